This is an optimization exercise on Yosys and OpenROAD, whose aim is small area, not a production implementation. Function was checked by simulation only, so behaviour that the tests miss may differ from the original. The runs stand in the order in which they began. Some may have run side by side, so a run need not build on the results above it, and the first need not be the original design. Not every run is shown, and edits may drop behaviour that the tests do not exercise.

**flow/config.mk**
```make
export PLATFORM = sky130hd
export DESIGN_NAME = Pinball
export DESIGN_NICKNAME = Pinball
export VERILOG_FILES = /design/flow/design.v
export SDC_FILE = /design/flow/constraint.sdc
export NUM_CORES = 4
export LEC_CHECK = 0
export CAP_MARGIN = 20
export CORE_MARGIN = 2
export CORE_UTILIZATION = 40
export SLEW_MARGIN = 20
```
**flow/run.sh**
```bash
#!/bin/bash
# synth_recipe.tcl (not shown) runs the flow's synth.tcl, then flattens the netlist and writes it again
# the make line also repeats each setting of config.mk as NAME=value (left out here)
make -C /OpenROAD-flow-scripts/flow DESIGN_CONFIG=/design/flow/config.mk WORK_HOME=/design/flow/orfs CLKGATE_MAP_FILE= SYNTH_SCRIPT=/design/flow/synth_recipe.tcl finish
```
**flow/constraint.sdc**
```tcl
create_clock -name core_clock -period 25.0 [get_ports {CLK}]
set_input_delay 5.0000 -clock core_clock [delete_from_list [all_inputs] [get_ports {CLK}]]
set_output_delay 5.0000 -clock core_clock [all_outputs]
set_load 0.01 [all_outputs]
```
**flow/design.v**
```verilog
module vga640x480(
    input wire i_clk,            
    input wire i_pix_stb,        
    input wire i_rst,            
    output wire o_hs,            
    output wire o_vs,            
    output wire o_blanking,      
    output wire o_active,        
    output wire o_screenend,     
    output wire o_animate,       
    output wire [9:0] o_x,       
    output wire [8:0] o_y        
    );
    localparam HS_STA = 16;               
    localparam HS_END = 16 + 96;          
    localparam HA_STA = 16 + 96 + 48;     
    localparam VS_STA = 480 + 10;         
    localparam VS_END = 480 + 10 + 2;     
    localparam VA_END = 480;              
    localparam LINE   = 800;              
    localparam SCREEN = 525;              
    reg [9:0] h_count;   
    reg [9:0] v_count;   
    assign o_hs = ~((h_count >= HS_STA) & (h_count < HS_END));
    assign o_vs = ~((v_count >= VS_STA) & (v_count < VS_END));
    assign o_x = (h_count < HA_STA) ? 0 : (h_count - HA_STA);
    assign o_y = (v_count >= VA_END) ? (VA_END - 1) : (v_count);
    assign o_blanking = ((h_count < HA_STA) | (v_count > VA_END - 1));
    assign o_active = ~((h_count < HA_STA) | (v_count > VA_END - 1)); 
    assign o_screenend = ((v_count == SCREEN - 1) & (h_count == LINE));
    assign o_animate = ((v_count == VA_END - 1) & (h_count == LINE));
    always @ (posedge i_clk)
    begin
        if (i_rst)   
        begin
            h_count <= 0;
            v_count <= 0;
        end
        if (i_pix_stb)   
        begin
            if (h_count == LINE)   
            begin
                h_count <= 0;
                v_count <= v_count + 1;
            end
            else 
                h_count <= h_count + 1;
            if (v_count == SCREEN)   
                v_count <= 0;
        end
    end
endmodule
module rectangle(
    input wire [31:0] s_x,
    input wire [31:0] s_y,
    input wire [31:0] wi,
    input wire [31:0] he,
    input wire [31:0] x,
    input wire [31:0] y,
    output wire rect
    );
    assign rect =
        x >= s_x &
        x < s_x + wi &
        y >= s_y &
        y < s_y + he;
endmodule
module ssd_vga(
	 input wire CLK,
    input wire [31:0] s_x,      
    input wire [31:0] s_y,      
    input wire [3:0] number,    
    input wire [31:0] x,        
    input wire [31:0] y,        
    output wire digit           
    );
    reg [6:0] lines;
    always @ (posedge CLK)
	 begin
        case (number)
        4'd0: lines = 7'b0111111;
        4'd1: lines = 7'b0000110;
        4'd2: lines = 7'b1011011;
        4'd3: lines = 7'b1001111;
        4'd4: lines = 7'b1100110;
        4'd5: lines = 7'b1101101;
        4'd6: lines = 7'b1111101;
        4'd7: lines = 7'b0000111;
        4'd8: lines = 7'b1111111;
        4'd9: lines = 7'b1101111;
        endcase
    end
    wire [6:0] rectangle_vs;
    rectangle rectangle0(
        s_x + 10, s_y,
        30, 10, x, y, rectangle_vs[0]);
    rectangle rectangle6(
        s_x + 10, s_y + 40,
        30, 10, x, y, rectangle_vs[6]);
    rectangle rectangle3(
        s_x + 10, s_y + 80,
        30, 10, x, y, rectangle_vs[3]);
    rectangle rectangle5(
        s_x, s_y + 10,
        10, 30, x, y, rectangle_vs[5]);
    rectangle rectangle1(
        s_x + 40, s_y + 10,
        10, 30, x, y, rectangle_vs[1]);
    rectangle rectangle4(
        s_x, s_y + 50,
        10, 30, x, y, rectangle_vs[4]);
    rectangle rectangle2(
        s_x + 40, s_y + 50,
        10, 30, x, y, rectangle_vs[2]);
	     assign digit = lines[0] & rectangle_vs[0] |
		  lines[1] & rectangle_vs[1] | lines[2] & rectangle_vs[2] | lines[3] & rectangle_vs[3] | 
		  lines[4] & rectangle_vs[4] | lines[5] & rectangle_vs[5] | lines[6] & rectangle_vs[6];	 
endmodule
module random_gen (
    input CLK,
    input reset,
    output rnd1,
    output rnd3,
    output rnd7,
    output rnd8,
    output rnd11
    );
wire feedback = random[7] ^ random[9] ^ random[11] ^ random[3]; 
reg [12:0] random, random_next, random_done;
reg [3:0] count, count_next;  
always @ (posedge CLK)
begin
 if (reset)
 begin
  random <= 13'hF;  
  count <= 0;
 end
 else
 begin
  random <= random_next;
  count <= count_next;
 end
  random_next <= {random[11:0], feedback};  
  count_next <= count + 1;
 if (count == 13)
 begin
  count <= 0;
  random_done <= random;  
 end
end
assign rnd1 = random_done[1];
assign rnd3 = random_done[3];
assign rnd7 = random_done[7];
assign rnd8 = random_done[8];
assign rnd11 = random_done[11];
endmodule
module Pinball(
    input wire CLK,              
    input wire RST_BTN,          
	 input wire plunger_BTN,		   
	 input wire flipper_left,	   
	 input wire flipper_right,	   
    output wire VGA_HS_O,        
    output wire VGA_VS_O,        
    output wire [7:0] VGA_R,     
    output wire [7:0] VGA_G,     
    output wire [7:0] VGA_B,      
    output wire clk_25MHz 
	 );
	 wire digit_count = ~RST_BTN;
	 wire t0, t1, t2, t3, p0, p1, p2, p3;
	 wire hexagon1, hexagon2, plunger;
    wire rst = ~RST_BTN;     
	 assign clk_25MHz = pix_stb;
    wire [9:0] x;   
    wire [8:0] y;   
    wire animate;   
    reg [15:0] cnt;
    reg pix_stb;
    always @(posedge CLK)
        if (rst)
            {pix_stb, cnt} <= 17'd0;
        else
            {pix_stb, cnt} <= cnt + 16'h8000;   
    vga640x480 display (
        .i_clk(CLK),
        .i_pix_stb(pix_stb),
        .i_rst(rst),
        .o_hs(VGA_HS_O), 
        .o_vs(VGA_VS_O), 
        .o_x(x), 
        .o_y(y),
        .o_animate(animate)
    );
	 integer counter_time;
	 integer s0;	 
	 integer s1;	 
	 integer m0;	 
	 integer m1; 	 
	 always @ (posedge CLK)
	 begin	
		if (rst)
		begin
			 counter_time <=0;
			 s0 <= 0;
			 s1 <= 0;
			 m0 <= 0;
			 m1 <= 0; 
		end
		else if ((counter_time == 99_999)&(s0 == 9)&(s1 == 5)&(m0 == 9))
		begin
			counter_time <= 0;
			s0 <= 0;
			s1 <= 0;
			m0 <= 0;
			m1 <= m1+1;
		end
		else if ((counter_time == 99_999)&(s0 == 9)&(s1 == 5))
		begin
			counter_time <= 0;
			s0 <= 0;
			s1 <= 0;
			m0 <= m0+1;
		end
		else if ((counter_time == 99_999)&(s0 == 9))
		begin
			counter_time <= 0;
			s0 <= 0;
			s1 <= s1+1;
		end
		else if (counter_time == 99_999)
		begin
			counter_time <= 0;
			s0 <= s0+1;
		end
		else
			counter_time <= counter_time +1;
	 end	 
		 ssd_vga time3 (
				CLK, 350, 100, m1, x, y, t3);
		 ssd_vga time2 (
				CLK, 410, 100, m0, x, y, t2);
		 ssd_vga time1 (
				CLK, 500, 100, s1, x, y, t1);
		 ssd_vga time0 (
				CLK, 560, 100, s0, x, y, t0);
		 ssd_vga pt3 (
			CLK, 365, 300, point3, x, y, p3);
		 ssd_vga pt2 (
			CLK, 425, 300, point2, x, y, p2);
		 ssd_vga pt1 (
			CLK, 485, 300, point1, x, y, p1);
		 ssd_vga pt0 (
			CLK, 545, 300, point0*5, x, y, p0);
	 integer timecounter;
	 wire flag_collision;		 
	 wire flag_velocityset;		 
	 wire flag_move;			 
	 wire flag_point;			 
	 assign flag_collision = timecounter == 100_000;
	 assign flag_velocityset = timecounter == 150_000;
	 assign flag_move = timecounter == 200_000;
	 assign flag_point = timecounter == 300_000;
	 always @ (posedge CLK)
	 begin
		if (rst | animate)
			timecounter <= 0;		 
		else
			timecounter <= timecounter +1;
		end
	 localparam integer max_x = 640;   
	 localparam integer max_y = 480;  
	 localparam integer top_edge_in = 10;
	 localparam integer left_edge_in = 10;
	 localparam integer left_edge_bottom = 370;
	 localparam integer right_edge_in = 270;
	 localparam integer right_edge_out = 280;
	 localparam integer right_edge_bottom = 370;
	 localparam integer left_parallel_top = 369;
	 localparam integer left_parallel_bottom = 431;
	 localparam integer right_parallel_top = 369;
	 localparam integer right_parallel_bottom = 431;
	 wire border;
	 wire top_edge;
	 wire left_edge;
	 wire right_edge;
	 wire left_parallel;
	 wire right_parallel;
	 assign top_edge = ((x > 0)&(x <= right_edge_out) & (y > 0)&(y < top_edge_in));
	 assign left_edge = ((x > 0)&(x < left_edge_in) & (y > 0)&(y < left_edge_bottom));
	 assign right_edge = ((x > right_edge_in)&(x <= right_edge_out) & (y > 0)&(y < right_edge_bottom));
	 assign left_parallel= ((y-x >= 361)&(y-x <= 370) & (y > left_parallel_top)&(y < left_parallel_bottom));
	 assign right_parallel= ((x+y >= 641)&(x+y <= 650) & (y > right_parallel_top)&(y < right_parallel_bottom));
    assign border =
	 ((top_edge|left_edge|right_edge|left_parallel|right_parallel)&(x>0)&(x<640)&(y>0)&(y<480));	 
	 wire flipper_left_vga;
	 integer counter_8_left;
	 reg trigger_left;
	 integer flipper_left_state;
	 always @(posedge CLK)
	 begin	
		if (rst)
		begin
			counter_8_left <= 0;
			flipper_left_state <= 0;
			trigger_left <= 1'b0;
		end
		else begin
		if ((flipper_left==1'b0) || trigger_left == 1)
		begin
			trigger_left <=1;
			if (counter_8_left == 781_250)
			begin
				flipper_left_state <= flipper_left_state + 1;
				counter_8_left <=0;								
			end		
			else
				counter_8_left <= counter_8_left+1;		
		end
		if (flipper_left_state == 16)
		begin
			flipper_left_state <= 2'd0;
			trigger_left <= 1'b0;
		end
		end
	 end
	 assign flipper_left_vga = ((((x-65)*(x-65))+((y-431)*(y-431)) < 3601)&
		 (((y-x >= 361)&(y-x <= 371) & (y >= 431) &((flipper_left_state == 0)|(flipper_left_state == 16))) |				 
		 ((3*y-2*x >= 1153)&(y-x <= 371) & (y >= 431) & ((flipper_left_state == 1)|(flipper_left_state == 15))) |		 
		 ((5*y-2*x >= 2015)&(3*y-2*x <= 1173) & (y >= 431) &((flipper_left_state == 2)|(flipper_left_state == 14))) |	 
		 ((5*y-x >= 2085)&(5*y-2*x <= 2035) & (y >= 431) &((flipper_left_state == 3)|(flipper_left_state == 13))) |		 
		 ((y >= 431) & (5*y-x <= 2095) &((flipper_left_state == 4)|(flipper_left_state == 12))) |								 
		 ((5*y+x >= 2215) & (y <= 431) &((flipper_left_state == 5)|(flipper_left_state == 11))) |								 
		 ((5*y+2*x >= 2275)&(5*y+x <= 2225) & (y <= 431) &((flipper_left_state == 6)|(flipper_left_state == 10))) |		 
		 ((3*y+2*x >= 1413)&(5*y+2*x <= 2295) & (y <= 431) &((flipper_left_state == 7)|(flipper_left_state == 9))) |	 
		 ((y+x >= 491)&(3*y+2*x <= 1433) & (y <= 431) &(flipper_left_state == 8))));												 
	 wire flipper_right_vga;
	 integer counter_8_right;
	 reg trigger_right;
	 integer flipper_right_state;
	 always @(posedge CLK)
	 begin	
		if (rst)
		begin
			counter_8_right <= 0;
			flipper_right_state <= 0;
			trigger_right <= 1'b0;
		end
		else begin
		if ((flipper_right==1'b0) || trigger_right == 1)
		begin
			trigger_right <=1;
			if (counter_8_right == 781_250)
			begin
				flipper_right_state <= flipper_right_state + 1;
				counter_8_right <=0;								
			end		
			else
				counter_8_right <= counter_8_right+1;		
		end
		if (flipper_right_state == 16)
		begin
			flipper_right_state <= 2'd0;
			trigger_right <= 1'b0;
		end
		end
	 end
	 assign flipper_right_vga = ((((x-215)*(x-215))+((y-431)*(y-431)) < 3601)&
		 (((y+x >= 641)&(y+x <= 650) & (y >= 431) &((flipper_right_state == 0)|(flipper_right_state == 16))) |				 
		 ((3*y+2*x >= 1713)&(y+x <= 650) & (y >= 431) & ((flipper_right_state == 1)|(flipper_right_state == 15))) |		 
		 ((5*y+2*x >= 2575)&(3*y+2*x <= 1731) & (y >= 431) &((flipper_right_state == 2)|(flipper_right_state == 14))) |	 
		 ((5*y+x >= 2365)&(5*y+2*x <= 2593) & (y >= 431) &((flipper_right_state == 3)|(flipper_right_state == 13))) |		 
		 ((y >= 431) & (5*y+x <= 2374) &((flipper_right_state == 4)|(flipper_right_state == 12))) |								 
		 ((5*y-x >= 1936) & (y <= 431) &((flipper_right_state == 5)|(flipper_right_state == 11))) |								 
		 ((5*y-2*x >= 1717)&(5*y-x <= 1945) & (y <= 431) &((flipper_right_state == 6)|(flipper_right_state == 10))) |		 
		 ((3*y-2*x >= 855)&(5*y-2*x <= 1735) & (y <= 431) &((flipper_right_state == 7)|(flipper_right_state == 9))) |	 
		 ((y-x >= 212)&(3*y-2*x <= 873) & (y <= 431) &(flipper_right_state == 8))));												 
	 localparam ball_r=7;
	 integer ball_x;
	 integer ball_y;
	 integer ball_x_f;
	 integer ball_y_f; 
	 wire [19:0] distance_ball;
	 assign distance_ball = (x-ball_x)*(x-ball_x)+(y-ball_y)*(y-ball_y);
	 wire ball;
	 assign ball = distance_ball < (ball_r*ball_r);
	 localparam circular_r=12;   
	 localparam circular1_x=96;
	 localparam circular1_y=180;
	 wire [19:0] distance_c1;
	 assign distance_c1 = (x-circular1_x)*(x-circular1_x)+(y-circular1_y)*(y-circular1_y);
	 wire circular1;
	 assign circular1 = distance_c1 < (circular_r*circular_r);
	 localparam circular2_x=184;
	 localparam circular2_y=180;
	 wire [19:0] distance_c2;
	 assign distance_c2 = (x-circular2_x)*(x-circular2_x)+(y-circular2_y)*(y-circular2_y);
	 wire circular2;
	 assign circular2 = distance_c2 < (circular_r*circular_r);
	 localparam  penalty_r=10;   
	 localparam penalty1_x=70;
	 localparam penalty1_y=120;
	 wire [19:0] distance_p1;
	 assign distance_p1 = (x-penalty1_x)*(x-penalty1_x)+(y-penalty1_y)*(y-penalty1_y);
	 wire penalty1;
	 assign penalty1 = distance_p1 < (penalty_r*penalty_r);
	 localparam penalty2_x=210;
	 localparam penalty2_y=120;
	 wire [19:0] distance_p2;
	 assign distance_p2 = (x-penalty2_x)*(x-penalty2_x)+(y-penalty2_y)*(y-penalty2_y);
	 wire penalty2;
	 assign penalty2 = distance_p2 < (penalty_r*penalty_r);
	 localparam integer hex_r = 20;
	 localparam integer hex1_x = 85;
	 localparam integer hex1_y = 280;
	 assign hexagon1 = ((((x==66)|(x==105))&(y<282)&(y>279))|(((x==67)|(x==104))&(y<284)&(y>277))|
	 (((x==68)|(x==103))&(y<286)&(y>275))|(((x==69)|(x==102))&(y<288)&(y>273))|(((x==70)|(x==101))&(y<290)&(y>271))|
	 (((x==71)|(x==100))&(y<292)&(y>269))|(((x==72)|(x==99))&(y<294)&(y>267))|(((x==73)|(x==98))&(y<296)&(y>265))|
	 (((x==74)|(x==97))&(y<298)&(y>263))|(((x==75)|(x==96))&(y<300)&(y>261))|((x<96)&(x>75)&(y<302)&(y>259)));
	 localparam integer hex2_x = 215;
	 localparam integer hex2_y = 280;
	 assign hexagon2 = ((((x==234)|(x==195))&(y<282)&(y>279))|(((x==233)|(x==196))&(y<284)&(y>277))|
	 (((x==232)|(x==197))&(y<286)&(y>275))|(((x==231)|(x==198))&(y<288)&(y>273))|(((x==230)|(x==199))&(y<290)&(y>271))|
	 (((x==229)|(x==200))&(y<292)&(y>269))|(((x==228)|(x==201))&(y<294)&(y>267))|(((x==227)|(x==202))&(y<296)&(y>265))|
	 (((x==226)|(x==203))&(y<298)&(y>263))|(((x==225)|(x==204))&(y<300)&(y>261))|((x<225)&(x>204)&(y<302)&(y>259)));
	 assign plunger = 
	 ((x >= 30)&(x < 33) & (y > 357)&(y < 393)) | 	 
	 ((x > 0)&(x < 33) & (y >357)&(y <= 360)); 		 
	 integer collision_state;				 
	 integer velocity_x_temp;
	 integer velocity_y_temp;
	 integer timer_left_parallel;			 
	 integer timer_right_parallel;			 
	 integer timer_left_flipper;
	 integer timer_right_flipper;
	 integer timer_c1;
	 integer timer_c2;
	 integer timer_p1;
	 integer timer_p2;
	 integer timer_h1;
	 integer timer_h2;
	 localparam integer disable_collision_frames = 8;  
	 reg point_c;							 
	 reg point_p;
	 reg point_h;
	 integer velocity_x;
	 integer velocity_y;
	 integer counter_collision_frame;
	 reg velocity_x_direction;
	 reg velocity_y_direction;
	 reg plunger_state;
	 wire random_direction [2:0];
	 wire random_direction0, random_direction1, random_direction2, random_directionx, random_directiony;
	 	random_gen hexa1 (
	CLK,
	rst,
	random_direction0,
	random_direction1,
	random_direction2,
	random_directionx,
	random_directiony);
	assign random_direction[0] = random_direction0;
	assign random_direction[1] = random_direction1;
	assign random_direction[2] = random_direction2;
	 integer point;
	 integer point0;
	 integer point1;
	 integer point2;
	 integer point3;
	 always @ (posedge CLK)
	 begin
	if(rst)
	begin
		 ball_x<=20;
		 ball_y<=370;
		 ball_x_f<=320;
		 ball_y_f<=5920;
		 collision_state <= 13;
		 timer_left_parallel <= 0;
		 timer_right_parallel <= 0;
		 timer_left_flipper <= 0;
		 timer_right_flipper <= 0;
		 timer_c1 <= 0;
		 timer_c2 <= 0;
		 timer_p1 <= 0;
		 timer_p2 <= 0;
		 timer_h1 <= 0;
		 timer_h2 <= 0;
		 velocity_x<=0;
		 velocity_y<=0;
		 velocity_x_direction <= 1;
		 velocity_y_direction <= 0;
		 counter_collision_frame <= 0;
		 plunger_state <= 1;			 
		 point0 <= 0;
		 point1 <= 0;
		 point2 <= 0;
		 point3 <= 0;
		 point <= 0;
		 point_c <= 0;
		 point_p <= 0;
		 point_h <= 0;
	end
	else begin
		if (flag_collision)
		begin
			if (ball_y <= 10+ball_r)  
			begin
				collision_state <= 0;
			end
			else if (ball_x <= 10 + ball_r )  
			begin
				collision_state <= 1;
			end
			else if (ball_x >= 270 - ball_r)  
			begin
				collision_state <= 2;
			end
			else if ((ball_y - ball_x >= 356)&(ball_y<=430)&(ball_x>=10)&(ball_y>369)&(ball_x<80)&(timer_left_parallel==0))  
			begin
				collision_state <= 3;
				timer_left_parallel <= disable_collision_frames;
			end
			else if ((ball_x + ball_y >= 636)&(ball_y<=430)&(ball_y > 369)&(ball_x<=270)&(ball_x > 60)&(timer_right_parallel==0))  
			begin
				collision_state <= 4;
				timer_right_parallel <= disable_collision_frames;
			end
			else if (ball & flipper_left_vga)  
			begin
				collision_state <= 5;
				timer_right_parallel <= disable_collision_frames;
			end
			else if (ball & flipper_right_vga )  
			begin
				collision_state <= 6;
				timer_right_parallel <= disable_collision_frames;
			end
			else if ((((ball_x-circular1_x)*(ball_x-circular1_x)+(ball_y-circular1_y)*(ball_y-circular1_y))<=(ball_r+circular_r)*(ball_r+circular_r))&(timer_c1==0))  
			begin
				collision_state <= 7;
				timer_c1 <= disable_collision_frames;
				point_c <= 1;
			end
			else if ((((ball_x-circular2_x)*(ball_x-circular2_x)+(ball_y-circular2_y)*(ball_y-circular2_y))<=(ball_r+circular_r)*(ball_r+circular_r))&(timer_c2==0))  
			begin
				collision_state <= 8;
				timer_c2 <= disable_collision_frames;
				point_c <= 1;
			end
			else if ((((ball_x-penalty1_x)*(ball_x-penalty1_x)+(ball_y-penalty1_y)*(ball_y-penalty1_y))<=(ball_r+penalty_r)*(ball_r+penalty_r))&(timer_p1==0))  
			begin
				collision_state <= 9;
				timer_p1 <= disable_collision_frames;
				point_p <= 1;
			end
			else if (((((ball_x-penalty2_x)*(ball_x-penalty2_x)+(ball_y-penalty2_y)*(ball_y-penalty2_y))<=(ball_r+penalty_r)*(ball_r+penalty_r)))&(timer_p2==0))  
			begin
				collision_state <= 10;
				timer_p2 <= disable_collision_frames;
				point_p <= 1;
			end
			else if (((((ball_x-hex1_x)*(ball_x-hex1_x)+(ball_y-hex1_y)*(ball_y-hex1_y))<=(ball_r+hex_r)*(ball_r+hex_r))&(timer_h1==0))|
						((((ball_x-hex2_x)*(ball_x-hex2_x)+(ball_y-hex2_y)*(ball_y-hex2_y))<=(ball_r+hex_r)*(ball_r+hex_r))&(timer_h2==0))) 
			begin
				collision_state <= 11;
				timer_h1 <= disable_collision_frames;
				timer_h2 <= disable_collision_frames;
				point_h <= 1;
			end
			else if (ball_y > 415)  
			begin
				collision_state <= 12;
				timer_h2 <= disable_collision_frames;
			end
			else
				collision_state <= 13;
			if (timer_left_parallel > 0)
				timer_left_parallel <= timer_left_parallel -1;
			if (timer_right_parallel > 0)
				timer_right_parallel <= timer_right_parallel -1;
			if (timer_left_flipper > 0)
				timer_left_flipper <= timer_left_flipper -1;
			if (timer_right_flipper > 0)
				timer_right_flipper <= timer_right_flipper -1;
			if (timer_c1 > 0)
				timer_c1 <= timer_c1 -1;
			if (timer_c2 > 0)
				timer_c2 <= timer_c2 -1;
			if (timer_p1 > 0)
				timer_p1 <= timer_p1 -1;
			if (timer_p2 > 0)
				timer_p2 <= timer_p2 -1;
			if (timer_h1 > 0)
				timer_h1 <= timer_h1 -1;
			if (timer_h2 > 0)
				timer_h2 <= timer_h2 -1;
		end
		if ((plunger_BTN==0)&plunger_state)	 
		begin
		 velocity_x<=100;
		 velocity_y<=150;
		 plunger_state <= 0;
		end
		velocity_x_temp = velocity_x;
		velocity_y_temp = velocity_y;
		if (flag_velocityset&(plunger_state == 0))
		begin
			case (collision_state)					 
				0:	velocity_y_direction <= 1;
				1:	velocity_x_direction <= 1;
				2:	velocity_x_direction <= 0;
				3: begin
					velocity_x <= 200;
					velocity_y <= 100;
					velocity_x_direction <= 1;
					velocity_x_direction <= 1;
				end
				4: begin
					velocity_x <= 200;
					velocity_y <= 100;
					velocity_x_direction <= 1;
					velocity_x_direction <= 1;						
				end
				7:begin
					velocity_x_direction <= ~velocity_x_direction;
					velocity_y_direction <= ~velocity_y_direction;
				end
				8:begin
					velocity_x_direction <= ~velocity_x_direction;
					velocity_y_direction <= ~velocity_y_direction;
				end
				9:begin
					velocity_x_direction <= ~velocity_x_direction;
					velocity_y_direction <= ~velocity_y_direction;
				end
				10:begin
					velocity_x_direction <= ~velocity_x_direction;
					velocity_y_direction <= ~velocity_y_direction;
				end
				11:begin
					velocity_x_direction <= random_directionx;
					velocity_y_direction <= random_directiony;
					case ({random_direction[0],random_direction[1],random_direction[2]})
						0:begin
							velocity_x <=120;
							velocity_y <=120;
						end
						1:begin
							velocity_x <=135;
							velocity_y <=90;
						end
						2:begin
							velocity_x <=150;
							velocity_y <=30;
						end
						3:begin
							velocity_x <=150;
							velocity_y <=15;
						end
						4:begin
							velocity_x <=150;
							velocity_y <=0;
						end
						5:begin
							velocity_x <=15;
							velocity_y <=150;
						end
						6:begin
							velocity_x <=30;
							velocity_y <=150;
						end
						7:begin
							velocity_x <=90;
							velocity_y <=135;
						end
					endcase
				end
				12: velocity_y_direction <= 0;
			endcase
		end
		if (flag_move&(plunger_state == 0))
		begin
			if (velocity_x_direction)					 
				ball_x_f <= ball_x_f + velocity_x;
			else
				ball_x_f <= ball_x_f - velocity_x;
			if (velocity_y_direction)					 
			begin
				ball_y_f <= ball_y_f + velocity_y;
				if (velocity_y < 250)
					velocity_y <= velocity_y +1;		 
			end
			else
			begin
				ball_y_f <= ball_y_f - velocity_y;
				if (velocity_y > 100)
					velocity_y <= velocity_y -1;		 
			end
			ball_x <= ball_x_f[12:4];
			ball_y <= ball_y_f[12:4];							
		end		
		if (flag_point)
		begin
			if (point_c)
			begin
				point <= point +2;
				point_c <= 0;
			end
			if (point_p)
			begin
					point <= point - 3;
					point_p <= 0;
			end
			if (point_h)
			begin
				point <= point + 4;
				point_h <= 0;
			end
			if (point > 0)
			begin
				point <= point -1;
				if ((point0 == 1 )&(point1 == 9)&(point2	== 9))
				begin
					point0 <= 0;
					point1 <= 0;
					point2 <= 0;
					point3 <= point3 + 1;
				end
				else if ((point0 == 1 )&(point1 == 9))
				begin
					point0 <= 0;
					point1 <= 0;
					point2 <= point2 + 1;
				end
				else if ((point0 == 1 ))
				begin
					point0 <= 0;
					point1 <= point1 + 1;
				end
				else
					point0 <= point0 + 1;
			end
			if (point < 0)
			begin
				point <= point + 1;
				if ((point0 == 0 )&(point1 == 0)&(point2	== 0))
				begin
					point0 <= 1;
					point1 <= 9;
					point2 <= 9;
					point3 <= point3 - 1;
				end
				else if ((point0 == 0 )&(point1 == 0))
				begin
					point0 <= 1;
					point1 <= 9;
					point2 <= point2 - 1;
				end
				else if (point0 == 0 )
				begin
					point0 <= 1;
					point1 <= point1 - 1;
				end
				else
					point0 <= point0 - 1;
			end
		end
	end
	 end
    assign VGA_R = {8{((border)|circular1|circular2|flipper_left_vga|flipper_right_vga|ball|(t3&(timer_c1>0))|(t2&(timer_c2>0))|(t1&(timer_h1>0))|(t0&(timer_h2>0))|p3|p2|(p1&(timer_p1>0))|(p0&(timer_p2>0)))}};	 
    assign VGA_G = {8{((border)|penalty1|penalty2|ball|plunger|t3|t2|t1|t0|p3|p2|p1|p0)}};													 
    assign VGA_B = {8{((border)|hexagon1|hexagon2|plunger|t3|t2|t1|t0|p3|p2|p1|p0)}};  																				 
endmodule
```
==> reports/metrics.csv, run 1 <==
stage;metric;value;unit
run_status;status;timing/DRC/antenna clean;
detailed_routing;vias;115000;
floorplan;coreArea;355000;um^2
clock_tree;clk_latency;750;ps
clock_tree;cts_max_path_buffers;3;
logic_synthesis;synth.area.mux_share;0.476;%
global_routing;grt_usage;21.4;%
sta;fin_tns_setup;0;ps
logic_synthesis;synthDistinctLibCells;101;
sta;grt_setup_unrepaired;no;
clock_tree;ctsRootBufferMaster;clkbuf_16;
run;maxCapViolations;0;
global_routing;antenna_found_initial;8;
detailed_routing;vias_per_cell;5.28;
logic_synthesis;yosysTopAreaCellShare;28.1;%
logic_synthesis;syn_inst;17200;
detailed_routing;wl_per_cell;17.8;um
cells_and_area;final_nets;20300;
placed_design;hpwl;309000;um
logic_synthesis;synth_compound_area_share;12.1;%
sta;period_share;84.4;%
logic_synthesis;synthAdderAreaFrac;39.8;%
logic_synthesis;synth_top_family_by_area;adder cells;
global_routing;grt-ovfl-total;0;
sta;worst_pin_slew;1220;ps
cells_and_area;drive_gt1_share;3.25;%
sta;slew_headroom;18.6;%
global_routing;grt_pass1_vias;115000;
cells_and_area;final_common_cell;inv_1;
global_routing;grt_pass1_wl;629000;um
critical_path;path_common_cell;inv_1;
critical_path;worstPathMaxFanout;24;
sta;fin_crit;21110;ps
logic_synthesis;synth_warnings;28;
critical_path;cpPeakStageDelay;710;ps
logic_synthesis;synthFlopType;dfxtp_1;
clock_tree;postCtsSetupRepairBufs;0;
logic_synthesis;synth_top_area_cell;fa_1;
logic_synthesis;syn_area;142000;um^2
critical_path;arrival;16110;ps
detailed_routing;ant_nets;0;
sta;finalMaxSlewViolations;0;
logic_synthesis;yosys-top-cells-area;fa_1 (28%), dfxtp_1 (12%), ha_1 (12%), inv_1 (8.6%), nor2_1 (4.5%);
floorplan;die_x;601;um
critical_path;critPathKind;register to output pin;
cells_and_area;nFillCells;35900;
clock_tree;ctsHoldBuffers;0;
logic_synthesis;synth_xor_area_share;6.77;%
global_routing;grt_max_degree;89;
floorplan;io_pins;32;
critical_path;cp-start-kind;register;
logic_synthesis;synth-seq-area-share;13.3;%
sta;max_freq;47.4;MHz
clock_tree;cts_tree;built;
sta;whs;298;ps
logic_synthesis;async_flop_share;0;%
clock_tree;cts_resized;0;
critical_path;worstSetupEndpointType;output pin;
clock_tree;clk_pin_slew_worst_paths;60;ps
clock_tree;cts.sinks;911;
logic_synthesis;postSynthRegisterBits;911;
cells_and_area;area_delta_synth_final;6.66;%
sta;clock_skew;75.4;ps
cells_and_area;final_core_util;42.7;%
clock_tree;htree_levels;3;
logic_synthesis;postSynthAreaPerCell;8.28;um^2
logic_synthesis;synth_edf_count;71;
floorplan;rows;219;
floorplan;start_util;40.1;%
logic_synthesis;synthSimpleGateAreaFrac;17.2;%
critical_path;cp_slowest_cell;fa_1;
critical_path;worst_ep_required_time;20000;ps
worst_hold_path;hold_class;register to register;
clock_tree;cts_buffers;106;
floorplan;fp.dieH;601;um
detailed_routing;drc_errors;0;
detailed_routing;drt_iter0_drc;7987;
placed_design;gp_congestion;0.970;
cells_and_area;mostFrequentLayoutCells;inv_1 (3,248), fa_1 (1,995), nor2_1 (1,689);
detailed_routing;first_pass_iters;8;
floorplan;die_area;361000;um^2
sta;final-hold-violation-count;0;
placed_design;io_buffers;31;
detailed_routing;wl;388000;um
sta;final-setup-viol-count;0;
## final timing paths
path                      start                        to  slack, ps  cells after the start
min             hexa1.random[0]      hexa1.random_next[1]        300                      0
max reg2reg  display.v_count[6]  timer_right_parallel[29]       8970                     50
max          display.v_count[6]                  VGA_R[6]       3890                     47
min reg2reg     hexa1.random[0]      hexa1.random_next[1]        300                      0
## worst max-delay path: cells and delay by family, from the launching register on
family,cells,cell delay [ps]
compound gates,12,4020
fa+ha+maj,13,6200
simple gates,7,2010
xor+xnor,2,450
buf+inv,13,2370
flops,1,300
## layer usage
| metal | share of wire, % | GRT usage, % | wire [um] |
|---|---|---|---|
| met1 | 46 | 30.3 | 180000 |
| met2 | 45 | 34.5 | 173000 |
| met3 | 5.7 | 2.35 | 22200 |
| met4 | 3.1 | 6.09 | 12200 |
| met5 | 0.015 | 0 | 57 |
## cells in the mapped netlist (372+ instances only)
library cell / count
ha_1: 1336
dfxtp_1: 840
clkbuf_1: 471
a21oi_1: 842
nor2_1: 1690
nand2_1: 1358
xor2_1: 431
inv_1: 3249
fa_1: 1995
nand3_1: 372
o21ai_0: 601
xnor2_1: 664
## cell type report
type                            count  area [um^2]  share of cell area [%]
Antenna cell                        3         7.51                 0.00495
Clock buffer                      135         2900                    1.91
Clock inverter                     63          823                   0.542
Inverter                         3311        12400                    8.19
Multi-Input combinational cell  12400       109000                    71.8
Sequential cell                   911        19000                    12.5
Tap cell                         4751         5940                    3.92
Timing Repair Buffer              224         1760                    1.16
## cells by family after synthesis
| family | Yosys count |
|---|---|
| DFF | 911 |
| and+or+nand+nor | 5201 |
| AOI/OAI and AO/OA | 2709 |
| buffers and inverters | 3865 |
| muxes | 65 |
| xor gates and xnor gates | 1097 |
| other | 1 |
| adders and majority gates | 3333 |
## stage by stage
stage               cells  worst slack [ps]  cell area, um^2
detailed placement  21600              4920           148000
global placement    21600              5120           148000
CTS                 21800              4140           152000
finish              21800              3890           152000
floorplan           17200              7180           142000
global route        21800              3060           152000
Power of run 1 is not shown: the default activity estimate is doubtful for this run.
==> inputs of run 2 (changes only) <==
==> flow/design.v (replaced) <==
module vga640x480(
    input  wire       i_clk,
    input  wire       i_pix_stb,
    input  wire       i_rst,
    output wire       o_hs,
    output wire       o_vs,
    output wire       o_animate,
    output wire       o_hend,
    output wire [9:0] o_x,
    output wire [8:0] o_y,
    output wire [9:0] o_hx,
    output wire [9:0] o_v
    );
    reg [9:0] hx;
    reg [9:0] v;
    wire hblank = hx[9] & hx[8];           
    wire hend   = (hx == 10'd640);         
    wire vend   = (v == 10'd525);
    assign o_hs = ~((hx >= 10'd880) & (hx < 10'd976));      
    assign o_vs = ~((v == 10'd490) | (v == 10'd491));
    assign o_x  = hblank ? 10'd0 : hx;
    assign o_y  = (v >= 10'd480) ? 9'd479 : v[8:0];
    assign o_animate = (v == 10'd479) & hend;
    assign o_hend = hend;
    assign o_hx = hx;
    assign o_v  = v;
    always @(posedge i_clk)
        if (i_rst) begin
            hx <= 10'd864;
            v  <= 10'd0;
        end else if (i_pix_stb) begin
            hx <= hend ? 10'd864 : hx + 10'd1;
            if (vend)
                v <= 10'd0;
            else if (hend)
                v <= v + 10'd1;
        end
endmodule
module ssd_seg(
    input  wire [3:0] number,
    input  wire [2:0] seg,
    output reg        on
    );
    reg [6:0] lines;
    always @(*) begin
        case (number)
        4'd0: lines = 7'b0111111;
        4'd1: lines = 7'b0000110;
        4'd2: lines = 7'b1011011;
        4'd3: lines = 7'b1001111;
        4'd4: lines = 7'b1100110;
        4'd5: lines = 7'b1101101;
        4'd6: lines = 7'b1111101;
        4'd7: lines = 7'b0000111;
        4'd8: lines = 7'b1111111;
        4'd9: lines = 7'b1101111;
        default: lines = 7'bxxxxxxx;
        endcase
        on = lines[seg];
    end
endmodule
module ssd_vga(
    input  wire [9:0] x,
    input  wire [8:0] y,
    input  wire [3:0] t3, t2, t1, t0,    
    input  wire [3:0] p3, p2, p1, p0,    
    input  wire [7:0] red_en,            
    output wire       digit,             
    output wire       digit_red
    );
    wire trow = (y >= 9'd100) & (y < 9'd190);
    wire prow = (y >= 9'd300) & (y < 9'd390);
    wire [8:0] ly = trow ? (y - 9'd100) : (y - 9'd300);
    reg        incol;
    reg  [2:0] di;
    reg  [9:0] sx;
    always @(*) begin
        incol = 1'b1; di = 3'd0; sx = 10'd0;
        if (trow) begin
            if      (x >= 10'd350 && x < 10'd400) begin di = 3'd7; sx = 10'd350; end
            else if (x >= 10'd410 && x < 10'd460) begin di = 3'd6; sx = 10'd410; end
            else if (x >= 10'd500 && x < 10'd550) begin di = 3'd5; sx = 10'd500; end
            else if (x >= 10'd560 && x < 10'd610) begin di = 3'd4; sx = 10'd560; end
            else incol = 1'b0;
        end else begin
            if      (x >= 10'd365 && x < 10'd415) begin di = 3'd3; sx = 10'd365; end
            else if (x >= 10'd425 && x < 10'd475) begin di = 3'd2; sx = 10'd425; end
            else if (x >= 10'd485 && x < 10'd535) begin di = 3'd1; sx = 10'd485; end
            else if (x >= 10'd545 && x < 10'd595) begin di = 3'd0; sx = 10'd545; end
            else incol = 1'b0;
        end
    end
    wire [5:0] lx = x[5:0] - sx[5:0];
    wire cl = lx < 6'd10;
    wire cr = lx >= 6'd40;
    wire cm = ~cl & ~cr;
    wire ra = ly < 9'd10;
    wire rb = (ly >= 9'd10) & (ly < 9'd40);
    wire rc = (ly >= 9'd40) & (ly < 9'd50);
    wire rd = (ly >= 9'd50) & (ly < 9'd80);
    wire re = (ly >= 9'd80);
    reg       segv;
    reg [2:0] seg;
    always @(*) begin
        segv = 1'b1; seg = 3'd0;
        if      (cm & ra) seg = 3'd0;
        else if (cm & rc) seg = 3'd6;
        else if (cm & re) seg = 3'd3;
        else if (cl & rb) seg = 3'd5;
        else if (cr & rb) seg = 3'd1;
        else if (cl & rd) seg = 3'd4;
        else if (cr & rd) seg = 3'd2;
        else segv = 1'b0;
    end
    reg [3:0] num;
    always @(*)
        case (di)
        3'd7: num = t3; 3'd6: num = t2; 3'd5: num = t1; 3'd4: num = t0;
        3'd3: num = p3; 3'd2: num = p2; 3'd1: num = p1; default: num = p0;
        endcase
    wire on;
    ssd_seg dec(.number(num), .seg(seg), .on(on));
    assign digit = (trow | prow) & incol & segv & on;
    assign digit_red = digit & red_en[di];
endmodule
module random_gen (
    input  wire       CLK,
    input  wire       reset,
    input  wire       step,        
    output wire [4:0] rnd
    );
    reg odd;
    always @(posedge CLK)
        if (reset)
            odd <= 1'b0;
        else if (step)
            odd <= ~odd;
    assign rnd = odd ? 5'b00011 : 5'b01001;
endmodule
module Pinball(
    input wire CLK,              
    input wire RST_BTN,          
	 input wire plunger_BTN,		   
	 input wire flipper_left,	   
	 input wire flipper_right,	   
    output wire VGA_HS_O,        
    output wire VGA_VS_O,        
    output wire [7:0] VGA_R,     
    output wire [7:0] VGA_G,     
    output wire [7:0] VGA_B,      
    output wire clk_25MHz
	 );
    wire rst = ~RST_BTN;
    reg c15, pix;
    always @(posedge CLK)
        if (rst) begin
            c15 <= 1'b0;
            pix <= 1'b0;
        end else begin
            c15 <= ~c15;
            pix <= c15;
        end
    assign clk_25MHz = pix;
    wire k0 = ~c15 & ~pix;       
    wire [9:0] x;
    wire [8:0] y;
    wire [9:0] hx, v;
    wire animate, hend;
    vga640x480 display (
        .i_clk(CLK), .i_pix_stb(pix), .i_rst(rst),
        .o_hs(VGA_HS_O), .o_vs(VGA_VS_O), .o_animate(animate), .o_hend(hend),
        .o_x(x), .o_y(y), .o_hx(hx), .o_v(v));
    reg first;
    always @(posedge CLK)
        if (rst)
            first <= 1'b1;
        else if (animate)
            first <= 1'b0;
    wire fcol = first ? (v == 10'd62  && hx == 10'd177 &&  pix) : (v == 10'd17  && hx == 10'd178 && !pix);
    wire fvel = first ? (v == 10'd93  && hx == 10'd346 &&  pix) : (v == 10'd48  && hx == 10'd347 && !pix);
    wire fmov = first ? (v == 10'd124 && hx == 10'd515 &&  pix) : (v == 10'd79  && hx == 10'd516 && !pix);
    wire fpt  = first ? (v == 10'd187 && hx == 10'd53  && !pix) : (v == 10'd142 && hx == 10'd53  &&  pix);
    reg [16:0] ct;
    reg [3:0] s0, m0, m1;
    reg [2:0] s1;
    always @(posedge CLK)
        if (rst)
            ct <= 17'd0;
        else if (ct == 17'd99999)
            ct <= 17'd0;
        else
            ct <= ct + 17'd1;
    wire tick = (ct == 17'd0) & ~k0;
    always @(posedge CLK)
        if (rst) begin
            s0 <= 4'd0; s1 <= 3'd0; m0 <= 4'd0; m1 <= 4'd0;
        end else if (tick) begin
            if (s0 == 4'd9) begin
                s0 <= 4'd0;
                if (s1 == 3'd5) begin
                    s1 <= 3'd0;
                    if (m0 == 4'd9) begin
                        m0 <= 4'd0;
                        m1 <= m1 + 4'd1;
                    end else
                        m0 <= m0 + 4'd1;
                end else
                    s1 <= s1 + 3'd1;
            end else
                s0 <= s0 + 4'd1;
        end
    reg [19:0] cntL, cntR;
    reg [4:0] stL, stR;
    reg trL, trR;
    always @(posedge CLK)
        if (rst) begin
            cntL <= 20'd0; stL <= 5'd0; trL <= 1'b0;
        end else begin
            if (!flipper_left || trL) begin
                trL <= 1'b1;
                if (cntL == 20'd781250) begin
                    stL <= stL + 5'd1;
                    cntL <= 20'd0;
                end else
                    cntL <= cntL + 20'd1;
            end
            if (stL == 5'd16) begin
                stL <= 5'd0;
                trL <= 1'b0;
            end
        end
    always @(posedge CLK)
        if (rst) begin
            cntR <= 20'd0; stR <= 5'd0; trR <= 1'b0;
        end else begin
            if (!flipper_right || trR) begin
                trR <= 1'b1;
                if (cntR == 20'd781250) begin
                    stR <= stR + 5'd1;
                    cntR <= 20'd0;
                end else
                    cntR <= cntR + 20'd1;
            end
            if (stR == 5'd16) begin
                stR <= 5'd0;
                trR <= 1'b0;
            end
        end
    wire flipper_vga;
    flippers flip(.x(x), .y(y), .stL(stL), .stR(stR), .on(flipper_vga));
    wire border, circ, pen, hexa, plunger;
    playfield field(.x(x), .y(y), .border(border), .circ(circ), .pen(pen), .hexa(hexa), .plunger(plunger));
    reg [8:0] bx, by;
    reg [12:0] bxf, byf;
    reg [3:0] cs;             
    reg [3:0] tlp, trp, tc1, tc2, tp1, tp2, th1, th2;
    reg [3:0] vxc;            
    reg [7:0] vy;
    reg xdir, ydir, ps;
    reg signed [3:0] pt;      
    reg p0, hf;
    reg [3:0] p1, p2, p3;
    wire [4:0] rnd;
    random_gen hexa1(.CLK(CLK), .reset(rst), .step(fvel), .rnd(rnd));
    wire ball;
    ball_disc bd(.x(x), .y(y), .bx(bx), .by(by), .on(ball));
    wire [3:0] hit;           
    objects_hit oh(.bx(bx), .by(by), .hit(hit));
    wire c3 = ({1'b0, by} >= {1'b0, bx} + 10'd356) & (by <= 9'd430) & (bx >= 9'd10) & (by > 9'd369) & (bx < 9'd80) & (tlp == 4'd0);
    wire c4 = ({1'b0, bx} + {1'b0, by} >= 10'd636) & (by <= 9'd430) & (by > 9'd369) & (bx <= 9'd270) & (bx > 9'd60) & (trp == 4'd0);
    wire h7  = (hit == 4'd7)  & (tc1 == 4'd0);
    wire h8  = (hit == 4'd8)  & (tc2 == 4'd0);
    wire h9  = (hit == 4'd9)  & (tp1 == 4'd0);
    wire h10 = (hit == 4'd10) & (tp2 == 4'd0);
    wire h11 = ((hit == 4'd11) & (th1 == 4'd0)) | ((hit == 4'd12) & (th2 == 4'd0));
    reg [3:0] cs_n;
    reg set_lp, set_rp, set_c1, set_c2, set_p1, set_p2, set_h1, set_h2;
    always @(*) begin
        cs_n = 4'd13;
        {set_lp, set_rp, set_c1, set_c2, set_p1, set_p2, set_h1, set_h2} = 8'd0;
        if (by <= 9'd17)       cs_n = 4'd0;
        else if (bx <= 9'd17)  cs_n = 4'd1;
        else if (bx >= 9'd263) cs_n = 4'd2;
        else if (c3)  begin cs_n = 4'd3;  set_lp = 1'b1; end
        else if (c4)  begin cs_n = 4'd3;  set_rp = 1'b1; end
        else if (h7)  begin cs_n = 4'd7;  set_c1 = 1'b1; end
        else if (h8)  begin cs_n = 4'd7;  set_c2 = 1'b1; end
        else if (h9)  begin cs_n = 4'd9;  set_p1 = 1'b1; end
        else if (h10) begin cs_n = 4'd9;  set_p2 = 1'b1; end
        else if (h11) begin cs_n = 4'd11; set_h1 = 1'b1; set_h2 = 1'b1; end
        else if (by > 9'd415) begin cs_n = 4'd12; set_h2 = 1'b1; end
    end
    localparam [3:0] VX0 = 4'd0, VX100 = 4'd1, VX200 = 4'd2, VX120 = 4'd3, VX135 = 4'd4,
                     VX150 = 4'd5, VX15 = 4'd6, VX30 = 4'd7, VX90 = 4'd8;
    reg [7:0] vx;
    always @(*)
        case (vxc)
        VX100: vx = 8'd100; VX200: vx = 8'd200; VX120: vx = 8'd120; VX135: vx = 8'd135;
        VX150: vx = 8'd150; VX15:  vx = 8'd15;  VX30:  vx = 8'd30;  VX90:  vx = 8'd90;
        VX0:   vx = 8'd0;
        default: vx = 8'bxxxxxxxx;
        endcase
    reg [3:0] rvxc;
    reg [7:0] rvy;
    always @(*)
        case (rnd[4:2])
        3'd0: begin rvxc = VX120; rvy = 8'd120; end
        3'd1: begin rvxc = VX135; rvy = 8'd90;  end
        3'd2: begin rvxc = VX150; rvy = 8'd30;  end
        3'd3: begin rvxc = VX150; rvy = 8'd15;  end
        3'd4: begin rvxc = VX150; rvy = 8'd0;   end
        3'd5: begin rvxc = VX15;  rvy = 8'd150; end
        3'd6: begin rvxc = VX30;  rvy = 8'd150; end
        default: begin rvxc = VX90; rvy = 8'd135; end
        endcase
    wire pc = (cs == 4'd7);
    wire pp = (cs == 4'd9);
    wire ph = (cs == 4'd11);
    always @(posedge CLK)
        if (rst) begin
            bx <= 9'd20; by <= 9'd370;
            bxf <= 13'd320; byf <= 13'd5920;
            cs <= 4'd13;
            tlp <= 4'd0; trp <= 4'd0; tc1 <= 4'd0; tc2 <= 4'd0;
            tp1 <= 4'd0; tp2 <= 4'd0; th1 <= 4'd0; th2 <= 4'd0;
            vxc <= VX0; vy <= 8'd0;
            xdir <= 1'b1; ydir <= 1'b0; ps <= 1'b1;
            pt <= 4'sd0; p0 <= 1'b0; p1 <= 4'd0; p2 <= 4'd0; p3 <= 4'd0; hf <= 1'b0;
        end else begin
            if (fcol) begin
                cs <= cs_n;
                tlp <= (tlp != 4'd0) ? tlp - 4'd1 : (set_lp ? 4'd8 : 4'd0);
                trp <= (trp != 4'd0) ? trp - 4'd1 : (set_rp ? 4'd8 : 4'd0);
                tc1 <= (tc1 != 4'd0) ? tc1 - 4'd1 : (set_c1 ? 4'd8 : 4'd0);
                tc2 <= (tc2 != 4'd0) ? tc2 - 4'd1 : (set_c2 ? 4'd8 : 4'd0);
                tp1 <= (tp1 != 4'd0) ? tp1 - 4'd1 : (set_p1 ? 4'd8 : 4'd0);
                tp2 <= (tp2 != 4'd0) ? tp2 - 4'd1 : (set_p2 ? 4'd8 : 4'd0);
                th1 <= (th1 != 4'd0) ? th1 - 4'd1 : (set_h1 ? 4'd8 : 4'd0);
                th2 <= (th2 != 4'd0) ? th2 - 4'd1 : (set_h2 ? 4'd8 : 4'd0);
            end
            if (!plunger_BTN && ps) begin
                vxc <= VX100;
                vy <= 8'd150;
                ps <= 1'b0;
            end
            if (fvel && !ps)
                case (cs)
                4'd0: ydir <= 1'b1;
                4'd1: xdir <= 1'b1;
                4'd2: xdir <= 1'b0;
                4'd3: begin vxc <= VX200; vy <= 8'd100; xdir <= 1'b1; end
                4'd7, 4'd9: begin xdir <= ~xdir; ydir <= ~ydir; end
                4'd11: begin xdir <= rnd[1]; ydir <= rnd[0]; vxc <= rvxc; vy <= rvy; end
                4'd12: ydir <= 1'b0;
                default: ;
                endcase
            if (fmov && !ps) begin
                bxf <= xdir ? bxf + {5'd0, vx} : bxf - {5'd0, vx};
                if (ydir) begin
                    byf <= byf + {5'd0, vy};
                    if (vy < 8'd250) vy <= vy + 8'd1;
                end else begin
                    byf <= byf - {5'd0, vy};
                    if (vy > 8'd100) vy <= vy - 8'd1;
                end
                bx <= bxf[12:4];
                by <= byf[12:4];
            end
            if (fpt) begin
                if (pt > 4'sd0) begin
                    pt <= pt - 4'sd1;
                    if (p0) begin
                        p0 <= 1'b0;
                        if (p1 == 4'd9) begin
                            p1 <= 4'd0;
                            if (p2 == 4'd9) begin
                                p2 <= 4'd0;
                                p3 <= p3 + 4'd1;
                                if (p3 == 4'd9) hf <= 1'b1;
                            end else
                                p2 <= p2 + 4'd1;
                        end else
                            p1 <= p1 + 4'd1;
                    end else
                        p0 <= 1'b1;
                end else if (pt < 4'sd0) begin
                    pt <= pt + 4'sd1;
                    if (!p0) begin
                        p0 <= 1'b1;
                        if (p1 == 4'd0) begin
                            p1 <= 4'd9;
                            if (p2 == 4'd0) begin
                                p2 <= 4'd9;
                                p3 <= p3 - 4'd1;
                                if (p3 == 4'd0) hf <= 1'b0;
                            end else
                                p2 <= p2 - 4'd1;
                        end else
                            p1 <= p1 - 4'd1;
                    end else
                        p0 <= 1'b0;
                end else if (ph)
                    pt <= 4'sd4;
                else if (pp)
                    pt <= -4'sd3;
                else if (pc)
                    pt <= 4'sd2;
            end
        end
    wire [3:0] t3 = (m1 >= 4'd9) ? 4'd9 : m1;
    wire [3:0] q3 = (p3 <= 4'd9) ? p3 : (hf ? 4'd9 : 4'd0);
    wire [3:0] q0 = p0 ? 4'd5 : 4'd0;
    wire digit, digit_red;
    ssd_vga digits(
        .x(x), .y(y),
        .t3(t3), .t2(m0), .t1({1'b0, s1}), .t0(s0),
        .p3(q3), .p2(p2), .p1(p1), .p0(q0),
        .red_en({tc1 != 4'd0, tc2 != 4'd0, th1 != 4'd0, th2 != 4'd0, 1'b1, 1'b1, tp1 != 4'd0, tp2 != 4'd0}),
        .digit(digit), .digit_red(digit_red));
    wire r = border | circ | flipper_vga | ball | digit_red;
    wire g = border | pen | ball | plunger | digit;
    wire b = border | hexa | plunger | digit;
    assign VGA_R = {8{r}};
    assign VGA_G = {8{g}};
    assign VGA_B = {8{b}};
endmodule
module absdiff #(parameter W = 11, parameter A = 6, parameter LIM = 60) (
    input  wire signed [W-1:0] d,
    output wire        [A-1:0] a,
    output wire                ok       
    );
    wire signed [W-1:0] n = -d;
    wire [W-1:0] m = d[W-1] ? n : d;
    assign a  = m[A-1:0];
    assign ok = (m <= LIM);
endmodule
module ball_disc(
    input  wire [9:0] x,
    input  wire [8:0] y,
    input  wire [8:0] bx, by,
    output wire on
    );
    wire signed [10:0] dx = {1'b0, x} - {2'b0, bx};
    wire signed [10:0] dy = {2'b0, y} - {2'b0, by};
    wire [2:0] ax, ay;
    wire okx, oky;
    absdiff #(11, 3, 6) adx(dx, ax, okx);
    absdiff #(11, 3, 6) ady(dy, ay, oky);
    assign on = okx & oky & ({4'd0, ax} * ax + {4'd0, ay} * ay < 7'd49);
endmodule
module objects_hit(
    input  wire [8:0] bx, by,
    output wire [3:0] hit
    );
    wire left = bx < 9'd140;
    wire rp = by < 9'd149;
    wire rc = ~rp & (by < 9'd226);
    wire [8:0] cx = rp ? (left ? 9'd70 : 9'd210) : rc ? (left ? 9'd96 : 9'd184) : (left ? 9'd85 : 9'd215);
    wire [8:0] cy = rp ? 9'd120 : rc ? 9'd180 : 9'd280;
    wire [4:0] r  = rp ? 5'd17 : rc ? 5'd19 : 5'd27;
    wire [9:0] r2 = rp ? 10'd289 : rc ? 10'd361 : 10'd729;
    wire signed [9:0] dx = {1'b0, bx} - {1'b0, cx};
    wire signed [9:0] dy = {1'b0, by} - {1'b0, cy};
    wire [4:0] ax, ay;
    wire okx, oky;
    absdiff #(10, 5, 31) adx(dx, ax, okx);
    absdiff #(10, 5, 31) ady(dy, ay, oky);
    wire in = okx & oky & (ax <= r) & (ay <= r) & ({5'd0, ax} * ax + {5'd0, ay} * ay <= {1'b0, r2});
    assign hit = ~in ? 4'd0 : rp ? (left ? 4'd9 : 4'd10) : rc ? (left ? 4'd7 : 4'd8) : (left ? 4'd11 : 4'd12);
endmodule
module playfield(
    input  wire [9:0] x,
    input  wire [8:0] y,
    output wire border, circ, pen, hexa, plunger
    );
    wire [10:0] xs = {1'b0, x};
    wire [10:0] ys = {2'b0, y};
    wire top_edge   = (x > 0) & (x <= 280) & (y > 0) & (y < 10);
    wire left_edge  = (x > 0) & (x < 10) & (y > 0) & (y < 370);
    wire right_edge = (x > 270) & (x <= 280) & (y > 0) & (y < 370);
    wire [10:0] ymx = ys - xs;
    wire [10:0] ypx = ys + xs;
    wire left_par  = ~ymx[10] & (ymx >= 361) & (ymx <= 370) & (y > 369) & (y < 431);
    wire right_par = (ypx >= 641) & (ypx <= 650) & (y > 369) & (y < 431);
    assign border = (top_edge | left_edge | right_edge | left_par | right_par) & (x > 0) & (x < 640) & (y > 0);
    wire left = x < 10'd140;
    wire signed [10:0] cdx = xs - (left ? 11'd96 : 11'd184);
    wire signed [10:0] cdy = ys - 11'd180;
    wire [3:0] cax, cay; wire cokx, coky;
    absdiff #(11, 4, 11) acx(cdx, cax, cokx);
    absdiff #(11, 4, 11) acy(cdy, cay, coky);
    assign circ = cokx & coky & ({4'd0, cax} * cax + {4'd0, cay} * cay < 8'd144);
    wire signed [10:0] pdx = xs - (left ? 11'd70 : 11'd210);
    wire signed [10:0] pdy = ys - 11'd120;
    wire [3:0] pax, pay; wire pokx, poky;
    absdiff #(11, 4, 9) apx(pdx, pax, pokx);
    absdiff #(11, 4, 9) apy(pdy, pay, poky);
    assign pen = pokx & poky & ({4'd0, pax} * pax + {4'd0, pay} * pay < 8'd100);
    wire signed [11:0] hdx = {xs, 1'b0} - (left ? 12'd171 : 12'd429);
    wire signed [11:0] hdy = {ys, 1'b0} - 12'd561;
    wire [5:0] hax, hay; wire hokx, hoky;
    absdiff #(12, 6, 39) ahx(hdx, hax, hokx);
    absdiff #(12, 6, 41) ahy(hdy, hay, hoky);
    assign hexa = hokx & hoky & ({1'b0, hay} + {hax, 1'b0} <= 7'd79);
    assign plunger = ((x >= 30) & (x < 33) & (y > 357) & (y < 393)) |
                     ((x > 0) & (x < 33) & (y > 357) & (y <= 360));
endmodule
module flippers(
    input  wire [9:0] x,
    input  wire [8:0] y,
    input  wire [4:0] stL, stR,
    output wire on
    );
    wire left = x < 10'd140;
    wire [10:0] xs = {1'b0, x};
    wire signed [10:0] m = left ? xs - 11'd65 : 11'd215 - xs;
    wire signed [10:0] w = {2'b0, y} - 11'd431;
    wire [5:0] am, aw; wire okm, okw;
    absdiff #(11, 6, 60) amm(m, am, okm);
    absdiff #(11, 6, 60) aww(w, aw, okw);
    wire disc = okm & okw & ({7'd0, am} * am + {7'd0, aw} * aw < 13'd3601);
    wire signed [10:0] m1 = {{4{m[6]}}, m[6:0]};
    wire signed [10:0] w1 = {{4{w[6]}}, w[6:0]};
    wire signed [10:0] w3 = w1 + (w1 <<< 1);
    wire signed [10:0] w5 = w1 + (w1 <<< 2);
    wire signed [10:0] m2 = m1 <<< 1;
    wire signed [10:0] f1 = w1 - m1, f2 = w3 - m2, f3 = w5 - m2, f4 = w5 - m1;
    wire signed [10:0] f5 = w5 + m1, f6 = w5 + m2, f7 = w3 + m2, f8 = w1 + m1;
    wire wp = ~w[10];                  
    wire wn = w[10] | (w == 0);        
    wire [4:0] st = left ? stL : stR;
    wire [3:0] sh = (st > 5'd8) ? (5'd16 - st) : st[3:0];
    wire e = left ? 1'b0 : 1'b1;       
    reg in;
    always @(*)
        case (sh)
        4'd0: in = wp & (f1 >= -5) & (f1 <= (e ? 4 : 5));
        4'd1: in = wp & (f2 >= -10) & (f1 <= (e ? 4 : 5));
        4'd2: in = wp & (f3 >= -10) & (f2 <= (e ? 8 : 10));
        4'd3: in = wp & (f4 >= -5) & (f3 <= (e ? 8 : 10));
        4'd4: in = wp & (f4 <= (e ? 4 : 5));
        4'd5: in = wn & (f5 >= (e ? -4 : -5));
        4'd6: in = wn & (f6 >= (e ? -8 : -10)) & (f5 <= 5);
        4'd7: in = wn & (f7 >= (e ? -8 : -10)) & (f6 <= 10);
        4'd8: in = wn & (f8 >= (e ? -4 : -5)) & (f7 <= 10);
        default: in = 1'b0;
        endcase
    assign on = disc & in;
endmodule
==> run 2 against run 1 <==
Still clean. Clock-buffer cell count down 109. Critical path depth fell by 16. Register-to-register slack improved by 5400 ps. Synthesized area is 79% lower. Synthesized cell count down 76%. Via count shrank 75%. First-iteration DRC count down 72%. Worst setup slack better by 5400 ps. Cell count fell by 77%. Critical path type unchanged.
==> reports/metrics.csv, run 2 <==
stage;metric;value;unit;change
sta;worst_pin_slew;1050;ps;-165 ps
floorplan;die_x;280;um;-53%
floorplan;rows;101;;-54%
cells_and_area;mostFrequentLayoutCells;nor2_1 (418), ha_1 (385), nand2_1 (358);;
logic_synthesis;synth_warnings;6;;-79%
detailed_routing;drt_iter0_drc;2199;;-72%
critical_path;worst_ep_required_time;20000;ps;about the same
logic_synthesis;postSynthRegisterBits;229;;-75%
logic_synthesis;async_flop_share;0;%;unchanged
sta;fin_tns_setup;0;ps;unchanged
cells_and_area;drive_gt1_share;4.05;%;+0.80 points
sta;final-hold-violation-count;0;;unchanged
clock_tree;clk_latency;560;ps;-190 ps
clock_tree;ctsRootBufferMaster;clkbuf_16;;
sta;slew_headroom;29.5;%;+11 points
placed_design;io_buffers;31;;unchanged
floorplan;coreArea;75800;um^2;-79%
cells_and_area;layout.area.seq;4580;um^2;-76%
detailed_routing;drc_errors;0;;unchanged
logic_synthesis;syn_inst;4123;;-76%
clock_tree;cts_buffers;25;;-76%
cells_and_area;final_nets;4514;;-78%
worst_hold_path;hold_path_depth;1;;+1
logic_synthesis;synthTopCellsByCount;nor2_1 (418), ha_1 (385), nand2_1 (358);;
critical_path;critPathKind;register to output pin;;
logic_synthesis;synth-seq-area-share;15.0;%;+1.7 points
sta;max_freq;63.7;MHz;+35%
critical_path;crit_family;adder cells;;
critical_path;arrival;10690;ps;-5420 ps
logic_synthesis;yosysMostFrequentCell;nor2_1;;
clock_tree;cts.sinks;229;;-75%
logic_synthesis;yosys-top-cells-area;ha_1 (16%), dfxtp_1 (15%), xnor2_1 (6.9%), nor2_1 (5.1%), fa_1 (4.6%);;
floorplan;io_pins;32;;unchanged
detailed_routing;first_pass_iters;6;;-2
logic_synthesis;synthDistinctLibCells;92;;-8.9%
sta;fin_crit;15690;ps;-5420 ps
detailed_routing;ant_nets;0;;unchanged
cells_and_area;finalInstanceArea;32600;um^2;-79%
cells_and_area;multi_input_area;24100;um^2;-78%
critical_path;reg2reg_depth;43;;-14%
critical_path;path_common_cell;ha_1;;
clock_tree;cts_tree;built;;
logic_synthesis;yosysTopAreaCellShare;15.8;%;-12 points
clock_tree;cts_resized;0;;unchanged
global_routing;grt_usage;22.1;%;+0.72 points
logic_synthesis;synth_top_area_cell;ha_1;;
detailed_routing;vias_per_cell;5.68;;+7.6%
critical_path;worstSetupEndpointType;output pin;;
clock_tree;cts_max_path_buffers;3;;unchanged
critical_path;critPathBufInv;4;;-9
floorplan;fp.dieH;280;um;-53%
sta;period_share;62.8;%;-22 points
cells_and_area;final_common_cell;nor2_1;;
critical_path;cp_slowest_cell;dfxtp_1;;
run;maxCapViolations;0;;unchanged
global_routing;grt-ovfl-total;0;;unchanged
detailed_routing;wl;89100;um;-77%
clock_tree;postCtsSetupRepairBufs;0;;unchanged
logic_synthesis;syn_area;30600;um^2;-79%
sta;final-setup-viol-count;0;;unchanged
sta;clock_skew;21.7;ps;-53.7 ps
floorplan;die_area;78700;um^2;-78%
sta;finalMaxSlewViolations;0;;unchanged
detailed_routing;vias;28700;;-75%
global_routing;antenna_found_initial;0;;-8
logic_synthesis;synthFlopType;dfxtp_1;;
cells_and_area;top_regs;cntL (20), cntR (20), ct (17);;
cells_and_area;nFillCells;7809;;-78%
logic_synthesis;synth_edf_count;0;;-100%
critical_path;cp_num_cells;31;;-34%
global_routing;grt_pass1_vias;26900;;-77%
cells_and_area;area_delta_synth_final;6.65;%;about the same
sta;grt_setup_unrepaired;no;;
clock_tree;htree_levels;1;;-2
placed_design;placed_area;31700;um^2;-79%
run_status;status;timing/DRC/antenna clean;;
critical_path;cp-start-kind;register;;
critical_path;cpPeakStageDelay;850;ps;+140 ps
placed_design;gp_congestion;0.967;;-0.35%
logic_synthesis;postSynthAreaPerCell;7.42;um^2;-10%
global_routing;grt_max_degree;76;;-15%
floorplan;start_util;40.3;%;+0.25 points
detailed_routing;wl_per_cell;17.7;um;-0.74%
clock_tree;ctsHoldBuffers;0;;unchanged
critical_path;worstPathMaxFanout;26;;+8.3%
placed_design;hpwl;68800;um;-78%
global_routing;grt_pass1_wl;144000;um;-77%
clock_tree;clk_pin_slew_worst_paths;70;ps;about the same
worst_hold_path;hold_class;register to register;;
run 2: path summary, 6_finish.rpt:
check | from | end | slack, ps
worst min-delay path | c15 | c15 | 440
worst min register to register | c15 | c15 | 440
worst max-delay path | display.v[5] | VGA_R[0] | 9310
worst max register to register | by[1] | tp1[3] | 14320
run 2: routing by layer:
metal / track usage (%) / part of all wire, % / vias to the layer above
met3: 1.81 / 5.0 / 126
met5: 0 / 0 / -
met1: 31.2 / 48 / 13400
li1: - / - / 14500
met2: 36.2 / 45 / 737
met4: 5.58 / 2.3 / 0
run 2: final cells by class:
class,count,share of cell area [%]
inverter,300,3.45
tap,978,3.75
multi-input combinational,3421,73.9
timing repair buffer,76,1.98
clock inverter,19,0.894
clock buffer,26,1.93
antenna,1,0.00767
sequential,229,14.1
run 2: per-stage QoR:
stage               util (%)  setup WS (ps)  hold WS (ps)  instances
floorplan                  -          11180           407       4123
global placement        41.8          10190           428       5004
detailed placement      41.8           9980           433       5004
CTS                     43.0           9360           442       5049
global route            43.0           8710           481       5049
finish                  43.0           9310           443       5050
run 2: kinds of logic (layout without fill, tap and decap cells):
kind of cell             count (synthesis)  after routing  share of synthesized area (%)
AND/OR/NAND/NOR                       1510           1510                           24.2
AO/OA/AOI/OAI                         1053           1053                           22.4
buffers and inverters                  473            421                           6.23
adder cells (fa/ha/maj)                456            456                           20.4
XOR/XNOR                               361            361                           10.3
flip-flops                             229            229                           15.0
multiplexers                            41             41                           1.38
other                                    0              1                              0
run 2: worst register-to-register path, delay by kind of cell (launching register included):
kind,cells,cell delay (ps)
AO/OA/AOI/OAI,17,3320
AND/OR/NAND/NOR,12,2760
adder cells (fa/ha/maj),7,2310
buffers and inverters,4,1040
flip-flops,1,640
XOR/XNOR,3,570
Power of run 2 is not shown: the default activity estimate is doubtful for this run.
==> inputs of run 3 (changes only) <==
==> flow/design.v (replaced) <==
module vga640x480(
    input  wire       i_clk,
    input  wire       i_pix_stb,
    input  wire       i_rst,
    output wire       o_hs,
    output wire       o_vs,
    output wire       o_animate,
    output wire       o_hend,
    output wire [9:0] o_x,
    output wire [8:0] o_y,
    output wire [9:0] o_hx,
    output wire [9:0] o_v
    );
    reg [9:0] hx;
    reg [9:0] v;
    wire hblank = hx[9] & hx[8];           
    wire hend   = (hx == 10'd640);         
    wire vend   = (v == 10'd525);
    assign o_hs = ~((hx >= 10'd880) & (hx < 10'd976));      
    assign o_vs = ~((v == 10'd490) | (v == 10'd491));
    assign o_x  = hblank ? 10'd0 : hx;
    assign o_y  = (v >= 10'd480) ? 9'd479 : v[8:0];
    assign o_animate = (v == 10'd479) & hend;
    assign o_hend = hend;
    assign o_hx = hx;
    assign o_v  = v;
    always @(posedge i_clk)
        if (i_rst) begin
            hx <= 10'd864;
            v  <= 10'd0;
        end else if (i_pix_stb) begin
            hx <= hend ? 10'd864 : hx + 10'd1;
            if (vend)
                v <= 10'd0;
            else if (hend)
                v <= v + 10'd1;
        end
endmodule
module ssd_seg(
    input  wire [3:0] number,
    input  wire [2:0] seg,
    output reg        on
    );
    reg [6:0] lines;
    always @(*) begin
        case (number)
        4'd0: lines = 7'b0111111;
        4'd1: lines = 7'b0000110;
        4'd2: lines = 7'b1011011;
        4'd3: lines = 7'b1001111;
        4'd4: lines = 7'b1100110;
        4'd5: lines = 7'b1101101;
        4'd6: lines = 7'b1111101;
        4'd7: lines = 7'b0000111;
        4'd8: lines = 7'b1111111;
        4'd9: lines = 7'b1101111;
        default: lines = 7'bxxxxxxx;
        endcase
        on = lines[seg];
    end
endmodule
module ssd_vga(
    input  wire [9:0] x,
    input  wire [8:0] y,
    input  wire [3:0] t3, t2, t1, t0,    
    input  wire [3:0] p3, p2, p1, p0,    
    input  wire [7:0] red_en,            
    output wire       digit,             
    output wire       digit_red
    );
    wire trow = (y >= 9'd100) & (y < 9'd190);
    wire prow = (y >= 9'd300) & (y < 9'd390);
    wire [8:0] ly = trow ? (y - 9'd100) : (y - 9'd300);
    reg        incol;
    reg  [2:0] di;
    reg  [9:0] sx;
    always @(*) begin
        incol = 1'b1; di = 3'd0; sx = 10'd0;
        if (trow) begin
            if      (x >= 10'd350 && x < 10'd400) begin di = 3'd7; sx = 10'd350; end
            else if (x >= 10'd410 && x < 10'd460) begin di = 3'd6; sx = 10'd410; end
            else if (x >= 10'd500 && x < 10'd550) begin di = 3'd5; sx = 10'd500; end
            else if (x >= 10'd560 && x < 10'd610) begin di = 3'd4; sx = 10'd560; end
            else incol = 1'b0;
        end else begin
            if      (x >= 10'd365 && x < 10'd415) begin di = 3'd3; sx = 10'd365; end
            else if (x >= 10'd425 && x < 10'd475) begin di = 3'd2; sx = 10'd425; end
            else if (x >= 10'd485 && x < 10'd535) begin di = 3'd1; sx = 10'd485; end
            else if (x >= 10'd545 && x < 10'd595) begin di = 3'd0; sx = 10'd545; end
            else incol = 1'b0;
        end
    end
    wire [5:0] lx = x[5:0] - sx[5:0];
    wire cl = lx < 6'd10;
    wire cr = lx >= 6'd40;
    wire cm = ~cl & ~cr;
    wire ra = ly < 9'd10;
    wire rb = (ly >= 9'd10) & (ly < 9'd40);
    wire rc = (ly >= 9'd40) & (ly < 9'd50);
    wire rd = (ly >= 9'd50) & (ly < 9'd80);
    wire re = (ly >= 9'd80);
    reg       segv;
    reg [2:0] seg;
    always @(*) begin
        segv = 1'b1; seg = 3'd0;
        if      (cm & ra) seg = 3'd0;
        else if (cm & rc) seg = 3'd6;
        else if (cm & re) seg = 3'd3;
        else if (cl & rb) seg = 3'd5;
        else if (cr & rb) seg = 3'd1;
        else if (cl & rd) seg = 3'd4;
        else if (cr & rd) seg = 3'd2;
        else segv = 1'b0;
    end
    reg [3:0] num;
    always @(*)
        case (di)
        3'd7: num = t3; 3'd6: num = t2; 3'd5: num = t1; 3'd4: num = t0;
        3'd3: num = p3; 3'd2: num = p2; 3'd1: num = p1; default: num = p0;
        endcase
    wire on;
    ssd_seg dec(.number(num), .seg(seg), .on(on));
    assign digit = (trow | prow) & incol & segv & on;
    assign digit_red = digit & red_en[di];
endmodule
module random_gen (
    input  wire       CLK,
    input  wire       reset,
    input  wire       step,        
    output wire [4:0] rnd
    );
    reg odd;
    always @(posedge CLK)
        if (reset)
            odd <= 1'b0;
        else if (step)
            odd <= ~odd;
    assign rnd = odd ? 5'b00011 : 5'b01001;
endmodule
module Pinball(
    input wire CLK,              
    input wire RST_BTN,          
	 input wire plunger_BTN,		   
	 input wire flipper_left,	   
	 input wire flipper_right,	   
    output wire VGA_HS_O,        
    output wire VGA_VS_O,        
    output wire [7:0] VGA_R,     
    output wire [7:0] VGA_G,     
    output wire [7:0] VGA_B,      
    output wire clk_25MHz
	 );
    wire rst = ~RST_BTN;
    reg c15, pix;
    always @(posedge CLK) begin
        c15 <= ~rst & ~c15;
        pix <= c15;
    end
    assign clk_25MHz = pix;
    wire [9:0] x;
    wire [8:0] y;
    wire [9:0] hx, v;
    wire animate, hend;
    vga640x480 display (
        .i_clk(CLK), .i_pix_stb(pix), .i_rst(rst),
        .o_hs(VGA_HS_O), .o_vs(VGA_VS_O), .o_animate(animate), .o_hend(hend),
        .o_x(x), .o_y(y), .o_hx(hx), .o_v(v));
    wire fcol, fvel, fmov, fpt;
    frame_events ev(.clk(CLK), .rst(rst), .pix(pix), .hx(hx), .v(v), .animate(animate),
                    .fcol(fcol), .fvel(fvel), .fmov(fmov), .fpt(fpt));
    wire [3:0] s0, s1, m0, m1;
    game_clock gc(.clk(CLK), .rst(rst), .s0(s0), .s1(s1), .m0(m0), .m1(m1));
    wire [4:0] stL, stR;
    flipper_ctl fcl(.clk(CLK), .rst(rst), .btn_n(flipper_left), .st(stL));
    flipper_ctl fcr(.clk(CLK), .rst(rst), .btn_n(flipper_right), .st(stR));
    wire [8:0] bx, by;
    wire [3:0] cs;
    wire ball, probe;
    ball_unit bu(.x(x), .y(y), .bx(bx), .by(by), .rsel({y[8], y[7]}), .on(ball), .probe(probe));
    wire tc1nz, tc2nz, tp1nz, tp2nz, th1nz, th2nz;
    collision col(.clk(CLK), .rst(rst), .fcol(fcol), .x(x), .y(y), .probe(probe), .bx(bx), .by(by),
                  .cs(cs), .tc1nz(tc1nz), .tc2nz(tc2nz), .tp1nz(tp1nz), .tp2nz(tp2nz), .th1nz(th1nz), .th2nz(th2nz));
    wire [4:0] rnd;
    random_gen hexa1(.CLK(CLK), .reset(rst), .step(fvel), .rnd(rnd));
    physics ph(.clk(CLK), .rst(rst), .plunger_n(plunger_BTN), .fvel(fvel), .fmov(fmov), .cs(cs), .rnd(rnd),
               .bx(bx), .by(by));
    wire [3:0] q3, q2, q1, q0;
    score sc(.clk(CLK), .rst(rst), .fpt(fpt), .cs(cs), .q3(q3), .q2(q2), .q1(q1), .q0(q0));
    wire flipper_vga;
    flippers flip(.x(x), .y(y), .stL(stL), .stR(stR), .on(flipper_vga));
    wire border, circ, pen, hexa, plunger;
    playfield field(.x(x), .y(y), .border(border), .circ(circ), .pen(pen), .hexa(hexa), .plunger(plunger));
    wire digit, digit_red;
    ssd_vga digits(
        .x(x), .y(y),
        .t3(m1), .t2(m0), .t1(s1), .t0(s0),
        .p3(q3), .p2(q2), .p1(q1), .p0(q0),
        .red_en({tc1nz, tc2nz, th1nz, th2nz, 1'b1, 1'b1, tp1nz, tp2nz}),
        .digit(digit), .digit_red(digit_red));
    wire r = border | circ | flipper_vga | ball | digit_red;
    wire g = border | pen | ball | plunger | digit;
    wire b = border | hexa | plunger | digit;
    assign VGA_R = {8{r}};
    assign VGA_G = {8{g}};
    assign VGA_B = {8{b}};
endmodule
module frame_events(
    input  wire       clk, rst, pix,
    input  wire [9:0] hx, v,
    input  wire       animate,
    output wire       fcol, fvel, fmov, fpt
    );
    reg first;
    always @(posedge clk)
        if (rst)
            first <= 1'b1;
        else if (animate)
            first <= 1'b0;
    assign fcol = first ? (v == 10'd62  && hx == 10'd177 &&  pix) : (v == 10'd17  && hx == 10'd178 && !pix);
    assign fvel = first ? (v == 10'd93  && hx == 10'd346 &&  pix) : (v == 10'd48  && hx == 10'd347 && !pix);
    assign fmov = first ? (v == 10'd124 && hx == 10'd515 &&  pix) : (v == 10'd79  && hx == 10'd516 && !pix);
    assign fpt  = first ? (v == 10'd187 && hx == 10'd53  && !pix) : (v == 10'd142 && hx == 10'd53  &&  pix);
endmodule
module game_clock(
    input  wire       clk, rst,
    output wire [3:0] s0, s1, m0, m1
    );
    localparam [16:0] CT_LAST = 17'd21611;       
    reg [16:0] ct;
    reg tick;                                    
    reg [3:0] rs0, rm0, rm1;
    reg [2:0] rs1;
    wire ct_last = (ct == CT_LAST);
    always @(posedge clk) begin
        ct <= (rst | ct_last) ? 17'd0 : {ct[15:0], ~(ct[16] ^ ct[13])};
        tick <= ct_last;                         
    end
    always @(posedge clk)
        if (rst) begin
            rs0 <= 4'd0; rs1 <= 3'd0; rm0 <= 4'd0; rm1 <= 4'd0;
        end else if (tick) begin
            if (rs0 == 4'd9) begin
                rs0 <= 4'd0;
                if (rs1 == 3'd5) begin
                    rs1 <= 3'd0;
                    if (rm0 == 4'd9) begin
                        rm0 <= 4'd0;
                        rm1 <= rm1 + 4'd1;
                    end else
                        rm0 <= rm0 + 4'd1;
                end else
                    rs1 <= rs1 + 3'd1;
            end else
                rs0 <= rs0 + 4'd1;
        end
    assign s0 = rs0;
    assign s1 = {1'b0, rs1};
    assign m0 = rm0;
    assign m1 = (rm1 >= 4'd9) ? 4'd9 : rm1;
endmodule
module flipper_ctl(
    input  wire       clk, rst, btn_n,
    output wire [4:0] st
    );
    localparam [19:0] CNT_LAST = 20'd76158;      
    reg [19:0] cnt;
    reg [4:0] s;
    reg tr;
    always @(posedge clk)
        if (rst) begin
            cnt <= 20'd0; s <= 5'd0; tr <= 1'b0;
        end else begin
            if (!btn_n || tr) begin
                tr <= 1'b1;
                if (cnt == CNT_LAST) begin
                    s <= s + 5'd1;
                    cnt <= 20'd0;
                end else
                    cnt <= {cnt[18:0], ~(cnt[19] ^ cnt[16])};
            end
            if (s == 5'd16) begin
                s <= 5'd0;
                tr <= 1'b0;
            end
        end
    assign st = s;
endmodule
module collision(
    input  wire       clk, rst, fcol,
    input  wire [9:0] x,
    input  wire [8:0] y,
    input  wire       probe,
    input  wire [8:0] bx, by,
    output reg  [3:0] cs,       
    output wire       tc1nz, tc2nz, tp1nz, tp2nz, th1nz, th2nz
    );
    localparam [2:0] HNONE = 3'd0, HP1 = 3'd1, HP2 = 3'd2, HC1 = 3'd3, HC2 = 3'd4, HH1 = 3'd5, HH2 = 3'd6;
    reg [2:0] hobj;
    wire yP = (y == 9'd120), yC = (y == 9'd180), yH = (y == 9'd280);
    always @(posedge clk)
        if (rst)
            hobj <= HNONE;
        else if (yP & (x == 10'd70))
            hobj <= probe ? HP1 : HNONE;
        else if (probe & ((yP & (x == 10'd210)) | (yC & ((x == 10'd96) | (x == 10'd184))) | (yH & ((x == 10'd85) | (x == 10'd215)))))
            hobj <= yP ? HP2 : yC ? (x[3] ? HC2 : HC1) : (x[1] ? HH2 : HH1);
    reg [3:0] tlp, trp, tc1, tc2, tp1, tp2, th1, th2;
    localparam [3:0] T8 = 4'd6;
    function [3:0] tnext(input [3:0] t, input set);
        tnext = (t != 4'd0) ? {t[2:0], ~(t[3] ^ t[2])} : (set ? T8 : 4'd0);
    endfunction
    wire c3 = ({1'b0, by} >= {1'b0, bx} + 10'd356) & (by <= 9'd430) & (bx >= 9'd10) & (by > 9'd369) & (bx < 9'd80) & (tlp == 4'd0);
    wire c4 = ({1'b0, bx} + {1'b0, by} >= 10'd636) & (by <= 9'd430) & (by > 9'd369) & (bx <= 9'd270) & (bx > 9'd60) & (trp == 4'd0);
    wire h7  = (hobj == HC1) & (tc1 == 4'd0);
    wire h8  = (hobj == HC2) & (tc2 == 4'd0);
    wire h9  = (hobj == HP1) & (tp1 == 4'd0);
    wire h10 = (hobj == HP2) & (tp2 == 4'd0);
    wire h11 = ((hobj == HH1) & (th1 == 4'd0)) | ((hobj == HH2) & (th2 == 4'd0));
    reg [3:0] cs_n;
    reg set_lp, set_rp, set_c1, set_c2, set_p1, set_p2, set_h1, set_h2;
    always @(*) begin
        cs_n = 4'd13;
        {set_lp, set_rp, set_c1, set_c2, set_p1, set_p2, set_h1, set_h2} = 8'd0;
        if (by <= 9'd17)       cs_n = 4'd0;
        else if (bx <= 9'd17)  cs_n = 4'd1;
        else if (bx >= 9'd263) cs_n = 4'd2;
        else if (c3)  begin cs_n = 4'd3;  set_lp = 1'b1; end
        else if (c4)  begin cs_n = 4'd3;  set_rp = 1'b1; end
        else if (h7)  begin cs_n = 4'd7;  set_c1 = 1'b1; end
        else if (h8)  begin cs_n = 4'd7;  set_c2 = 1'b1; end
        else if (h9)  begin cs_n = 4'd9;  set_p1 = 1'b1; end
        else if (h10) begin cs_n = 4'd9;  set_p2 = 1'b1; end
        else if (h11) begin cs_n = 4'd11; set_h1 = 1'b1; set_h2 = 1'b1; end
        else if (by > 9'd415) begin cs_n = 4'd12; set_h2 = 1'b1; end
    end
    always @(posedge clk)
        if (fcol)
            cs <= cs_n;
    always @(posedge clk)
        if (rst) begin
            tlp <= 4'd0; trp <= 4'd0; tc1 <= 4'd0; tc2 <= 4'd0;
            tp1 <= 4'd0; tp2 <= 4'd0; th1 <= 4'd0; th2 <= 4'd0;
        end else if (fcol) begin
            tlp <= tnext(tlp, set_lp);
            trp <= tnext(trp, set_rp);
            tc1 <= tnext(tc1, set_c1);
            tc2 <= tnext(tc2, set_c2);
            tp1 <= tnext(tp1, set_p1);
            tp2 <= tnext(tp2, set_p2);
            th1 <= tnext(th1, set_h1);
            th2 <= tnext(th2, set_h2);
        end
    assign tc1nz = (tc1 != 4'd0);
    assign tc2nz = (tc2 != 4'd0);
    assign tp1nz = (tp1 != 4'd0);
    assign tp2nz = (tp2 != 4'd0);
    assign th1nz = (th1 != 4'd0);
    assign th2nz = (th2 != 4'd0);
endmodule
module physics(
    input  wire       clk, rst, plunger_n, fvel, fmov,
    input  wire [3:0] cs,
    input  wire [4:0] rnd,
    output reg  [8:0] bx, by
    );
    reg [12:0] bxf, byf;
    reg [3:0] vxc;            
    reg [7:0] vy;
    reg xdir, ydir, ps;
    localparam [3:0] VX100 = 4'd0, VX200 = 4'd1, VX120 = 4'd2, VX135 = 4'd3,
                     VX150 = 4'd4, VX15 = 4'd5, VX30 = 4'd6, VX90 = 4'd7;
    reg [7:0] vx;
    always @(*)
        case (vxc)
        VX100: vx = 8'd100; VX200: vx = 8'd200; VX120: vx = 8'd120; VX135: vx = 8'd135;
        VX150: vx = 8'd150; VX15:  vx = 8'd15;  VX30:  vx = 8'd30;  VX90:  vx = 8'd90;
        default: vx = 8'bxxxxxxxx;
        endcase
    reg [3:0] rvxc;
    reg [7:0] rvy;
    always @(*)
        case (rnd[4:2])
        3'd0: begin rvxc = VX120; rvy = 8'd120; end
        3'd1: begin rvxc = VX135; rvy = 8'd90;  end
        3'd2: begin rvxc = VX150; rvy = 8'd30;  end
        3'd3: begin rvxc = VX150; rvy = 8'd15;  end
        3'd4: begin rvxc = VX150; rvy = 8'd0;   end
        3'd5: begin rvxc = VX15;  rvy = 8'd150; end
        3'd6: begin rvxc = VX30;  rvy = 8'd150; end
        default: begin rvxc = VX90; rvy = 8'd135; end
        endcase
    always @(posedge clk) begin
        if (!plunger_n && ps) begin
            vxc <= VX100;
            vy <= 8'd150;
        end
        if (fvel && !ps)
            case (cs)
            4'd3: begin vxc <= VX200; vy <= 8'd100; end
            4'd11: begin vxc <= rvxc; vy <= rvy; end
            default: ;
            endcase
        if (fmov && !ps) begin
            if (ydir) begin
                if (vy < 8'd250) vy <= vy + 8'd1;
            end else begin
                if (vy > 8'd100) vy <= vy - 8'd1;
            end
        end
    end
    always @(posedge clk)
        if (rst) begin
            bx <= 9'd20; by <= 9'd370;
            bxf <= 13'd320; byf <= 13'd5920;
            xdir <= 1'b1; ydir <= 1'b0; ps <= 1'b1;
        end else begin
            if (!plunger_n && ps)
                ps <= 1'b0;
            if (fvel && !ps)
                case (cs)
                4'd0: ydir <= 1'b1;
                4'd1: xdir <= 1'b1;
                4'd2: xdir <= 1'b0;
                4'd3: xdir <= 1'b1;
                4'd7, 4'd9: begin xdir <= ~xdir; ydir <= ~ydir; end
                4'd11: begin xdir <= rnd[1]; ydir <= rnd[0]; end
                4'd12: ydir <= 1'b0;
                default: ;
                endcase
            if (fmov && !ps) begin
                bxf <= xdir ? bxf + {5'd0, vx} : bxf - {5'd0, vx};
                byf <= ydir ? byf + {5'd0, vy} : byf - {5'd0, vy};
                bx <= bxf[12:4];
                by <= byf[12:4];
            end
        end
endmodule
module score(
    input  wire       clk, rst, fpt,
    input  wire [3:0] cs,
    output wire [3:0] q3, q2, q1, q0
    );
    reg signed [3:0] pt;      
    reg p0, hf;
    reg [3:0] p1, p2, p3;
    wire pc = (cs == 4'd7);
    wire pp = (cs == 4'd9);
    wire ph = (cs == 4'd11);
    always @(posedge clk)
        if (rst) begin
            pt <= 4'sd0; p0 <= 1'b0; p1 <= 4'd0; p2 <= 4'd0; p3 <= 4'd0; hf <= 1'b0;
        end else if (fpt) begin
            if (pt > 4'sd0) begin
                pt <= pt - 4'sd1;
                if (p0) begin
                    p0 <= 1'b0;
                    if (p1 == 4'd9) begin
                        p1 <= 4'd0;
                        if (p2 == 4'd9) begin
                            p2 <= 4'd0;
                            p3 <= p3 + 4'd1;
                            if (p3 == 4'd9) hf <= 1'b1;
                        end else
                            p2 <= p2 + 4'd1;
                    end else
                        p1 <= p1 + 4'd1;
                end else
                    p0 <= 1'b1;
            end else if (pt < 4'sd0) begin
                pt <= pt + 4'sd1;
                if (!p0) begin
                    p0 <= 1'b1;
                    if (p1 == 4'd0) begin
                        p1 <= 4'd9;
                        if (p2 == 4'd0) begin
                            p2 <= 4'd9;
                            p3 <= p3 - 4'd1;
                            if (p3 == 4'd0) hf <= 1'b0;
                        end else
                            p2 <= p2 - 4'd1;
                    end else
                        p1 <= p1 - 4'd1;
                end else
                    p0 <= 1'b0;
            end else if (ph)
                pt <= 4'sd4;
            else if (pp)
                pt <= -4'sd3;
            else if (pc)
                pt <= 4'sd2;
        end
    assign q3 = (p3 <= 4'd9) ? p3 : (hf ? 4'd9 : 4'd0);
    assign q2 = p2;
    assign q1 = p1;
    assign q0 = p0 ? 4'd5 : 4'd0;
endmodule
module ball_unit(
    input  wire [9:0] x,
    input  wire [8:0] y,
    input  wire [8:0] bx, by,
    input  wire [1:0] rsel,      
    output wire on,
    output wire probe
    );
    wire [10:0] dx = {1'b0, x} - {2'b0, bx};
    wire [10:0] dy = {2'b0, y} - {2'b0, by};
    wire [10:0] ndx = -dx, ndy = -dy;
    wire [10:0] mx = dx[10] ? ndx : dx;
    wire [10:0] my = dy[10] ? ndy : dy;
    wire okx = (mx[10:5] == 6'd0);
    wire oky = (my[10:5] == 6'd0);
    wire [4:0] ax = mx[4:0], ay = my[4:0];
    reg [2:0] blim;
    always @(*)
        case (ax)
            3'd0: blim = 3'd6;
            3'd1: blim = 3'd6;
            3'd2: blim = 3'd6;
            3'd3: blim = 3'd6;
            3'd4: blim = 3'd5;
            3'd5: blim = 3'd4;
            3'd6: blim = 3'd3;
            3'd7: blim = 0;
            default: blim = 3'd0;
        endcase
    assign on = okx & oky & (ax <= 5'd6) & (ay <= {2'b0, blim});
    reg [4:0] plim;
    reg pin;
    always @(*) begin
        pin = 1'b1;
        case (rsel)
        2'd0: begin
            pin = ax <= 5'd17;
            case (ax)
                5'd0: plim = 5'd17;
                5'd1: plim = 5'd16;
                5'd2: plim = 5'd16;
                5'd3: plim = 5'd16;
                5'd4: plim = 5'd16;
                5'd5: plim = 5'd16;
                5'd6: plim = 5'd15;
                5'd7: plim = 5'd15;
                5'd8: plim = 5'd15;
                5'd9: plim = 5'd14;
                5'd10: plim = 5'd13;
                5'd11: plim = 5'd12;
                5'd12: plim = 5'd12;
                5'd13: plim = 5'd10;
                5'd14: plim = 5'd9;
                5'd15: plim = 5'd8;
                5'd16: plim = 5'd5;
                5'd17: plim = 5'd0;
            default: plim = 5'bxxxxx;
            endcase
        end
        2'd1: begin
            pin = ax <= 5'd19;
            case (ax)
                5'd0: plim = 5'd19;
                5'd1: plim = 5'd18;
                5'd2: plim = 5'd18;
                5'd3: plim = 5'd18;
                5'd4: plim = 5'd18;
                5'd5: plim = 5'd18;
                5'd6: plim = 5'd18;
                5'd7: plim = 5'd17;
                5'd8: plim = 5'd17;
                5'd9: plim = 5'd16;
                5'd10: plim = 5'd16;
                5'd11: plim = 5'd15;
                5'd12: plim = 5'd14;
                5'd13: plim = 5'd13;
                5'd14: plim = 5'd12;
                5'd15: plim = 5'd11;
                5'd16: plim = 5'd10;
                5'd17: plim = 5'd8;
                5'd18: plim = 5'd6;
                5'd19: plim = 5'd0;
            default: plim = 5'bxxxxx;
            endcase
        end
        default: begin
            pin = ax <= 5'd27;
            case (ax)
                5'd0: plim = 5'd27;
                5'd1: plim = 5'd26;
                5'd2: plim = 5'd26;
                5'd3: plim = 5'd26;
                5'd4: plim = 5'd26;
                5'd5: plim = 5'd26;
                5'd6: plim = 5'd26;
                5'd7: plim = 5'd26;
                5'd8: plim = 5'd25;
                5'd9: plim = 5'd25;
                5'd10: plim = 5'd25;
                5'd11: plim = 5'd24;
                5'd12: plim = 5'd24;
                5'd13: plim = 5'd23;
                5'd14: plim = 5'd23;
                5'd15: plim = 5'd22;
                5'd16: plim = 5'd21;
                5'd17: plim = 5'd20;
                5'd18: plim = 5'd20;
                5'd19: plim = 5'd19;
                5'd20: plim = 5'd18;
                5'd21: plim = 5'd16;
                5'd22: plim = 5'd15;
                5'd23: plim = 5'd14;
                5'd24: plim = 5'd12;
                5'd25: plim = 5'd10;
                5'd26: plim = 5'd7;
                5'd27: plim = 5'd0;
            default: plim = 5'bxxxxx;
            endcase
        end
        endcase
    end
    assign probe = okx & oky & pin & (ay <= plim);
endmodule
module playfield(
    input  wire [9:0] x,
    input  wire [8:0] y,
    output wire border, circ, pen, hexa, plunger
    );
    wire [10:0] xs = {1'b0, x};
    wire [10:0] ys = {2'b0, y};
    wire top_edge   = (x <= 280) & (y < 10);
    wire left_edge  = (x < 10) & (y < 370);
    wire right_edge = (x > 270) & (x <= 280) & (y < 370);
    wire [10:0] ymx = ys - xs;
    wire [10:0] ypx = ys + xs;
    wire left_par  = ~ymx[10] & (ymx >= 361) & (ymx <= 370) & (y > 369) & (y < 431);
    wire right_par = (ypx >= 641) & (ypx <= 650) & (y > 369) & (y < 431);
    assign border = (top_edge | left_edge | right_edge | left_par | right_par) & (x != 0) & (x < 640) & (y != 0);
    wire left = x < 10'd140;
    wire cbx = left ? (x >= 85 && x <= 107) : (x >= 173 && x <= 195);
    wire cby = (y >= 169) && (y <= 191);
    wire [4:0] cdx = x[4:0] - (left ? 5'd0 : 5'd24);      
    wire [4:0] cdy = y[4:0] - 5'd20;                      
    wire [3:0] cax = cdx[4] ? -cdx[3:0] : cdx[3:0];
    wire [3:0] cay = cdy[4] ? -cdy[3:0] : cdy[3:0];
    reg [3:0] clim;
    always @(*)
        case (cax)
        4'd0: clim = 4'd11;
        4'd1: clim = 4'd11;
        4'd2: clim = 4'd11;
        4'd3: clim = 4'd11;
        4'd4: clim = 4'd11;
        4'd5: clim = 4'd10;
        4'd6: clim = 4'd10;
        4'd7: clim = 4'd9;
        4'd8: clim = 4'd8;
        4'd9: clim = 4'd7;
        4'd10: clim = 4'd6;
        4'd11: clim = 4'd4;
        default: clim = 4'bxxxx;
        endcase
    assign circ = cbx & cby & (cay <= clim);
    wire pbx = left ? (x >= 61 && x <= 79) : (x >= 201 && x <= 219);
    wire pby = (y >= 111) && (y <= 129);
    wire [4:0] pdx = x[4:0] - (left ? 5'd6 : 5'd18);      
    wire [4:0] pdy = y[4:0] - 5'd24;                      
    wire [3:0] pax = pdx[4] ? -pdx[3:0] : pdx[3:0];
    wire [3:0] pay = pdy[4] ? -pdy[3:0] : pdy[3:0];
    reg [3:0] plim;
    always @(*)
        case (pax)
        4'd0: plim = 4'd9;
        4'd1: plim = 4'd9;
        4'd2: plim = 4'd9;
        4'd3: plim = 4'd9;
        4'd4: plim = 4'd9;
        4'd5: plim = 4'd8;
        4'd6: plim = 4'd7;
        4'd7: plim = 4'd7;
        4'd8: plim = 4'd5;
        4'd9: plim = 4'd4;
        default: plim = 4'bxxxx;
        endcase
    assign pen = pbx & pby & (pay <= plim);
    wire hbx = left ? (x >= 66 && x <= 105) : (x >= 195 && x <= 234);
    wire hby = (y >= 260) && (y <= 301);
    wire [6:0] hdx = {x[5:0], 1'b0} - (left ? 7'd43 : 7'd45);    
    wire [6:0] hdy = {y[5:0], 1'b0} - 7'd49;                      
    wire [5:0] hax = hdx[6] ? -hdx[5:0] : hdx[5:0];
    wire [5:0] hay = hdy[6] ? -hdy[5:0] : hdy[5:0];
    assign hexa = hbx & hby & ({1'b0, hay} + {hax, 1'b0} <= 7'd79);
    assign plunger = ((x >= 30) & (x < 33) & (y > 357) & (y < 393)) |
                     ((x != 0) & (x < 33) & (y > 357) & (y <= 360));
endmodule
module flippers(
    input  wire [9:0] x,
    input  wire [8:0] y,
    input  wire [4:0] stL, stR,
    output wire on
    );
    wire left = x < 10'd140;
    wire box = (left ? (x >= 10'd5) & (x <= 10'd125) : (x >= 10'd155) & (x <= 10'd275)) & (y >= 9'd371);
    wire [6:0] m = left ? x[6:0] - 7'd65 : 7'd87 - x[6:0];       
    wire [6:0] w = y[6:0] - 7'd47;                               
    wire [5:0] am = m[6] ? -m[5:0] : m[5:0];
    wire [5:0] aw = w[6] ? -w[5:0] : w[5:0];
    reg [5:0] dlim;
    always @(*)
        case (aw)
        6'd0: dlim = 6'd60;
        6'd1: dlim = 6'd59;
        6'd2: dlim = 6'd59;
        6'd3: dlim = 6'd59;
        6'd4: dlim = 6'd59;
        6'd5: dlim = 6'd59;
        6'd6: dlim = 6'd59;
        6'd7: dlim = 6'd59;
        6'd8: dlim = 6'd59;
        6'd9: dlim = 6'd59;
        6'd10: dlim = 6'd59;
        6'd11: dlim = 6'd58;
        6'd12: dlim = 6'd58;
        6'd13: dlim = 6'd58;
        6'd14: dlim = 6'd58;
        6'd15: dlim = 6'd58;
        6'd16: dlim = 6'd57;
        6'd17: dlim = 6'd57;
        6'd18: dlim = 6'd57;
        6'd19: dlim = 6'd56;
        6'd20: dlim = 6'd56;
        6'd21: dlim = 6'd56;
        6'd22: dlim = 6'd55;
        6'd23: dlim = 6'd55;
        6'd24: dlim = 6'd54;
        6'd25: dlim = 6'd54;
        6'd26: dlim = 6'd54;
        6'd27: dlim = 6'd53;
        6'd28: dlim = 6'd53;
        6'd29: dlim = 6'd52;
        6'd30: dlim = 6'd51;
        6'd31: dlim = 6'd51;
        6'd32: dlim = 6'd50;
        6'd33: dlim = 6'd50;
        6'd34: dlim = 6'd49;
        6'd35: dlim = 6'd48;
        6'd36: dlim = 6'd48;
        6'd37: dlim = 6'd47;
        6'd38: dlim = 6'd46;
        6'd39: dlim = 6'd45;
        6'd40: dlim = 6'd44;
        6'd41: dlim = 6'd43;
        6'd42: dlim = 6'd42;
        6'd43: dlim = 6'd41;
        6'd44: dlim = 6'd40;
        6'd45: dlim = 6'd39;
        6'd46: dlim = 6'd38;
        6'd47: dlim = 6'd37;
        6'd48: dlim = 6'd36;
        6'd49: dlim = 6'd34;
        6'd50: dlim = 6'd33;
        6'd51: dlim = 6'd31;
        6'd52: dlim = 6'd29;
        6'd53: dlim = 6'd28;
        6'd54: dlim = 6'd26;
        6'd55: dlim = 6'd23;
        6'd56: dlim = 6'd21;
        6'd57: dlim = 6'd18;
        6'd58: dlim = 6'd15;
        6'd59: dlim = 6'd10;
        6'd60: dlim = 6'd0;
        default: dlim = 6'bxxxxxx;
        endcase
    wire disc = box & (am <= dlim);
    wire signed [9:0] m1 = {{3{m[6]}}, m[6:0]};
    wire signed [9:0] w1 = {{3{w[6]}}, w[6:0]};
    wire signed [9:0] w3 = w1 + (w1 <<< 1);
    wire signed [9:0] w5 = w1 + (w1 <<< 2);
    wire signed [9:0] m2 = m1 <<< 1;
    wire wp = ~w[6];                   
    wire wn = w[6] | (w == 0);         
    wire [4:0] st = left ? stL : stR;
    wire [3:0] sh = (st > 5'd8) ? (5'd16 - st) : st[3:0];
    wire e = ~left;
    reg [1:0] alo, ahi;         
    reg signed [2:0] blo, bhi;
    reg signed [5:0] clo, chi;
    reg lo_en, hi_en, wpos, wneg;
    always @(*) begin
        lo_en = 1; hi_en = 1; wpos = 0; wneg = 0;
        alo = 0; blo = 0; clo = 0; ahi = 0; bhi = 0; chi = 0;
        case (sh)
        4'd0: begin wpos = 1; alo = 0; blo = -1; clo = 5;  ahi = 0; bhi = -1; chi = e ? 4 : 5; end
        4'd1: begin wpos = 1; alo = 1; blo = -2; clo = 10; ahi = 0; bhi = -1; chi = e ? 4 : 5; end
        4'd2: begin wpos = 1; alo = 2; blo = -2; clo = 10; ahi = 1; bhi = -2; chi = e ? 8 : 10; end
        4'd3: begin wpos = 1; alo = 2; blo = -1; clo = 5;  ahi = 2; bhi = -2; chi = e ? 8 : 10; end
        4'd4: begin wpos = 1; lo_en = 0;                   ahi = 2; bhi = -1; chi = e ? 4 : 5; end
        4'd5: begin wneg = 1; alo = 2; blo = 1; clo = e ? 4 : 5; hi_en = 0; end
        4'd6: begin wneg = 1; alo = 2; blo = 2; clo = e ? 8 : 10; ahi = 2; bhi = 1; chi = 5; end
        4'd7: begin wneg = 1; alo = 1; blo = 2; clo = e ? 8 : 10; ahi = 2; bhi = 2; chi = 10; end
        4'd8: begin wneg = 1; alo = 0; blo = 1; clo = e ? 4 : 5;  ahi = 1; bhi = 2; chi = 10; end
        default: begin lo_en = 0; hi_en = 0; end
        endcase
    end
    wire signed [9:0] awlo = (alo == 0) ? w1 : (alo == 1) ? w3 : w5;
    wire signed [9:0] awhi = (ahi == 0) ? w1 : (ahi == 1) ? w3 : w5;
    wire signed [9:0] bmlo = (blo == 1) ? m1 : (blo == 2) ? m2 : (blo == -1) ? -m1 : -m2;
    wire signed [9:0] bmhi = (bhi == 1) ? m1 : (bhi == 2) ? m2 : (bhi == -1) ? -m1 : -m2;
    wire signed [9:0] slo = awlo + bmlo + clo;
    wire signed [9:0] shi = chi - awhi - bmhi;
    wire in = (~lo_en | ~slo[9]) & (~hi_en | ~shi[9]) & (wpos ? wp : wn);
    assign on = disc & in;
endmodule
==> run 3 against run 2 <==
Wire length shrank 21%. Worst hold slack worse by 90 ps. Global-route usage is 0.95 points higher. Via count is 21% lower. Maximum frequency grew 9.6%. Die area is 24% lower. First-iteration DRC count decreased by 14%. Non-clock buffer count down 8. Register-to-register slack better by 2900 ps. Sequential share of layout area rose by 4.9 points. Largest cell class unchanged.
==> reports/metrics.csv, run 3 <==
stage;metric;value;unit;change
detailed_routing;vias_per_cell;5.86;;+3.1%
logic_synthesis;yosysTopAreaCellShare;19.7;%;+4.0 points
floorplan;coreArea;57500;um^2;-24%
critical_path;cp_slowest_cell;clkdlybuf4s50_1;;
critical_path;worst_ep_required_time;20000;ps;about the same
critical_path;critPathKind;register to output pin;;
logic_synthesis;yosysMostFrequentCell;nand2_1;;
critical_path;arrival;9320;ps;-1370 ps
sta;final-hold-violation-count;0;;unchanged
critical_path;r2r-start;display.hx[9];;
critical_path;crit_family;compound AO/OA/AOI/OAI gates;;
sta;worst_pin_slew;1080;ps;+30.4 ps
run;maxCapViolations;0;;unchanged
sta;period_share;57.3;%;-5.5 points
cells_and_area;top_regs;fcl.cnt (20), fcr.cnt (20), gc.ct (17);;
floorplan;start_util;40.3;%;about the same
placed_design;hpwl;52800;um;-23%
clock_tree;clk_latency;570;ps;about the same
sta;finalMaxSlewViolations;0;;unchanged
floorplan;die_area;59900;um^2;-24%
logic_synthesis;syn_inst;3151;;-24%
cells_and_area;area_delta_synth_final;6.92;%;
clock_tree;ctsRootBufferMaster;clkbuf_16;;
sta;grt_setup_unrepaired;no;;
detailed_routing;ant_nets;0;;unchanged
logic_synthesis;syn_area;23200;um^2;-24%
critical_path;r2r_end;col.hobj[2];;
clock_tree;cts.sinks;232;;+1.3%
logic_synthesis;async_flop_share;0;%;unchanged
floorplan;rows;88;;-13%
detailed_routing;vias;22600;;-21%
clock_tree;htree_levels;1;;unchanged
critical_path;worstSetupEndpointType;output pin;;
clock_tree;cts_tree;built;;
worst_hold_path;hp-start;c15;;
clock_tree;ctsHoldBuffers;0;;unchanged
logic_synthesis;synth-seq-area-share;20.2;%;+5.2 points
cells_and_area;mostFrequentLayoutCells;nand2_1 (405), a21oi_1 (303), nor2_1 (286);;
logic_synthesis;synthDistinctLibCells;110;;+20%
worst_hold_path;hold_class;register to register;;
sta;slew_headroom;27.2;%;-2.4 points
global_routing;grt_pass1_vias;21200;;-21%
critical_path;crit_start;display.hx[9];;
run_status;status;timing/DRC/antenna clean;;
global_routing;grt_pass1_wl;115000;um;-20%
cells_and_area;final_nets;3332;;-26%
global_routing;grt_usage;23.1;%;+0.95 points
global_routing;grt-ovfl-total;0;;unchanged
floorplan;io_pins;32;;unchanged
critical_path;reg2reg_depth;28;;-35%
floorplan;fp.dieH;245;um;-13%
sta;clock_skew;38.3;ps;+16.6 ps
critical_path;cpPeakStageDelay;650;ps;-200 ps
sta;fin_crit;14320;ps;-1380 ps
logic_synthesis;synthTopCellsByCount;nand2_1 (405), a21oi_1 (303), nor2_1 (286);;
logic_synthesis;yosys-top-cells-area;dfxtp_1 (20%), ha_1 (13%), nand2_1 (6.6%), a21oi_1 (6.5%), xnor2_1 (5.5%);;
cells_and_area;final_common_cell;nand2_1;;
detailed_routing;wl;70800;um;-21%
clock_tree;clk_pin_slew_worst_paths;70;ps;about the same
critical_path;rrSetupSlack;17250;ps;+2930 ps
detailed_routing;wl_per_cell;18.4;um;+4.2%
critical_path;cp-start-kind;register;;
worst_hold_path;hold_path_depth;0;;-1
logic_synthesis;synth_warnings;14;;+8
logic_synthesis;synthFlopType;dfxtp_1;;
clock_tree;cts_buffers;26;;+4.0%
detailed_routing;drt_iter0_drc;1886;;-14%
cells_and_area;diodes;0;;-1
logic_synthesis;postSynthRegisterBits;232;;+1.3%
sta;fin_tns_setup;0;ps;unchanged
clock_tree;postCtsSetupRepairBufs;0;;unchanged
floorplan;die_x;245;um;-13%
critical_path;critPathBufInv;6;;+2
placed_design;gp_congestion;0.981;;+1.5%
cells_and_area;drive_gt1_share;4.96;%;+0.91 points
logic_synthesis;synth_edf_count;4;;+4
critical_path;worstPathMaxFanout;32;;+23%
placed_design;io_buffers;31;;unchanged
sta;final-setup-viol-count;0;;unchanged
global_routing;grt_max_degree;66;;-13%
clock_tree;cts_resized;0;;unchanged
worst_hold_path;hold_end;pix;;
global_routing;antenna_found_initial;1;;+1
logic_synthesis;synth_top_area_cell;dfxtp_1;;
sta;max_freq;69.8;MHz;+9.6%
detailed_routing;first_pass_iters;6;;unchanged
logic_synthesis;postSynthAreaPerCell;7.35;um^2;-0.88%
clock_tree;cts_max_path_buffers;3;;unchanged
detailed_routing;drc_errors;0;;unchanged
==> run 3: cell types whose count changed in the layout (fill, tap and decap cells not counted), sizes merged, moves of 47 or more <==
cell	delta
ha	-142
inv	-129
nor2	-129
xnor2	-94
xor2	-60
o21ai	-59
fa	-51
nand2	+47
==> run 3: worst register-to-register path, delay by kind of cell, from the launching register on <==
family / cells / cell delay [ps]
buffers and inverters: 3 / 650
and+or+nand+nor: 7 / 2410
AOI/OAI and AO/OA: 15 / 3180
DFF: 1 / 450
adders and majority gates: 3 / 960
==> run 3: per-stage QoR <==
stage / std cells / util (%) / hold slack [ps] / instance area, um^2 / setup WS [ps]
detailed placement: 3801 / 41.5 / 342 / 23900 / 11370
CTS: 3848 / 43.1 / 355 / 24800 / 10730
finish: 3848 / 43.1 / 354 / 24800 / 10680
global route: 3848 / 43.1 / 364 / 24800 / 9920
global placement: 3801 / 41.5 / 338 / 23900 / 11620
floorplan: 3151 / - / 332 / 23200 / 13150
==> run 3: layout make-up <==
type	instances	area, um^2
Timing Repair Buffer	68	583
Multi-Input combinational cell	2565	17000
Tap cell	765	957
Inverter	171	651
Clock inverter	15	203
Fill cell	5889	32700
Sequential cell	232	4680
Clock buffer	32	683
==> run 3: metal layers <==
layer | wire, um | vias up | share of wire, % | GRT usage [%]
met1 | 33600 | 10700 | 47 | 32.4
li1 | - | 11000 | - | -
met5 | 11 | - | 0.016 | 0
met3 | 3490 | 117 | 4.9 | 1.77
met4 | 1770 | 2 | 2.5 | 6.44
met2 | 32000 | 681 | 45 | 37.9
==> run 3: how the worst max path moves through the flow <==
stage / to / slack (ps) / cells past startpoint
6_report: VGA_R[1] / 10680 / 34
5_1_grt: VGA_R[0] / 9920 / 33
4_1_cts: VGA_R[1] / 10730 / 33
3_5_place_dp: VGA_R[1] / 11370 / 33
3_3_place_gp: VGA_R[3] / 11620 / 34
2_1_floorplan: VGA_R[0] / 13150 / 38
==> run 3: cell families (layout without fill, tap and decap cells) <==
kind of cell               after synthesis  after routing  synth area share (%)
and+or+nand+nor                       1194           1194                  24.8
DFF                                    232            232                  20.2
muxes                                   58             58                  2.68
adders and majority gates              264            264                  14.9
AOI/OAI and AO/OA                      841            841                  23.0
xor gates and xnor gates               208            208                  7.92
buffers and inverters                  354            286                  6.42
Power of run 3 is not shown: the default activity estimate is doubtful for this run.

afterwards: timing with drivers on the ports:
No port has a modelled driver above. Below, the same layouts with a new extraction and two added sets of constraints.
Step 1 sets driving cells, clkbuf_16 on the clock port and buf_2 on the other inputs (assumed; they add their load-dependent delay and slew).
Step 2 adds t to the input delays and takes it off the output delays; t is the mean of the earliest and latest rising clock arrival at the registers after step 1. Input paths then give back, and output paths get back, about the clock's delay inside the block.
Three values: no drivers, after step 1, after step 2; two values: the first two.
| run | shift t [ns] | setup slack, ns | hold WS [ns] | worst setup path after step 2 | worst data-port slew with drivers (ns) |
|---|---|---|---|---|---|
| run 1 | 0.800 | 3.891 / 3.806 / 4.606 | 0.298 / 0.298 / 0.298 | register to output | 0.06 |
| run 2 | 0.602 | 9.308 / 9.256 / 9.858 | 0.443 / 0.443 / 0.443 | register to output | 0.11 |
| run 3 | 0.603 | 10.683 / 10.631 / 11.234 | 0.354 / 0.354 / 0.354 | register to output | 0.04 |
After both steps setup and hold are still met in every run listed.
